This design comes from an exercise in tuning for a short achievable clock period and few clock cycles on the open sky130 flow, not from production work.
Where RTL was checked, it was by simulation tests only, not by an equivalence proof against the original.
Runs are listed by start time; runs that overlapped did not see each other's results, and the first one shown may already differ from the original design.
Some runs may be left out. An edit can pass the tests and still lose a function that they never use.
For run 2, only the layout was checked, not whether the RTL still works.
Power figures rest on the tool's default switching activity, not on a simulated workload.

`flow/config.mk`:
```
export PLATFORM = sky130hd
export DESIGN_NAME = CONNECTED
export DESIGN_NICKNAME = CONNECTED
export VERILOG_FILES = /design/flow/design.v
export SDC_FILE = /design/flow/constraint.sdc
export NUM_CORES = 4
export LEC_CHECK = 0
export CAP_MARGIN = 20
export CORE_MARGIN = 2
export CORE_UTILIZATION = 40
export PLACE_DENSITY = 0.6
export SLEW_MARGIN = 20
```
`flow/constraint.sdc`:
```
create_clock -name core_clock -period 8.0 [get_ports {clk}]
set_input_delay 1.6000 -clock core_clock [delete_from_list [all_inputs] [get_ports {clk}]]
set_output_delay 1.6000 -clock core_clock [all_outputs]
set_load 0.01 [all_outputs]
```
`flow/design.v`:
```
module MUX2x1(input Sel, input [31:0] A, B, output [31:0] O);
    assign O = (Sel)? B:A;
endmodule
module MUX3x1(input [1:0] Sel, input [31:0] A, B, C, output [31:0] O);
    assign O = (Sel[1])? C:(Sel[0]? B:A);
endmodule
module ALU(out_sig, zero, a, b, alu_ct);
  output reg [31:0]out_sig;
  output zero;
  input [31:0]a;
  input [31:0]b;
  input [3:0]alu_ct;
  assign zero = (out_sig==0);
  always @ ( alu_ct, a, b) begin
	case ( alu_ct)
	0: out_sig <= a & b;  
	1: out_sig <= a | b;   
	2: out_sig <= a + b;  
	6: out_sig <= a - b;  
	default: out_sig <= 0;  
	endcase
   end
endmodule
module alu_control( ALUCtl, ALUOp, FuncCode);
   input [1:0] ALUOp;
   input [3:0] FuncCode;
   output reg [3:0]ALUCtl;
   always @ (ALUOp, FuncCode) begin
   if (ALUOp==2'b00)  
     ALUCtl <= 2;  
   else if(ALUOp==2'b01) 
       ALUCtl <= 6;  
   else if (ALUOp==2'b10)
      begin
      case(FuncCode)              
	   0: ALUCtl <= 2;  
	   8: ALUCtl <= 6;  
	   7: ALUCtl <= 0;  
	   6: ALUCtl <= 1;  
	   default: ALUCtl <=15;  
       endcase
      end
   else ALUCtl <=15;
   end
endmodule
module IMM_GEN(sign_ex_imm, inst);
   input [31:0]inst;
   output reg [31:0]sign_ex_imm;
   wire [6:0]opcode;
   assign opcode = inst[6:0]; 
   always @ (inst)
   begin
   case (opcode)
	7'd03: sign_ex_imm <= { {20{inst[31]}}, inst[31:20]}; 
	7'd35: sign_ex_imm  <= { {20{inst[31]}}, inst[31:25], inst[11:7]};  
	7'd99: sign_ex_imm  <= { {19{inst[31]}}, inst[31], inst[7],
                                    inst[30:25], inst[11:8], 1'b0}; 
	default: sign_ex_imm <= 32'b0;
   endcase
   end
endmodule
module REGISTER_FILE( input [4:0] Read_Reg1,
                      input [4:0] Read_Reg2,
                      input [4:0] Write_Reg,
                      input [31:0] Write_Data,
                      input Reset,
                      input Clk,
                      input RegWrite,
                      output [31:0] Read_Data1,
                      output [31:0] Read_Data2
                     );
reg [31:0] R [15:0];
integer ind;
assign Read_Data1 = (Read_Reg1[3:0] == 4'd0) ? 32'b0 : R[Read_Reg1[3:0]];
assign Read_Data2 = (Read_Reg2[3:0] == 4'd0) ? 32'b0 : R[Read_Reg2[3:0]];
always @(posedge Clk)
begin
    if (Reset == 1)
    begin
        for (ind = 0; ind < 16; ind = ind + 1)
            if (ind != 14)
                R[ind] <= 32'b0;
            else
                R[ind] <= 32'h1000;
    end
    else if (RegWrite == 1 && Write_Reg[3:0] != 4'd0)       
        R[Write_Reg[3:0]] <= Write_Data;
end
endmodule
module CONTROL(input [6:0] Opcode, input clk, rst, 
    output reg [1:0] PCSource, ALUOp, ALUSrcB, ALUSrcA,
    output reg PCWriteCond, PCWrite, IorD, MemRead, MemWrite,
        Mem2Reg, IRWrite, RegWrite);
    integer Step;
    always@(posedge clk)
    if(rst) begin 
        {PCSource, ALUOp, ALUSrcB,PCWriteCond, PCWrite, IorD, 
            MemRead, MemWrite, Mem2Reg, IRWrite, ALUSrcA, RegWrite} <= 0;
        Step <= 1;
    end
    else begin
        if (Step == 1)
	    begin
                PCSource <= 0;
                ALUOp <= 0;
                ALUSrcA <= 0;
                ALUSrcB <= 1;
                PCWriteCond <= 0;
                PCWrite <= 1;
                IorD <= 0;
                MemRead <= 1;
                MemWrite <= 0;
                Mem2Reg <= 0;
                IRWrite <= 1;
                RegWrite <= 0;
            end
        else if (Step == 2)
	    begin
                ALUSrcA <= 2;
                ALUSrcB <= 2;
                PCWrite <= 0;
                MemRead <= 0;
                IRWrite <= 0;
            end
        else if (Step == 3)
	    casex(Opcode[6:4])
                3'b0?0: begin
                    ALUSrcA <= 1;
                    ALUSrcB <= 2;
                    ALUOp <= 0;
                end
                3'b011: begin
                    ALUSrcA <= 1;
                    ALUSrcB <= 0;
                    ALUOp <= 2;
                end
                3'b110: begin
                    PCSource <= 1;
                    PCWriteCond <= 1;
                    ALUSrcA <= 1;
                    ALUSrcB <= 0;
                    ALUOp <= 1;
                end
            endcase
        else if (Step == 4)
	    begin
            PCWriteCond <= 0;
	    casex(Opcode[6:4])
                3'b000: begin
                    MemRead <= 1;
                    IorD <= 1;
                end
                3'b010: begin
                    MemWrite <= 1;
                    IorD <= 1;
                end
                3'b011: begin
                    RegWrite <= 1;
                    Mem2Reg <= 0;
                end
            endcase
            end
        else if (Step == 5)
	    begin
            MemWrite <= 0;
            RegWrite <= 0;
	    if(Opcode[6:4] == 3'b000) begin
                RegWrite <= 1;
                Mem2Reg <= 1;
            end
            end
        if (Step == 5) Step <= 1;
        else Step <= Step + 1;
    end
endmodule
module CONNECTED
    (
    input clk, rst,
    input [31:0] mem_rdata,
    output [31:0] mem_addr, mem_wdata,
    output mem_we, mem_re
    );
    wire pc_sel, pc_write_cond, pc_write, I_or_D, mem_read, mem_write,
        mem_to_reg, IR_write, reg_write, alu_zero_out, and_or;
    wire [3:0] alu_ctl;
    wire [31:0] read_data1, read_data2, write_data, imm_out_val, alu_input_A,
        alu_input_B, alu_out_signal, read_mem_data, pc_in, mem_address;
    wire [1:0] pc_src, alu_op, alu_src_B, alu_src_A;
    reg [31:0] pc_out, pc_old, instruction, mem_data_reg, A, B, ALUOut;
    MUX2x1 mux_I_or_D(I_or_D, pc_out, ALUOut, mem_address);
    assign mem_addr = mem_address;
    assign mem_wdata = B;
    assign mem_we = mem_write;
    assign mem_re = mem_read;
    assign read_mem_data = mem_rdata;
    MUX2x1 mux_mem_to_reg(mem_to_reg, ALUOut, mem_data_reg, write_data);
    REGISTER_FILE register_file(instruction[19:15], instruction[24:20], instruction[11:7], write_data, 
        rst, clk , reg_write, read_data1, read_data2);
    IMM_GEN imm_gen(imm_out_val, instruction);
    MUX3x1 mux_alu_input_A(alu_src_A, pc_out, A, pc_old, alu_input_A);
    MUX3x1 mux_alu_input_B(alu_src_B, B, 32'h4, imm_out_val, alu_input_B);
    ALU alu(alu_out_signal, alu_zero_out,alu_input_A, alu_input_B, alu_ctl);
    MUX2x1 muxPCSource(pc_src[0], alu_out_signal, ALUOut, pc_in);
    and(and_or, alu_zero_out, pc_write_cond);
    or(pc_sel, and_or, pc_write);
    CONTROL control(instruction[6:0], clk, rst, pc_src, alu_op, alu_src_B, alu_src_A,
        pc_write_cond, pc_write, I_or_D, mem_read, mem_write,
        mem_to_reg, IR_write, reg_write);
    alu_control aluControl(alu_ctl, alu_op, {instruction[30], instruction[14:12]});
    always@(posedge clk)
    if (rst) begin
        pc_out <= 0;
        pc_old <= 0;
        instruction <= 0;
        mem_data_reg <= 0;
        A <= 0;
        B <= 0;
        ALUOut <= 0;
    end
    else begin
        if(pc_sel) pc_out <= pc_in;
        if(IR_write) begin
            instruction <= read_mem_data;
            pc_old <= pc_out;
        end
        mem_data_reg <= read_mem_data;
        A <= read_data1;
        B <= read_data2;
        ALUOut <= alu_out_signal;
    end
endmodule
```
`flow/run.sh`:
```
#!/bin/bash
# synth_recipe.tcl (not shown) runs the flow's synth.tcl, then flattens the netlist and writes it again
# the make line also repeats each setting of config.mk as NAME=value (left out here)
make -C /OpenROAD-flow-scripts/flow DESIGN_CONFIG=/design/flow/config.mk WORK_HOME=/design/flow/orfs CLKGATE_MAP_FILE= SYNTH_SCRIPT=/design/flow/synth_recipe.tcl finish
```
==> impl_metrics.py, run 1 <==
metrics = {
    "status": {
        "outcome": "timing/DRC/antenna clean",
    },
    "clocking": {
        "cts_tree": "done",
        "insertion_delay_ns": 0.65,
        "clock_tree.root_cell": "clkbuf_16",
        "cts_sinks": 781,
        "numCtsBuffers": 83,
        "htreeDepth": 3,
        "postCtsSetupRepairBufs": 0,
        "path_clk_slew_ns": 0.06,
        "clockBufferDepth": 3,
        "hold_buffers": 0,
        "cts_resized": 0,
    },
    "detailed_routing": {
        "drt_pass1_iterations": 5,
        "via_per_inst": 5.98,
        "wl_mm": 130,
        "drt_iter0_drc": 3136,
        "drc_errors": 0,
        "dr_total_vias": 28024,
        "routedWlPerCell_um": 27.8,
        "ant_nets": 0,
    },
    "sta": {
        "finalMaxSlewViolations": 0,
        "finalSetupTns_ns": 0,
        "relSlewSlack_pct": 16.9,
        "fmax_ghz": 0.143,
        "rsz0062_at_grt": "false",
        "hold_violations": 0,
        "fin_crit_sh_pct": 87.4,
        "period_needed_ns": 6.99,
        "worst_slew_pin_slew_ns": 1.22,
        "setup_viol": 0,
        "worst_clock_skew_ns": 0.0250,
    },
    "worst_setup_path": {
        "r2r_slack_ns": 1.01,
        "cp_slowest_cell": "or4b_4",
        "arrival_ns": 7.52,
        "critical_path_class": "register to register",
        "cp-start-kind": "register",
        "slowest_delay_ns": 0.57,
        "cp-end-kind": "register",
        "r2r-end": "pc_out[10]",
        "cp.required_ns": 8.53,
        "cp.buffers_inverters": 1,
        "path_max_fanout": 20,
        "critical-path-top-delay-family": "simple AND/OR/NAND/NOR gates",
        "r2r_start": "instruction[4]",
        "reg2reg_depth": 26,
        "worstSetupStartpoint": "instruction[4]",
    },
    "global_routing": {
        "track_usage_pct": 25.2,
        "grt_max_degree": 100,
        "grt_first_pass_wirelength_mm": 188,
        "grt_pass1_vias": 27068,
        "antenna_found_initial": 2,
        "grt-ovfl-total": 0,
    },
    "yosys": {
        "synth_ff_type": "edfxtp_1",
        "synth_edf_count": 512,
        "yosysWarnings": 6,
        "syn_area_um2": 40000,
        "syn_avg_cell_area_um2": 12.2,
        "yosysUniqueCellTypes": 89,
        "yosysSeqAreaShare_pct": 51.8,
        "synth-async-reset-ratio_pct": 0,
        "syn_inst": 3280,
        "ys_ff_latch": 781,
    },
    "floorplanning": {
        "rows": 116,
        "die-area_um2": 103000,
        "core_area_um2": 99700,
        "fp.dieH_um": 320,
        "start_util_pct": 40.2,
        "dieWidth_um": 320,
        "io_pins": 100,
    },
    "finish": {
        "fin_cells": 4686,
        "multi_input_area_um2": 18400,
        "fillCellCount": 8923,
        "drive_gt1_share_pct": 19.8,
        "top_register": "register_file.R",
        "largest_reg_flops": 512,
        "nets": 3393,
        "syn_to_final_growth_pct": 13.1,
        "seqCellArea_um2": 20800,
    },
    "pwr": {
        "cellLeakagePower_nw": 15.3,
        "power_density_nw_per_um2": 312,
        "peakVddDrop_mv": 0.170,
    },
    "worst_hold_path": {
        "hold_path_depth": 2,
        "worstHoldPathType": "register to register",
        "min_to": "control.PCWriteCond",
        "min_from": "control.PCWriteCond",
    },
    "place": {
        "place_inst": 4533,
        "gp_congestion": 0.938,
        "io_buffers": 99,
        "hpwlAfterDp_mm": 81.8,
    },
    "flow_run": {
        "maxCapViolations": 0,
    },
}
## final cells by class
class                      count  share of cell area (%)
inverter                      22                   0.182
sequential                   781                    45.9
timing repair buffer         190                    3.76
antenna                        1                 0.00552
tap                         1298                    3.58
multi-input combinational   2242                    40.7
clock buffer                 109                    5.03
clock inverter                43                   0.842
## stage by stage
stage / hold slack [ns] / instance area [µm²] / total power [W] / worst slack, ns / utilization [%]
floorplan: 0.437 / 40200 / 0.00853 / 1.17 / -
global placement: 0.459 / 42600 / 0.0103 / 1.21 / 42.7
detailed placement: 0.459 / 42600 / 0.0103 / 1.11 / 42.7
CTS: 0.478 / 45300 / 0.0142 / 1.07 / 45.4
global route: 0.492 / 45300 / 0.0148 / 0.578 / 45.4
finish: 0.477 / 45300 / 0.0142 / 1.01 / 45.4
## synth_stat cells (12+ instances only)
master / number / area, µm²
mux4_2: 320 / 7210
o21a_1: 18 / 135
o21ai_0: 99 / 495
dfxtp_1: 269 / 5390
maj3_1: 12 / 120
nand3_1: 31 / 155
buf_1: 51 / 191
inv_1: 22 / 82.6
and3_1: 15 / 93.8
xnor2_1: 22 / 193
nand4_1: 15 / 93.8
mux2_2: 34 / 383
or3_1: 14 / 87.6
xor2_1: 43 / 377
a21oi_1: 119 / 596
edfxtp_1: 512 / 15400
clkbuf_1: 194 / 728
nand2_1: 175 / 657
nor3_1: 18 / 90.1
nor2b_1: 135 / 845
buf_2: 17 / 85.1
a31oi_1: 14 / 87.6
a22oi_1: 26 / 195
ha_1: 38 / 475
mux2i_1: 135 / 1350
nor2_1: 756 / 2840
mux2_4: 25 / 375
## placed cells by master, fill, tap and decap left out, types with 16 or more instances in the layout
cell type | synthesis | layout
clkdlybuf4s50_1 | 0 | 98
nand2_2 | 0 | 26
o21ai_0 | 99 | 98
edfxtp_1 | 512 | 512
nand2_1 | 175 | 149
o21a_1 | 18 | 18
buf_4 | 1 | 88
inv_1 | 22 | 22
dfxtp_1 | 269 | 255
clkbuf_1 | 194 | 20
xor2_1 | 43 | 43
ha_1 | 38 | 38
a21oi_1 | 119 | 119
mux2_2 | 34 | 34
clkbuf_16 | 0 | 87
mux2_4 | 25 | 25
a22oi_1 | 26 | 26
clkinv_2 | 0 | 16
nand3_1 | 31 | 27
mux4_2 | 320 | 320
nor2_1 | 756 | 755
mux2i_1 | 135 | 126
conb_1 | 1 | 32
nor3_1 | 18 | 18
nor2b_1 | 135 | 135
xnor2_1 | 22 | 22
## worst max-delay path by stage
stage                 end  cells after the start
2_1_floorplan  pc_out[10]                     31
3_3_place_gp    pc_out[7]                     27
3_5_place_dp   pc_out[10]                     27
4_1_cts        pc_out[13]                     26
6_report       pc_out[10]                     26
5_1_grt        pc_out[10]                     27
## where the power goes
group | total [W] | internal [W] | switching [W]
Combinational | 0.00531 | 0.00216 | 0.00316
Sequential | 0.00503 | 0.00463 | 0.000396
Clock | 0.00382 | 0.00218 | 0.00164
## layer usage
layer	track usage (%)	vias up	share of wire (%)
li1	-	12159	-
met1	34.4	14136	40
met2	41.0	1472	47
met3	4.27	253	8.9
met4	8.44	4	3.4
met5	0	-	0.021
## worst min-delay path, cell delays in order, from the launching register on
cell	delay, ns
dfxtp_1	0.31
nand2_1	0.05
a21oi_1	0.06
## cells by family (layout without fill, tap and decap cells)
group / Yosys count / after routing / synth area share (%)
mux: 514 / 514 / 23.3
compound gates: 365 / 365 / 5.76
flops: 781 / 781 / 51.8
other cells: 1 / 33 / 0.00936
fa+ha+maj: 51 / 51 / 1.54
simple gates: 1214 / 1214 / 13.2
buf+inv: 288 / 364 / 2.88
xor+xnor: 66 / 66 / 1.48
Testbench counts, summed over its fixed seeds: cycles 305,590.
==> run 2, diff against run 1 <==
--- a/flow/design.v
+++ b/flow/design.v
@@ -60,7 +60,7 @@
    end
 endmodule
-module REGISTER_FILE( input [4:0] Read_Reg1,
-                      input [4:0] Read_Reg2,
-                      input [4:0] Write_Reg,
+module REGISTER_FILE( input [3:0] Read_Reg1,
+                      input [3:0] Read_Reg2,
+                      input [3:0] Write_Reg,
                       input [31:0] Write_Data,
                       input Reset,
@@ -70,13 +70,13 @@
                       output [31:0] Read_Data2
                      );
-reg [31:0] R [15:0];
+reg [31:0] R [15:1];
 integer ind;
-assign Read_Data1 = (Read_Reg1[3:0] == 4'd0) ? 32'b0 : R[Read_Reg1[3:0]];
-assign Read_Data2 = (Read_Reg2[3:0] == 4'd0) ? 32'b0 : R[Read_Reg2[3:0]];
+assign Read_Data1 = (Read_Reg1 == 4'd0) ? 32'b0 : R[Read_Reg1];
+assign Read_Data2 = (Read_Reg2 == 4'd0) ? 32'b0 : R[Read_Reg2];
 always @(posedge Clk)
 begin
     if (Reset == 1)
     begin
-        for (ind = 0; ind < 16; ind = ind + 1)
+        for (ind = 1; ind < 16; ind = ind + 1)
             if (ind != 14)
                 R[ind] <= 32'b0;
@@ -84,6 +84,6 @@
                 R[ind] <= 32'h1000;
     end
-    else if (RegWrite == 1 && Write_Reg[3:0] != 4'd0)       
-        R[Write_Reg[3:0]] <= Write_Data;
+    else if (RegWrite == 1 && Write_Reg != 4'd0)
+        R[Write_Reg] <= Write_Data;
 end
 endmodule
@@ -181,51 +181,127 @@
     output mem_we, mem_re
     );
-    wire pc_sel, pc_write_cond, pc_write, I_or_D, mem_read, mem_write,
-        mem_to_reg, IR_write, reg_write, alu_zero_out, and_or;
-    wire [3:0] alu_ctl;
-    wire [31:0] read_data1, read_data2, write_data, imm_out_val, alu_input_A,
-        alu_input_B, alu_out_signal, read_mem_data, pc_in, mem_address;
-    wire [1:0] pc_src, alu_op, alu_src_B, alu_src_A;
-    reg [31:0] pc_out, pc_old, instruction, mem_data_reg, A, B, ALUOut;
-    MUX2x1 mux_I_or_D(I_or_D, pc_out, ALUOut, mem_address);
-    assign mem_addr = mem_address;
-    assign mem_wdata = B;
-    assign mem_we = mem_write;
-    assign mem_re = mem_read;
-    assign read_mem_data = mem_rdata;
-    MUX2x1 mux_mem_to_reg(mem_to_reg, ALUOut, mem_data_reg, write_data);
-    REGISTER_FILE register_file(instruction[19:15], instruction[24:20], instruction[11:7], write_data, 
-        rst, clk , reg_write, read_data1, read_data2);
-    IMM_GEN imm_gen(imm_out_val, instruction);
-    MUX3x1 mux_alu_input_A(alu_src_A, pc_out, A, pc_old, alu_input_A);
-    MUX3x1 mux_alu_input_B(alu_src_B, B, 32'h4, imm_out_val, alu_input_B);
-    ALU alu(alu_out_signal, alu_zero_out,alu_input_A, alu_input_B, alu_ctl);
-    MUX2x1 muxPCSource(pc_src[0], alu_out_signal, ALUOut, pc_in);
-    and(and_or, alu_zero_out, pc_write_cond);
-    or(pc_sel, and_or, pc_write);
-    CONTROL control(instruction[6:0], clk, rst, pc_src, alu_op, alu_src_B, alu_src_A,
-        pc_write_cond, pc_write, I_or_D, mem_read, mem_write,
-        mem_to_reg, IR_write, reg_write);
-    alu_control aluControl(alu_ctl, alu_op, {instruction[30], instruction[14:12]});
-    always@(posedge clk)
-    if (rst) begin
-        pc_out <= 0;
-        pc_old <= 0;
-        instruction <= 0;
-        mem_data_reg <= 0;
-        A <= 0;
-        B <= 0;
-        ALUOut <= 0;
-    end
-    else begin
-        if(pc_sel) pc_out <= pc_in;
-        if(IR_write) begin
-            instruction <= read_mem_data;
-            pc_old <= pc_out;
+    reg [11:0] aout;           
+    reg        re_q, we_q;
+    reg [31:0] wd_q;
+    reg        mcyc;           
+    reg        mload;          
+    reg [3:0]  mrd;            
+    assign mem_addr  = {18'b0, aout, 2'b00};
+    assign mem_re    = re_q;
+    assign mem_we    = we_q;
+    assign mem_wdata = wd_q;
+    reg [11:0] fa;             
+    reg [31:0] ir;
+    reg [11:0] pcD;
+    reg        vD;
+    wire [6:0] opD  = ir[6:0];
+    wire [3:0] rs1D = ir[18:15];
+    wire [3:0] rs2D = ir[23:20];
+    wire [3:0] rdD  = ir[10:7];
+    wire isR_D  = (opD[6:4] == 3'b011);
+    wire isLW_D = (opD[6:4] == 3'b000);
+    wire isSW_D = (opD[6:4] == 3'b010);
+    wire isBQ_D = (opD[6:4] == 3'b110);
+    wire [11:0] immI = ir[31:20];
+    wire [11:0] immS = {ir[31:25], ir[11:7]};
+    wire [11:0] offB = {ir[31], ir[31], ir[7], ir[30:25], ir[11:9]};
+    wire predT_D = isBQ_D & ((ir[19:15] == ir[24:20]) | ir[31]);
+    wire [11:0] tgtD = pcD + offB;
+    wire [11:0] seqD = pcD + 12'd1;
+    wire [31:0] rf_a, rf_b;
+    reg  [31:0] W;
+    reg  [3:0]  rdW;
+    reg         wW;
+    REGISTER_FILE register_file(.Read_Reg1(rs1D), .Read_Reg2(rs2D), .Write_Reg(rdW),
+        .Write_Data(W), .Reset(rst), .Clk(clk), .RegWrite(wW),
+        .Read_Data1(rf_a), .Read_Data2(rf_b));
+    wire [31:0] opA_D = (wW && rdW == rs1D && rs1D != 4'd0) ? W : rf_a;
+    wire [31:0] opB_D = (wW && rdW == rs2D && rs2D != 4'd0) ? W : rf_b;
+    reg        vE;
+    reg        isR_E, isLW_E, isSW_E, isBQ_E;
+    reg        predE;
+    reg [11:0] altE;           
+    reg [3:0]  rdE;
+    reg        wrE;            
+    reg [1:0]  aluE;           
+    reg [11:0] immE;
+    reg [31:0] A, B;
+    reg        fwdA, fwdB;
+    wire [31:0] Ae = fwdA ? W : A;
+    wire [31:0] Be = fwdB ? W : B;
+    reg [31:0] resE;
+    always @* begin
+        case (aluE)
+            2'd0: resE = Ae + Be;
+            2'd1: resE = Ae - Be;
+            2'd2: resE = Ae & Be;
+            default: resE = Ae | Be;
+        endcase
+    end
+    wire [13:0] daddr = Ae[13:0] + {{2{immE[11]}}, immE};
+    wire eq      = (Ae == Be);
+    wire mispE   = vE & isBQ_E & (eq != predE);
+    wire memE    = vE & (isLW_E | isSW_E);
+    wire predT_eff = vD & predT_D & ~mispE;
+    wire [11:0] fa_next = mispE ? altE : (predT_eff ? tgtD : fa + 12'd1);
+    always @(posedge clk) begin
+        if (rst) begin
+            aout <= 12'd0;
+            re_q <= 1'b1;
+            we_q <= 1'b0;
+            mcyc <= 1'b0;
+            mload <= 1'b0;
+            fa <= 12'd0;
+            vD <= 1'b0;
+            vE <= 1'b0;
+            wW <= 1'b0;
+        end else if (mcyc) begin
+            mcyc <= 1'b0;
+            re_q <= 1'b1;
+            we_q <= 1'b0;
+            aout <= fa;
+            wW <= mload;
+        end else begin
+            fa   <= fa_next;
+            mcyc <= memE;
+            mload <= vE & isLW_E;
+            re_q <= ~(vE & isSW_E);
+            we_q <= vE & isSW_E;
+            aout <= memE ? daddr[13:2] : fa_next;
+            vD <= ~(mispE | predT_eff);
+            vE <= vD & ~mispE;
+            wW <= vE & isR_E & wrE;
         end
-        mem_data_reg <= read_mem_data;
-        A <= read_data1;
-        B <= read_data2;
-        ALUOut <= alu_out_signal;
-    end
-endmodule
+    end
+    always @(posedge clk) begin
+        if (!mcyc) begin
+            ir  <= mem_rdata;
+            pcD <= fa;
+            isR_E  <= isR_D;
+            isLW_E <= isLW_D;
+            isSW_E <= isSW_D;
+            isBQ_E <= isBQ_D;
+            predE  <= predT_D;
+            altE   <= predT_D ? seqD : tgtD;
+            rdE    <= rdD;
+            wrE    <= (isR_D | isLW_D) & (rdD != 4'd0);
+            aluE   <= isBQ_D ? 2'd1 :
+                      ~isR_D ? 2'd0 :
+                      (ir[14:12] == 3'b111) ? 2'd2 :
+                      (ir[14:12] == 3'b110) ? 2'd3 :
+                      ir[30] ? 2'd1 : 2'd0;
+            immE   <= isSW_D ? immS : immI;
+            A      <= opA_D;
+            B      <= opB_D;
+            fwdA   <= vE & wrE & (rdE == rs1D);
+            fwdB   <= vE & wrE & (rdE == rs2D);
+            mrd    <= rdE;
+            wd_q   <= Be;
+            W      <= resE;
+            rdW    <= rdE;
+        end else begin
+            W      <= mem_rdata;
+            rdW    <= mrd;
+        end
+    end
+endmodule
--- a/flow/config.mk
+++ b/flow/config.mk
@@ -6,7 +6,9 @@
 export NUM_CORES = 4
 export LEC_CHECK = 0
+export ABC_CLOCK_PERIOD_IN_PS = 2500
 export CAP_MARGIN = 20
 export CORE_MARGIN = 2
 export CORE_UTILIZATION = 40
 export PLACE_DENSITY = 0.6
+export SETUP_SLACK_MARGIN = 5
 export SLEW_MARGIN = 20
==> run 2 against run 1 <==
Compared with the run above:
- via count rose by 4.8%
- clock-buffer cell count up 4
- clock power grew 8.1%
- setup slack better by 3.3 ns
- die area up 7.3%
- critical path depth decreased by 12
- combinational power fell by about 40%
- global-route usage is 0.66 points lower
- critical endpoint is now aout[2]
- largest cell class unchanged
==> impl_metrics.py, run 2 <==
metrics = {
    "finish": {
        "postLayoutCellArea_um2": 51600,
        "fin_cells": 4973,
        "final_common_cell": "edfxtp_1",
        "syn_to_final_growth_pct": 20.0,
        "largest_reg_flops": 512,
        "nets": 3659,
        "fillCellCount": 9219,
        "drive_gt1_share_pct": 26.4,
        "final_cell_mix": "edfxtp_1 (690), and2_1 (481), mux4_2 (257)",
        "top_register": "register_file.R",
    },
    "yosys": {
        "yosysWarnings": 2,
        "syn_inst": 3380,
        "synth_ff_type": "edfxtp_1",
        "synth_commonest_cells": "edfxtp_1 (690), and2_1 (481), mux4_2 (257)",
        "synth_edf_count": 690,
        "synth_top_area_share_pct": 48.2,
        "yosysSeqAreaShare_pct": 51.5,
        "synth-async-reset-ratio_pct": 0,
        "syn_area_um2": 43000,
        "syn_avg_cell_area_um2": 12.7,
        "ys_ff_latch": 761,
        "yosysUniqueCellTypes": 89,
        "yosysMostFrequentCell": "edfxtp_1",
        "ys_top_cells_by_area": "edfxtp_1 (48%), mux4_2 (13%), and2_1 (7.0%), ha_1 (3.7%), dfxtp_1 (3.3%)",
        "synth_top_area_cell": "edfxtp_1",
    },
    "floorplanning": {
        "core_area_um2": 107000,
        "rows": 120,
        "dieWidth_um": 332,
        "die-area_um2": 110000,
        "io_pins": 100,
        "fp.dieH_um": 332,
        "start_util_pct": 40.2,
    },
    "global_routing": {
        "antenna_found_initial": 4,
        "grt_first_pass_wirelength_mm": 200,
        "grt_pass1_vias": 29146,
        "grt-ovfl-total": 0,
        "grt_max_degree": 133,
        "track_usage_pct": 24.6,
    },
    "clocking": {
        "htreeDepth": 3,
        "hold_buffers": 0,
        "insertion_delay_ns": 0.66,
        "cts_tree": "done",
        "path_clk_slew_ns": 0.06,
        "numCtsBuffers": 88,
        "clock_tree.root_cell": "clkbuf_16",
        "clockBufferDepth": 3,
        "cts_sinks": 761,
    },
    "detailed_routing": {
        "drt_iter0_drc": 2861,
        "drc_errors": 0,
        "wl_mm": 139,
        "dr_total_vias": 29370,
        "ant_nets": 0,
        "routedWlPerCell_um": 28.0,
        "via_per_inst": 5.91,
        "drt_pass1_iterations": 5,
    },
    "worst_setup_path": {
        "r2r_slack_ns": 4.30,
        "r2r_start": "fwdA",
        "crit_chain": "buf_6 -> buf_16 -> mux2i_4 -> ha_4 -> or3_4 -> or4_4 -> nor4_4 -> xor2_1 -> and3_4 -> buf_12 -> nor3_2 -> nor2_1 -> o32ai_2 -> o2bb2ai_1",
        "slowest_delay_ns": 0.58,
        "cp.required_ns": 8.58,
        "arrival_ns": 4.29,
        "reg2reg_depth": 14,
        "cp_slowest_cell": "or4_4",
        "critical_path_class": "register to register",
        "r2r-end": "aout[2]",
        "cp-end-kind": "register",
        "cp-start-kind": "register",
        "path_max_fanout": 13,
    },
    "place": {
        "gp_congestion": 0.959,
        "io_buffers": 79,
        "place_inst": 4640,
        "postPlaceCellArea_um2": 45100,
        "hpwlAfterDp_mm": 79.7,
    },
    "worst_hold_path": {
        "min_to": "mload",
        "worstHoldPathType": "register to register",
        "hold_path_depth": 2,
        "min_from": "mload",
    },
    "sta": {
        "fmax_ghz": 0.270,
        "setup_viol": 0,
        "worst_clock_skew_ns": 0.0262,
        "finalMaxSlewViolations": 0,
        "finalSetupTns_ns": 0,
        "relSlewSlack_pct": 24.0,
        "worst_slew_pin_slew_ns": 1.14,
        "fin_crit_sh_pct": 46.3,
        "rsz0062_at_grt": "true",
        "period_needed_ns": 3.70,
        "hold_violations": 0,
    },
    "pwr": {
        "peakVddDrop_mv": 0.170,
        "cellLeakagePower_nw": 19.2,
        "power_density_nw_per_um2": 250,
    },
    "flow_run": {
        "maxCapViolations": 0,
    },
    "status": {
        "outcome": "timing/DRC/antenna clean",
    },
}
[run 2: cell types whose count changed after synthesis, moves of 54 or more]
cell | before | now
nor2b_1 | 135 | 76
nand2_1 | 175 | 115
a211oi_1 | 7 | 82
a21oi_1 | 119 | 173
a22o_1 | 4 | 66
edfxtp_1 | 512 | 690
mux4_2 | 320 | 257
dfxtp_1 | 269 | 71
inv_1 | 22 | 117
and2_1 | 6 | 481
ha_1 | 38 | 128
nor2_1 | 756 | 133
[run 2: worst max path at each step]
stage | to | startpoint | cells after the start
global placement | aout[3] | fwdB | 12
CTS | aout[3] | fwdA | 13
floorplan | aout[7] | fwdB | 16
global route | aout[2] | fwdA | 14
detailed placement | aout[3] | fwdB | 12
finish | aout[2] | fwdA | 14
[run 2: repair_timing]
action	4_1_cts	5_1_grt
gates cloned	19	6
endpoints found under the setup margin	758	371
setup buffers	84	58
resized for setup	405	136
pin swaps	100	96
[run 2: critical path, delay by kind of cell, from the launching register on]
| family | cells | cell delay [ns] |
|---|---|---|
| compound gates | 2 | 0.46 |
| xor+xnor | 1 | 0.12 |
| fa+ha+maj | 1 | 0.30 |
| buf+inv | 3 | 0.47 |
| flops | 1 | 0.42 |
| mux | 1 | 0.20 |
| simple gates | 6 | 1.64 |
[run 2: logic make-up (layout without fill, tap and decap cells)]
kind of cell    count (synthesis)  count (layout)  synth area share [%]
simple gates                  974             991                  12.6
xor+xnor                       77              77                  1.60
compound gates                592             593                  9.15
mux                           415             415                  17.2
buf+inv                       429             547                  4.13
fa+ha+maj                     131             131                  3.86
other cells                     1              55               0.00872
flops                         761             761                  51.5
[run 2: metrics by stage]
step,power (W),setup slack (ns),utilization (%),hold WS (ns)
global route,0.0134,4.24,48.3,0.513
finish,0.0129,4.30,48.3,0.478
global placement,0.00796,3.23,42.1,0.462
floorplan,0.00699,4.63,-,0.406
CTS,0.0126,4.30,47.2,0.483
detailed placement,0.00797,3.17,42.1,0.474
[run 2: metal layers]
| metal | GRT usage, % | share of wire (%) |
|---|---|---|
| met5 | 0 | 0.019 |
| met4 | 9.97 | 4.6 |
| met3 | 4.52 | 8.0 |
| met2 | 40.3 | 47 |
| met1 | 32.2 | 40 |
[run 2: layout make-up]
class,count,area [µm²],area share [%]
Inverter,119,470,0.911
Multi-Input combinational cell,2259,21600,41.7
Sequential cell,761,22200,43.0
Timing Repair Buffer,265,2710,5.25
Clock inverter,50,536,1.04
Clock buffer,113,2390,4.63
Tap cell,1403,1760,3.40
Antenna cell,3,7.51,0.0145
[run 2: where the power goes]
group          switching, W  internal (W)
sequential         0.000810       0.00477
combinational       0.00174       0.00147
clock               0.00171       0.00241
total               0.00426       0.00865
==> run 3, diff against run 2 <==
--- a/flow/design.v
+++ b/flow/design.v
@@ -5,20 +5,6 @@
     assign O = (Sel[1])? C:(Sel[0]? B:A);
 endmodule
-module ALU(out_sig, zero, a, b, alu_ct);
-  output reg [31:0]out_sig;
-  output zero;
-  input [31:0]a;
-  input [31:0]b;
-  input [3:0]alu_ct;
-  assign zero = (out_sig==0);
-  always @ ( alu_ct, a, b) begin
-	case ( alu_ct)
-	0: out_sig <= a & b;  
-	1: out_sig <= a | b;   
-	2: out_sig <= a + b;  
-	6: out_sig <= a - b;  
-	default: out_sig <= 0;  
-	endcase
-   end
+module ADD32(input [31:0] a, input [31:0] b, input cin, output [31:0] s);
+    assign s = a + b + cin;
 endmodule
 module alu_control( ALUCtl, ALUOp, FuncCode);
@@ -181,4 +167,6 @@
     output mem_we, mem_re
     );
+    reg rst_rf;
+    always @(posedge clk) rst_rf <= rst;
     reg [11:0] aout;           
     reg        re_q, we_q;
@@ -205,14 +193,19 @@
     wire [11:0] immI = ir[31:20];
     wire [11:0] immS = {ir[31:25], ir[11:7]};
+    wire [11:0] immD = isSW_D ? immS : immI;
     wire [11:0] offB = {ir[31], ir[31], ir[7], ir[30:25], ir[11:9]};
     wire predT_D = isBQ_D & ((ir[19:15] == ir[24:20]) | ir[31]);
     wire [11:0] tgtD = pcD + offB;
     wire [11:0] seqD = pcD + 12'd1;
+    wire andD = isR_D & (ir[14:12] == 3'b111);
+    wire orD  = isR_D & (ir[14:12] == 3'b110);
+    wire logD = andD | orD;
+    wire subD = isR_D & ~logD & ir[30];
     wire [31:0] rf_a, rf_b;
-    reg  [31:0] W;
+    reg  [31:0] W, Wn;         
     reg  [3:0]  rdW;
     reg         wW;
     REGISTER_FILE register_file(.Read_Reg1(rs1D), .Read_Reg2(rs2D), .Write_Reg(rdW),
-        .Write_Data(W), .Reset(rst), .Clk(clk), .RegWrite(wW),
+        .Write_Data(W), .Reset(rst_rf), .Clk(clk), .RegWrite(wW),
         .Read_Data1(rf_a), .Read_Data2(rf_b));
     wire [31:0] opA_D = (wW && rdW == rs1D && rs1D != 4'd0) ? W : rf_a;
@@ -224,25 +217,36 @@
     reg [3:0]  rdE;
     reg        wrE;            
-    reg [1:0]  aluE;           
+    reg        subE, orE;
     reg [11:0] immE;
-    reg [31:0] A, B;
-    reg        fwdA, fwdB;
+    reg [31:0] A, B, Bs;       
+    reg        fwdA, fwdB;     
+    reg        selAB, selWB, selAW, selAWn, selWW, selLOG;
     wire [31:0] Ae = fwdA ? W : A;
     wire [31:0] Be = fwdB ? W : B;
-    reg [31:0] resE;
-    always @* begin
-        case (aluE)
-            2'd0: resE = Ae + Be;
-            2'd1: resE = Ae - Be;
-            2'd2: resE = Ae & Be;
-            default: resE = Ae | Be;
-        endcase
-    end
-    wire [13:0] daddr = Ae[13:0] + {{2{immE[11]}}, immE};
-    wire eq      = (Ae == Be);
+    wire [31:0] sAB, sWB, sAW, sAWn;
+    ADD32 addAB (.a(A), .b(Bs), .cin(subE), .s(sAB));
+    ADD32 addWB (.a(W), .b(Bs), .cin(subE), .s(sWB));
+    ADD32 addAW (.a(A), .b(W),  .cin(1'b0), .s(sAW));
+    ADD32 addAWn(.a(A), .b(Wn), .cin(1'b1), .s(sAWn));
+    wire [31:0] sWW  = {W[30:0], 1'b0};
+    wire [31:0] logE = orE ? (Ae | Be) : (Ae & Be);
+    wire [31:0] resE = ({32{selAB}}  & sAB)  | ({32{selWB}} & sWB) |
+                       ({32{selAW}}  & sAW)  | ({32{selAWn}} & sAWn) |
+                       ({32{selWW}}  & sWW)  | ({32{selLOG}} & logE);
+    wire [13:0] dA = A[13:0] + {{2{immE[11]}}, immE};
+    wire [13:0] dW = W[13:0] + {{2{immE[11]}}, immE};
+    wire [11:0] daddr = fwdA ? dW[13:2] : dA[13:2];
+    wire eqAB = (A == B);
+    wire eqWB = (W == B);
+    wire eqAW = (A == W);
+    wire eq   = fwdA ? (fwdB | eqWB) : (fwdB ? eqAW : eqAB);
     wire mispE   = vE & isBQ_E & (eq != predE);
     wire memE    = vE & (isLW_E | isSW_E);
     wire predT_eff = vD & predT_D & ~mispE;
-    wire [11:0] fa_next = mispE ? altE : (predT_eff ? tgtD : fa + 12'd1);
+    wire [11:0] fa_seq  = predT_eff ? tgtD : fa + 12'd1;
+    wire [11:0] fa_next = mispE ? altE : fa_seq;
+    wire [11:0] aout_next = mispE ? altE : (memE ? daddr : fa_seq);
+    wire fA_D = vE & wrE & (rdE == rs1D);
+    wire fB_D = vE & wrE & (rdE == rs2D);
     always @(posedge clk) begin
         if (rst) begin
@@ -268,5 +272,5 @@
             re_q <= ~(vE & isSW_E);
             we_q <= vE & isSW_E;
-            aout <= memE ? daddr[13:2] : fa_next;
+            aout <= aout_next;
             vD <= ~(mispE | predT_eff);
             vE <= vD & ~mispE;
@@ -286,20 +290,26 @@
             rdE    <= rdD;
             wrE    <= (isR_D | isLW_D) & (rdD != 4'd0);
-            aluE   <= isBQ_D ? 2'd1 :
-                      ~isR_D ? 2'd0 :
-                      (ir[14:12] == 3'b111) ? 2'd2 :
-                      (ir[14:12] == 3'b110) ? 2'd3 :
-                      ir[30] ? 2'd1 : 2'd0;
-            immE   <= isSW_D ? immS : immI;
+            subE   <= subD;
+            orE    <= orD;
+            immE   <= immD;
             A      <= opA_D;
             B      <= opB_D;
-            fwdA   <= vE & wrE & (rdE == rs1D);
-            fwdB   <= vE & wrE & (rdE == rs2D);
+            Bs     <= opB_D ^ {32{subD}};
+            fwdA   <= fA_D;
+            fwdB   <= fB_D;
+            selAB  <= ~logD & ~fA_D & ~fB_D;
+            selWB  <= ~logD &  fA_D & ~fB_D;
+            selAW  <= ~logD & ~subD & ~fA_D & fB_D;
+            selAWn <=  subD & ~fA_D & fB_D;
+            selWW  <= ~logD & ~subD &  fA_D & fB_D;
+            selLOG <=  logD;
             mrd    <= rdE;
             wd_q   <= Be;
             W      <= resE;
+            Wn     <= ~resE;
             rdW    <= rdE;
         end else begin
             W      <= mem_rdata;
+            Wn     <= ~mem_rdata;
             rdW    <= mrd;
         end
==> run 3 against run 2 <==
Compared with the run above:
- global-route usage up 2.5 points
- clock power up 5.8%
- synthesized cell count up 18%
- highest routed layer is now met4
- sequential share of layout area down 1.0 points
- first-iteration DRC count up 52%
- largest power group is now combinational cells
- clock skew up 0.013 ns
==> impl_metrics.py, run 3 <==
metrics = {
    "sta": {
        "setup_viol": 0,
        "period_needed_ns": 3.78,
        "fin_crit_sh_pct": 47.2,
        "rsz0062_at_grt": "true",
        "whs_ns": 0.482,
        "worst_slew_pin_slew_ns": 1.21,
        "finalMaxSlewViolations": 0,
        "relSlewSlack_pct": 19.1,
        "fmax_ghz": 0.265,
        "worst_clock_skew_ns": 0.0392,
        "finalSetupTns_ns": 0,
        "hold_violations": 0,
    },
    "clocking": {
        "cts_sinks": 832,
        "hold_buffers": 0,
        "htreeDepth": 3,
        "clockBufferDepth": 3,
        "insertion_delay_ns": 0.71,
        "clock_tree.root_cell": "clkbuf_16",
        "cts_tree": "done",
        "numCtsBuffers": 93,
        "path_clk_slew_ns": 0.06,
    },
    "worst_hold_path": {
        "min_to": "wW",
        "worstHoldPathType": "register to register",
        "min_from": "mload",
        "hold_path_depth": 2,
    },
    "finish": {
        "fin_util_pct": 47.0,
        "final_cell_mix": "edfxtp_1 (728), and2_1 (489), mux4_2 (256)",
        "nets": 4292,
        "largest_reg_flops": 512,
        "final_common_cell": "edfxtp_1",
        "drive_gt1_share_pct": 23.2,
        "top_register": "register_file.R",
        "syn_to_final_growth_pct": 16.8,
        "fillCellCount": 10908,
    },
    "pwr": {
        "power_density_nw_per_um2": 292,
        "internal_power_w": 0.0105,
        "peakVddDrop_mv": 0.165,
        "p_switching_w": 0.00628,
        "share_seq_of_total_power_pct": 36.5,
        "comb_power_share_pct": 37.4,
        "p_clk_share_pct": 26.1,
        "cellLeakagePower_nw": 21.5,
        "switching_share_pct": 37.5,
    },
    "floorplanning": {
        "start_util_pct": 40.3,
        "die-area_um2": 125000,
        "rows": 128,
        "dieWidth_um": 354,
        "io_pins": 100,
        "core_area_um2": 122000,
        "fp.dieH_um": 354,
    },
    "place": {
        "io_buffers": 79,
        "gp_congestion": 0.986,
        "hpwlAfterDp_mm": 109,
    },
    "yosys": {
        "ys_top_cells_by_area": "edfxtp_1 (45%), mux4_2 (12%), and2_1 (6.3%), dfxtp_1 (4.2%), ha_1 (3.8%)",
        "syn_avg_cell_area_um2": 12.3,
        "yosysSeqAreaShare_pct": 48.9,
        "yosysMostFrequentCell": "edfxtp_1",
        "synth_top_area_cell": "edfxtp_1",
        "synth_edf_count": 728,
        "yosysWarnings": 2,
        "syn_area_um2": 49000,
        "syn_inst": 3985,
        "synth_ff_type": "edfxtp_1",
        "synth_top_area_share_pct": 44.6,
        "yosysUniqueCellTypes": 91,
        "ys_ff_latch": 832,
        "synth_commonest_cells": "edfxtp_1 (728), and2_1 (490), clkbuf_1 (256), mux4_2 (256), a21oi_1 (239)",
        "synth-async-reset-ratio_pct": 0,
    },
    "worst_setup_path": {
        "r2r_slack_ns": 4.22,
        "path_max_fanout": 3,
        "reg2reg_depth": 12,
        "r2r_start": "Bs[0]",
        "crit_path_frequent_cell": "a21oi_2",
        "arrival_ns": 4.37,
        "slowest_delay_ns": 0.45,
        "r2r-end": "Wn[30]",
        "cp_slowest_cell": "edfxtp_1",
        "crit_chain": "fa_2 -> fa_2 -> a21oi_2 -> nand4b_1 -> a21oi_2 -> a311o_1 -> a41o_4 -> a221o_1 -> a221oi_2 -> xnor2_2 -> a21oi_2 -> a32o_1",
        "critical_path_class": "register to register",
        "cp.required_ns": 8.60,
        "cp-end-kind": "register",
        "cp-start-kind": "register",
    },
    "global_routing": {
        "grt-ovfl-total": 0,
        "grt_max_degree": 133,
        "grt_first_pass_wirelength_mm": 245,
        "antenna_found_initial": 9,
        "track_usage_pct": 27.0,
        "grt_pass1_vias": 34406,
    },
    "flow_run": {
        "maxCapViolations": 0,
    },
    "detailed_routing": {
        "drt_pass1_iterations": 8,
        "via_per_inst": 6.15,
        "drt_iter0_drc": 4362,
        "dr_total_vias": 35721,
        "routedWlPerCell_um": 30.1,
        "drc_errors": 0,
        "wl_mm": 175,
        "ant_nets": 0,
    },
    "status": {
        "outcome": "timing/DRC/antenna clean",
    },
}
run 3: cell count changes in the layout (fill, tap and decap cells not counted), sizes merged, moves of 21 or more:
cell         before  now
xnor2            51  176
a21oi           174  242
mux2i           142   82
mux2             16   72
buf             186  240
nand2           115  168
xor2             25   73
a21o             15   60
edfxtp          690  728
inv             119   83
dfxtp            71  104
o21ai           102  126
dlygate4sd2      37   14
maj3              0   21
run 3: layout make-up:
type,count,area (µm²),area share [%]
inverter,78,300,0.525
tap,1625,2030,3.55
sequential,832,24000,42.0
clock buffer,122,2570,4.49
clock inverter,53,483,0.844
timing repair buffer,291,2740,4.79
multi-input combinational,2808,25000,43.8
antenna,3,7.51,0.0131
run 3: metrics by stage:
stage / setup slack [ns] / std cells / instance area [µm²] / power [W]
global placement: 3.57 / 5499 / 51500 / 0.0114
CTS: 4.20 / 5769 / 56300 / 0.0163
detailed placement: 3.49 / 5500 / 51500 / 0.0114
floorplan: 4.72 / 4036 / 49300 / 0.00963
finish: 4.22 / 5812 / 57200 / 0.0167
global route: 4.16 / 5809 / 57200 / 0.0174
run 3: critical path, delay by kind of cell (launching register included):
| kind | cells | cell delay (ns) |
|---|---|---|
| and+or+nand+nor | 1 | 0.18 |
| adders and majority gates | 2 | 0.84 |
| DFF | 1 | 0.45 |
| xor gates and xnor gates | 1 | 0.18 |
| AOI/OAI and AO/OA | 8 | 2.04 |
run 3: logic make-up after synthesis:
kind of cell             synth area share [%]
other                                 0.00765
flip-flops                               48.9
AND/OR/NAND/NOR                          12.4
XOR/XNOR                                 4.50
AO/OA/AOI/OAI                            11.3
buffers and inverters                    3.32
multiplexers                             15.2
adder cells (fa/ha/maj)                  4.47
run 3: per-layer routing:
metal	vias up	wire length, µm	global-route usage, %
li1	15277	-	-
met1	18155	70700	36.9
met2	1907	80000	42.8
met3	382	16400	4.61
met4	0	7760	11.0
met5	-	0	0
run 3: how the worst max path moves through the flow:
stage | end | from | slack (ns) | cells after the start
4_1_cts | Wn[30] | A[0] | 4.20 | 12
3_3_place_gp | aout[10] | fwdB | 3.57 | 12
5_1_grt | Wn[30] | Bs[0] | 4.16 | 12
6_report | Wn[30] | Bs[0] | 4.22 | 12
3_5_place_dp | aout[9] | fwdB | 3.49 | 11
2_1_floorplan | W[28] | subE | 4.72 | 12
run 3: what timing repair did:
item	in CTS	in global routing
cloned	7	0
gates resized for setup	367	136
pin swaps	53	99
endpoints found under the setup margin	500	391
setup buffers	87	40
run 3: power by group through the flow:
stage	registers [W]	clock network (W)	logic, W
detailed placement	0.00618	0	0.00520
CTS	0.00609	0.00441	0.00580
floorplan	0.00563	0	0.00400
global placement	0.00618	0	0.00520
global route	0.00617	0.00456	0.00664
finish	0.00610	0.00437	0.00626
Testbench counts for the RTL of run 3, summed over its fixed seeds: cycles 93,178.
==> run 4, diff against run 3 <==
--- a/flow/design.v
+++ b/flow/design.v
@@ -5,6 +5,25 @@
     assign O = (Sel[1])? C:(Sel[0]? B:A);
 endmodule
-module ADD32(input [31:0] a, input [31:0] b, input cin, output [31:0] s);
-    assign s = a + b + cin;
+module PREFIX32(input [31:0] g0, input [31:0] p0, output [31:0] c);
+    reg [31:0] g, p, gn, pn;
+    integer k, i;
+    always @* begin
+        g = g0;
+        p = p0;
+        for (k = 1; k < 32; k = k * 2) begin
+            for (i = 0; i < 32; i = i + 1) begin
+                if (i >= k) begin
+                    gn[i] = g[i] | (p[i] & g[i-k]);
+                    pn[i] = p[i] & p[i-k];
+                end else begin
+                    gn[i] = g[i];
+                    pn[i] = p[i];
+                end
+            end
+            g = gn;
+            p = pn;
+        end
+    end
+    assign c = {g[30:0], 1'b0};
 endmodule
 module alu_control( ALUCtl, ALUOp, FuncCode);
@@ -180,6 +199,11 @@
     assign mem_wdata = wd_q;
     reg [11:0] fa;             
+    wire [31:0] fw = mem_rdata;
+    wire predT_F = (fw[6:4] == 3'b110) & ((fw[19:15] == fw[24:20]) | fw[31]);
+    wire [11:0] offF = {fw[31], fw[31], fw[7], fw[30:25], fw[11:9]};
+    wire [11:0] tgtF = fa + offF;
     reg [31:0] ir;
     reg [11:0] pcD;
+    reg [11:0] pcD1;           
     reg        vD;
     wire [6:0] opD  = ir[6:0];
@@ -193,22 +217,19 @@
     wire [11:0] immI = ir[31:20];
     wire [11:0] immS = {ir[31:25], ir[11:7]};
-    wire [11:0] immD = isSW_D ? immS : immI;
+    wire [31:0] immD = {{20{isSW_D ? immS[11] : immI[11]}}, isSW_D ? immS : immI};
     wire [11:0] offB = {ir[31], ir[31], ir[7], ir[30:25], ir[11:9]};
     wire predT_D = isBQ_D & ((ir[19:15] == ir[24:20]) | ir[31]);
-    wire [11:0] tgtD = pcD + offB;
-    wire [11:0] seqD = pcD + 12'd1;
+    wire [11:0] altD = predT_D ? pcD1 : pcD + offB;
     wire andD = isR_D & (ir[14:12] == 3'b111);
     wire orD  = isR_D & (ir[14:12] == 3'b110);
-    wire logD = andD | orD;
-    wire subD = isR_D & ~logD & ir[30];
+    wire subD = isR_D & ~andD & ~orD & ir[30];
+    wire immSelD = isLW_D | isSW_D;
     wire [31:0] rf_a, rf_b;
-    reg  [31:0] W, Wn;         
-    reg  [3:0]  rdW;
-    reg         wW;
-    REGISTER_FILE register_file(.Read_Reg1(rs1D), .Read_Reg2(rs2D), .Write_Reg(rdW),
-        .Write_Data(W), .Reset(rst_rf), .Clk(clk), .RegWrite(wW),
+    wire [31:0] wdata;
+    wire [3:0]  wreg;
+    wire        wen;
+    REGISTER_FILE register_file(.Read_Reg1(rs1D), .Read_Reg2(rs2D), .Write_Reg(wreg),
+        .Write_Data(wdata), .Reset(rst_rf), .Clk(clk), .RegWrite(wen),
         .Read_Data1(rf_a), .Read_Data2(rf_b));
-    wire [31:0] opA_D = (wW && rdW == rs1D && rs1D != 4'd0) ? W : rf_a;
-    wire [31:0] opB_D = (wW && rdW == rs2D && rs2D != 4'd0) ? W : rf_b;
     reg        vE;
     reg        isR_E, isLW_E, isSW_E, isBQ_E;
@@ -217,36 +238,34 @@
     reg [3:0]  rdE;
     reg        wrE;            
-    reg        subE, orE;
-    reg [11:0] immE;
-    reg [31:0] A, B, Bs;       
-    reg        fwdA, fwdB;     
-    reg        selAB, selWB, selAW, selAWn, selWW, selLOG;
-    wire [31:0] Ae = fwdA ? W : A;
-    wire [31:0] Be = fwdB ? W : B;
-    wire [31:0] sAB, sWB, sAW, sAWn;
-    ADD32 addAB (.a(A), .b(Bs), .cin(subE), .s(sAB));
-    ADD32 addWB (.a(W), .b(Bs), .cin(subE), .s(sWB));
-    ADD32 addAW (.a(A), .b(W),  .cin(1'b0), .s(sAW));
-    ADD32 addAWn(.a(A), .b(Wn), .cin(1'b1), .s(sAWn));
-    wire [31:0] sWW  = {W[30:0], 1'b0};
-    wire [31:0] logE = orE ? (Ae | Be) : (Ae & Be);
-    wire [31:0] resE = ({32{selAB}}  & sAB)  | ({32{selWB}} & sWB) |
-                       ({32{selAW}}  & sAW)  | ({32{selAWn}} & sAWn) |
-                       ({32{selWW}}  & sWW)  | ({32{selLOG}} & logE);
-    wire [13:0] dA = A[13:0] + {{2{immE[11]}}, immE};
-    wire [13:0] dW = W[13:0] + {{2{immE[11]}}, immE};
-    wire [11:0] daddr = fwdA ? dW[13:2] : dA[13:2];
-    wire eqAB = (A == B);
-    wire eqWB = (W == B);
-    wire eqAW = (A == W);
-    wire eq   = fwdA ? (fwdB | eqWB) : (fwdB ? eqAW : eqAB);
+    reg        subE, andE, orE, immSelE;
+    reg [31:0] immE;
+    reg [31:0] Araw, Braw;     
+    reg        ldA, ldB;       
+    reg [31:0] g0, p0;         
+    wire [31:0] cy;
+    PREFIX32 carry(.g0(g0), .p0(p0), .c(cy));
+    wire [31:0] sum  = p0 ^ cy;
+    wire [31:0] resE = andE ? g0 : orE ? (g0 | p0) : subE ? ~sum : sum;
+    wire [11:0] daddr = sum[13:2];
+    wire eq      = ~|p0;
     wire mispE   = vE & isBQ_E & (eq != predE);
     wire memE    = vE & (isLW_E | isSW_E);
-    wire predT_eff = vD & predT_D & ~mispE;
-    wire [11:0] fa_seq  = predT_eff ? tgtD : fa + 12'd1;
+    wire fA = vE & isR_E & wrE & (rdE == rs1D);
+    wire fB = vE & isR_E & wrE & (rdE == rs2D);
+    wire [31:0] opA = fA ? resE : rf_a;
+    wire [31:0] opB = fB ? resE : rf_b;
+    assign wdata = mcyc ? mem_rdata : resE;
+    assign wreg  = mcyc ? mrd : rdE;
+    assign wen   = mcyc ? mload : (vE & isR_E & wrE);
+    wire [31:0] xA   = mcyc ? (ldA ? mem_rdata : Araw) : opA;
+    wire [31:0] xB   = mcyc ? (ldB ? mem_rdata : Braw) : opB;
+    wire        xsub = mcyc ? subE : subD;
+    wire        ximm = mcyc ? immSelE : immSelD;
+    wire [31:0] xI   = mcyc ? immE : immD;
+    wire [31:0] aIn  = xA ^ {32{xsub}};
+    wire [31:0] bIn  = ximm ? xI : xB;
+    wire [11:0] fa_seq  = predT_F ? tgtF : fa + 12'd1;
     wire [11:0] fa_next = mispE ? altE : fa_seq;
     wire [11:0] aout_next = mispE ? altE : (memE ? daddr : fa_seq);
-    wire fA_D = vE & wrE & (rdE == rs1D);
-    wire fB_D = vE & wrE & (rdE == rs2D);
     always @(posedge clk) begin
         if (rst) begin
@@ -259,5 +278,4 @@
             vD <= 1'b0;
             vE <= 1'b0;
-            wW <= 1'b0;
         end else if (mcyc) begin
             mcyc <= 1'b0;
@@ -265,21 +283,24 @@
             we_q <= 1'b0;
             aout <= fa;
-            wW <= mload;
         end else begin
             fa   <= fa_next;
             mcyc <= memE;
-            mload <= vE & isLW_E;
+            mload <= vE & isLW_E & wrE;
             re_q <= ~(vE & isSW_E);
             we_q <= vE & isSW_E;
             aout <= aout_next;
-            vD <= ~(mispE | predT_eff);
+            vD <= ~mispE;
             vE <= vD & ~mispE;
-            wW <= vE & isR_E & wrE;
         end
     end
     always @(posedge clk) begin
+        g0   <= aIn & bIn;
+        p0   <= aIn ^ bIn;
+        Araw <= xA;
+        Braw <= xB;
         if (!mcyc) begin
             ir  <= mem_rdata;
             pcD <= fa;
+            pcD1 <= fa + 12'd1;
             isR_E  <= isR_D;
             isLW_E <= isLW_D;
@@ -287,30 +308,16 @@
             isBQ_E <= isBQ_D;
             predE  <= predT_D;
-            altE   <= predT_D ? seqD : tgtD;
+            altE   <= altD;
             rdE    <= rdD;
             wrE    <= (isR_D | isLW_D) & (rdD != 4'd0);
             subE   <= subD;
+            andE   <= andD;
             orE    <= orD;
+            immSelE <= immSelD;
             immE   <= immD;
-            A      <= opA_D;
-            B      <= opB_D;
-            Bs     <= opB_D ^ {32{subD}};
-            fwdA   <= fA_D;
-            fwdB   <= fB_D;
-            selAB  <= ~logD & ~fA_D & ~fB_D;
-            selWB  <= ~logD &  fA_D & ~fB_D;
-            selAW  <= ~logD & ~subD & ~fA_D & fB_D;
-            selAWn <=  subD & ~fA_D & fB_D;
-            selWW  <= ~logD & ~subD &  fA_D & fB_D;
-            selLOG <=  logD;
+            ldA    <= vE & isLW_E & wrE & (rdE == rs1D);
+            ldB    <= vE & isLW_E & wrE & (rdE == rs2D);
             mrd    <= rdE;
-            wd_q   <= Be;
-            W      <= resE;
-            Wn     <= ~resE;
-            rdW    <= rdE;
-        end else begin
-            W      <= mem_rdata;
-            Wn     <= ~mem_rdata;
-            rdW    <= mrd;
+            wd_q   <= Braw;
         end
     end
==> run 4 against run 3 <==
Compared with the run above:
- still clean
- cell count down 11%
- global-route usage is essentially flat
- sequential power decreased by 9.8%
- synthesized cell count decreased by 13%
- flip-flop and latch count fell by 5
- die area decreased by 13%
- maximum frequency grew 16%
- sequential share of layout area is 0.72 points higher
- setup slack improved by 0.52 ns
- first-iteration DRC count is the same
- clock skew grew 0.0058 ns
- critical endpoint is now p0[28]
==> impl_metrics.py, run 4 <==
metrics = {
    "detailed_routing": {
        "drc_errors": 0,
        "routedWlPerCell_um": 29.8,
        "ant_nets": 0,
        "via_per_inst": 6.16,
        "drt_iter0_drc": 4362,
        "wl_mm": 155,
        "drt_pass1_iterations": 7,
        "dr_total_vias": 31923,
    },
    "sta": {
        "hold_violations": 0,
        "worst_clock_skew_ns": 0.0449,
        "finalMaxSlewViolations": 0,
        "worst_slew_pin_slew_ns": 1.09,
        "layout_setup_ws_ns": 4.74,
        "rsz0062_at_grt": "true",
        "setup_viol": 0,
        "period_needed_ns": 3.26,
        "finalSetupTns_ns": 0,
        "fmax_ghz": 0.306,
        "relSlewSlack_pct": 27.2,
        "fin_crit_sh_pct": 40.8,
    },
    "worst_setup_path": {
        "critical_path_depth": 8,
        "slowest_delay_ns": 0.92,
        "cp-start-kind": "register",
        "path_max_fanout": 14,
        "reg2reg_depth": 8,
        "r2r-end": "p0[28]",
        "cp.buffers_inverters": 3,
        "endpoint": "p0[28]",
        "worstSetupStartpoint": "andE",
        "r2r_start": "andE",
        "crit_chain": "buf_4 -> buf_4 -> clkinvlp_4 -> nor2_1 -> o41ai_2 -> a21boi_2 -> mux2_4 -> ha_4",
        "arrival_ns": 3.81,
        "critical_path_class": "register to register",
        "cp-end-kind": "register",
        "r2r_slack_ns": 4.74,
        "crit_path_frequent_cell": "buf_4",
        "critical-path-top-delay-family": "simple AND/OR/NAND/NOR gates",
        "cp.required_ns": 8.55,
        "cp_slowest_cell": "nor2_1",
    },
    "yosys": {
        "ys_ff_latch": 827,
        "synth_top_area_share_pct": 43.8,
        "yosysSeqAreaShare_pct": 53.4,
        "syn_inst": 3453,
        "yosysMostFrequentCell": "edfxtp_1",
        "synth_top_area_cell": "edfxtp_1",
        "syn_avg_cell_area_um2": 12.4,
        "syn_area_um2": 42700,
        "synth_ff_type": "edfxtp_1",
        "yosysWarnings": 3,
        "ys_top_cells_by_area": "edfxtp_1 (44%), mux4_2 (14%), dfxtp_1 (9.6%), nor2_1 (5.3%), mux2i_1 (3.2%)",
        "yosysUniqueCellTypes": 91,
        "synth_commonest_cells": "edfxtp_1 (622), nor2_1 (602), mux4_2 (268)",
        "synth_edf_count": 622,
        "synth-async-reset-ratio_pct": 0,
    },
    "clocking": {
        "insertion_delay_ns": 0.68,
        "cts_sinks": 827,
        "cts_tree": "done",
        "numCtsBuffers": 89,
        "clock_tree.root_cell": "clkbuf_16",
        "clockBufferDepth": 3,
        "htreeDepth": 3,
        "path_clk_slew_ns": 0.06,
    },
    "finish": {
        "postLayoutCellArea_um2": 53600,
        "final_common_cell": "edfxtp_1",
        "syn_to_final_growth_pct": 25.7,
        "largest_reg_flops": 512,
        "final_cell_mix": "edfxtp_1 (622), nor2_1 (520), mux4_2 (268)",
        "drive_gt1_share_pct": 33.7,
        "top_register": "register_file.R",
        "fin_util_pct": 50.8,
        "nets": 3811,
    },
    "floorplanning": {
        "core_area_um2": 106000,
        "die-area_um2": 109000,
        "rows": 119,
        "io_pins": 100,
        "dieWidth_um": 331,
        "fp.dieH_um": 331,
        "start_util_pct": 40.4,
    },
    "pwr": {
        "p_total_w": 0.0141,
        "peakVddDrop_mv": 0.164,
        "power_density_nw_per_um2": 264,
        "cellLeakagePower_nw": 20.0,
    },
    "status": {
        "outcome": "timing/DRC/antenna clean",
    },
    "worst_hold_path": {
        "worstHoldPathType": "register to register",
    },
    "place": {
        "io_buffers": 79,
        "hpwlAfterDp_mm": 83.6,
        "dp_slack_ns": 3.55,
        "postPlaceCellArea_um2": 45100,
        "gp_congestion": 0.936,
    },
    "global_routing": {
        "grt_first_pass_wirelength_mm": 213,
        "antenna_found_initial": 1,
        "grt_max_degree": 76,
        "grt-ovfl-total": 0,
        "grt_pass1_vias": 30249,
        "track_usage_pct": 27.1,
    },
    "flow_run": {
        "maxCapViolations": 0,
    },
}
==> run 4: per-stage QoR <==
stage	cells	hold slack, ns
after floorplan	3504	0.401
after global placement	4766	0.405
after detailed placement	4766	0.411
after CTS	5077	0.425
after global routing	5184	0.431
final	5186	0.426
==> run 4: worst min path at each step <==
stage,startpoint,endpoint,depth (start not counted),slack [ns]
floorplan,Braw[30],wd_q[30],0,0.40
global placement,Braw[30],wd_q[30],0,0.41
detailed placement,Braw[30],wd_q[30],0,0.41
CTS,Braw[30],wd_q[30],0,0.42
global route,Braw[28],wd_q[28],0,0.43
finish,Braw[30],wd_q[30],0,0.43
==> run 4: layout make-up <==
class	count	area, µm²
fill	8867	51900
sequential	827	22900
multi-input combinational	2294	21200
timing repair buffer	416	4580
clock buffer	122	2510
tap	1391	1740
inverter	89	353
clock inverter	43	347
timing repair inverter	2	15.0
antenna	2	5.00
==> run 4: report_power, final <==
part,internal [W],switching (W),leakage (nW)
sequential,0.00507,0.000431,8.21
clock,0.00235,0.00176,1.39
combinational,0.00189,0.00264,10.3
total,0.00932,0.00483,20.0
==> run 4: what timing repair did <==
item | CTS | global route
buffers inserted | 130 | 91
pin swaps | 92 | 168
endpoints found under the hold margin | 0 | 0
endpoints found under the setup margin | 1226 | 820
gates cloned | 16 | 16
hold buffers | 0 | 0
gates resized for setup | 442 | 440
==> run 4: worst reg2reg max path, stage by stage, from the launching register on <==
cell	delay (ns)
edfxtp_1	0.46
buf_4	0.20
buf_4	0.28
clkinvlp_4	0.37
nor2_1	0.92
o41ai_2	0.18
a21boi_2	0.20
mux2_4	0.29
ha_4	0.23
==> run 4: layer usage <==
layer / global-route usage [%] / up-vias / wire [µm]
met1: 35.4 / 16177 / 58200
met2: 43.3 / 1922 / 72500
met4: 12.6 / 0 / 7550
met3: 5.74 / 377 / 16500
met5: 0 / - / 0
li1: - / 13447 / -
==> run 4: cells by family (layout without fill, tap and decap cells) <==
family / count (synthesis) / in the layout / synth area share, %
AND/OR/NAND/NOR: 1039 / 1043 / 10.6
flip-flops: 827 / 827 / 53.4
AO/OA/AOI/OAI: 563 / 564 / 9.13
multiplexers: 462 / 462 / 18.9
buffers and inverters: 388 / 672 / 3.77
XOR/XNOR: 115 / 115 / 2.48
adder cells (fa/ha/maj): 58 / 58 / 1.74
other: 1 / 54 / 0.00879
Testbench counts for the RTL of run 4, summed over its fixed seeds: cycles 88,240.
==> run 5, diff against run 4 <==
--- a/flow/design.v
+++ b/flow/design.v
@@ -69,7 +69,10 @@
                       input [3:0] Write_Reg,
                       input [31:0] Write_Data,
+                      input RegWrite,
+                      input [3:0] Write_Reg2,
+                      input [31:0] Write_Data2,
+                      input RegWrite2,
                       input Reset,
                       input Clk,
-                      input RegWrite,
                       output [31:0] Read_Data1,
                       output [31:0] Read_Data2
@@ -81,14 +84,11 @@
 always @(posedge Clk)
 begin
-    if (Reset == 1)
-    begin
-        for (ind = 1; ind < 16; ind = ind + 1)
-            if (ind != 14)
-                R[ind] <= 32'b0;
-            else
-                R[ind] <= 32'h1000;
-    end
-    else if (RegWrite == 1 && Write_Reg != 4'd0)
-        R[Write_Reg] <= Write_Data;
+    for (ind = 1; ind < 16; ind = ind + 1)
+        if (Reset == 1)
+            R[ind] <= (ind == 14) ? 32'h1000 : 32'b0;
+        else if (RegWrite == 1 && Write_Reg == ind)
+            R[ind] <= Write_Data;
+        else if (RegWrite2 == 1 && Write_Reg2 == ind)
+            R[ind] <= Write_Data2;
 end
 endmodule
@@ -186,4 +186,6 @@
     output mem_we, mem_re
     );
+    localparam CB = 4;                  
+    localparam CN = 1 << CB;
     reg rst_rf;
     always @(posedge clk) rst_rf <= rst;
@@ -203,4 +205,14 @@
     wire [11:0] offF = {fw[31], fw[31], fw[7], fw[30:25], fw[11:9]};
     wire [11:0] tgtF = fa + offF;
+    reg          c_v   [0:CN-1];
+    reg [11-CB:0] c_tag [0:CN-1];
+    reg [31:0]   c_ins [0:CN-1];
+    reg          c_pt  [0:CN-1];
+    reg [11:0]   c_tgt [0:CN-1];
+    wire [CB-1:0] cidx = fa[CB-1:0];
+    wire chit = c_v[cidx] & (c_tag[cidx] == fa[11:CB]);
+    wire [31:0] fins = mcyc ? c_ins[cidx] : fw;
+    wire        fpt  = mcyc ? c_pt[cidx]  : predT_F;
+    wire [11:0] ftgt = mcyc ? c_tgt[cidx] : tgtF;
     reg [31:0] ir;
     reg [11:0] pcD;
@@ -225,11 +237,4 @@
     wire subD = isR_D & ~andD & ~orD & ir[30];
     wire immSelD = isLW_D | isSW_D;
-    wire [31:0] rf_a, rf_b;
-    wire [31:0] wdata;
-    wire [3:0]  wreg;
-    wire        wen;
-    REGISTER_FILE register_file(.Read_Reg1(rs1D), .Read_Reg2(rs2D), .Write_Reg(wreg),
-        .Write_Data(wdata), .Reset(rst_rf), .Clk(clk), .RegWrite(wen),
-        .Read_Data1(rf_a), .Read_Data2(rf_b));
     reg        vE;
     reg        isR_E, isLW_E, isSW_E, isBQ_E;
@@ -249,23 +254,32 @@
     wire [11:0] daddr = sum[13:2];
     wire eq      = ~|p0;
-    wire mispE   = vE & isBQ_E & (eq != predE);
-    wire memE    = vE & (isLW_E | isSW_E);
+    wire stallE  = mcyc & (ldA | ldB);
+    wire exE     = vE & ~stallE;
+    wire mispE   = exE & isBQ_E & (eq != predE);
+    wire memE    = exE & (isLW_E | isSW_E);
+    wire [31:0] rf_a, rf_b;
+    REGISTER_FILE register_file(.Read_Reg1(rs1D), .Read_Reg2(rs2D),
+        .Write_Reg(rdE), .Write_Data(resE), .RegWrite(exE & isR_E & wrE),
+        .Write_Reg2(mrd), .Write_Data2(mem_rdata), .RegWrite2(mcyc & mload),
+        .Reset(rst_rf), .Clk(clk), .Read_Data1(rf_a), .Read_Data2(rf_b));
     wire fA = vE & isR_E & wrE & (rdE == rs1D);
     wire fB = vE & isR_E & wrE & (rdE == rs2D);
-    wire [31:0] opA = fA ? resE : rf_a;
-    wire [31:0] opB = fB ? resE : rf_b;
-    assign wdata = mcyc ? mem_rdata : resE;
-    assign wreg  = mcyc ? mrd : rdE;
-    assign wen   = mcyc ? mload : (vE & isR_E & wrE);
-    wire [31:0] xA   = mcyc ? (ldA ? mem_rdata : Araw) : opA;
-    wire [31:0] xB   = mcyc ? (ldB ? mem_rdata : Braw) : opB;
-    wire        xsub = mcyc ? subE : subD;
-    wire        ximm = mcyc ? immSelE : immSelD;
-    wire [31:0] xI   = mcyc ? immE : immD;
+    wire mA = mcyc & mload & (mrd == rs1D);
+    wire mB = mcyc & mload & (mrd == rs2D);
+    wire [31:0] opA = fA ? resE : mA ? mem_rdata : rf_a;
+    wire [31:0] opB = fB ? resE : mB ? mem_rdata : rf_b;
+    wire [31:0] xA   = stallE ? (ldA ? mem_rdata : Araw) : opA;
+    wire [31:0] xB   = stallE ? (ldB ? mem_rdata : Braw) : opB;
+    wire        xsub = stallE ? subE : subD;
+    wire        ximm = stallE ? immSelE : immSelD;
+    wire [31:0] xI   = stallE ? immE : immD;
     wire [31:0] aIn  = xA ^ {32{xsub}};
     wire [31:0] bIn  = ximm ? xI : xB;
-    wire [11:0] fa_seq  = predT_F ? tgtF : fa + 12'd1;
+    wire moveD   = ~stallE;
+    wire fetch   = (~mcyc | chit) & (moveD | ~vD);
+    wire [11:0] fa_seq  = fetch ? (fpt ? ftgt : fa + 12'd1) : fa;
     wire [11:0] fa_next = mispE ? altE : fa_seq;
     wire [11:0] aout_next = mispE ? altE : (memE ? daddr : fa_seq);
+    integer ci;
     always @(posedge clk) begin
         if (rst) begin
@@ -278,29 +292,38 @@
             vD <= 1'b0;
             vE <= 1'b0;
-        end else if (mcyc) begin
-            mcyc <= 1'b0;
-            re_q <= 1'b1;
-            we_q <= 1'b0;
-            aout <= fa;
+            for (ci = 0; ci < CN; ci = ci + 1) c_v[ci] <= 1'b0;
         end else begin
-            fa   <= fa_next;
-            mcyc <= memE;
-            mload <= vE & isLW_E & wrE;
-            re_q <= ~(vE & isSW_E);
-            we_q <= vE & isSW_E;
-            aout <= aout_next;
-            vD <= ~mispE;
-            vE <= vD & ~mispE;
+            fa    <= fa_next;
+            aout  <= aout_next;
+            mcyc  <= memE;
+            mload <= memE & isLW_E & wrE;
+            re_q  <= ~(memE & isSW_E);
+            we_q  <= memE & isSW_E;
+            vD    <= ~mispE & (fetch | (vD & ~moveD));
+            vE    <= stallE ? vE : (vD & ~mispE);
+            if (~mcyc) c_v[cidx] <= 1'b1;
         end
     end
     always @(posedge clk) begin
+        if (~mcyc) begin
+            c_tag[cidx] <= fa[11:CB];
+            c_ins[cidx] <= fw;
+            c_pt[cidx]  <= predT_F;
+            c_tgt[cidx] <= tgtF;
+        end
+        if (fetch) begin
+            ir   <= fins;
+            pcD  <= fa;
+            pcD1 <= fa + 12'd1;
+        end
         g0   <= aIn & bIn;
         p0   <= aIn ^ bIn;
         Araw <= xA;
         Braw <= xB;
-        if (!mcyc) begin
-            ir  <= mem_rdata;
-            pcD <= fa;
-            pcD1 <= fa + 12'd1;
+        if (memE) begin
+            mrd  <= rdE;
+            wd_q <= Braw;
+        end
+        if (moveD) begin
             isR_E  <= isR_D;
             isLW_E <= isLW_D;
@@ -316,8 +339,6 @@
             immSelE <= immSelD;
             immE   <= immD;
-            ldA    <= vE & isLW_E & wrE & (rdE == rs1D);
-            ldB    <= vE & isLW_E & wrE & (rdE == rs2D);
-            mrd    <= rdE;
-            wd_q   <= Braw;
+            ldA    <= vD & memE & isLW_E & wrE & (rdE == rs1D);
+            ldB    <= vD & memE & isLW_E & wrE & (rdE == rs2D);
         end
     end
==> run 5 against run 4 <==
Compared with the run above:
- largest power group unchanged
- cell count is 76% higher
- clock power is 87% higher
- still clean
- critical endpoint is now p0[7]
- setup slack worse by 0.13 ns
- maximum frequency is 3.8% lower
==> impl_metrics.py, run 5 <==
metrics = {
    "worst_hold_path": {
        "hold_path_depth": 0,
        "worstHoldPathType": "register to register",
    },
    "global_routing": {
        "grt_first_pass_wirelength_mm": 432,
        "grt-ovfl-total": 0,
        "antenna_found_initial": 25,
        "track_usage_pct": 31.4,
        "grt_pass1_vias": 57461,
        "grt_max_degree": 208,
    },
    "sta": {
        "relSlewSlack_pct": 12.6,
        "finalSetupTns_ns": 0,
        "worst_slew_pin_slew_ns": 1.31,
        "rsz0062_at_grt": "true",
        "worst_clock_skew_ns": 0.0300,
        "setup_viol": 0,
        "layout_setup_ws_ns": 4.61,
        "fmax_ghz": 0.295,
        "finalMaxSlewViolations": 0,
        "period_needed_ns": 3.39,
        "fin_crit_sh_pct": 42.4,
        "hold_violations": 0,
    },
    "yosys": {
        "yosysMostFrequentCell": "edfxtp_1",
        "syn_inst": 6253,
        "synth-async-reset-ratio_pct": 0,
        "synth_top_area_share_pct": 36.0,
        "synth_ff_type": "edfxtp_1",
        "ys_top_cells_by_area": "edfxtp_1 (36%), dfxtp_1 (18%), mux4_2 (6.7%), mux2i_1 (6.3%), a211oi_1 (5.8%)",
        "yosysSeqAreaShare_pct": 54.5,
        "ys_ff_latch": 1587,
        "syn_area_um2": 74800,
        "yosysWarnings": 36,
        "synth_commonest_cells": "edfxtp_1 (898), dfxtp_1 (689), a211oi_1 (579), nor2_1 (579), mux2i_1 (474)",
        "synth_edf_count": 898,
        "synth_top_area_cell": "edfxtp_1",
        "syn_avg_cell_area_um2": 12.0,
        "yosysUniqueCellTypes": 100,
    },
    "worst_setup_path": {
        "arrival_ns": 4.10,
        "path_max_fanout": 8,
        "cp-end-kind": "register",
        "cp-start-kind": "register",
        "reg2reg_depth": 16,
        "crit_path_frequent_cell": "buf_6",
        "critical_path_depth": 16,
        "cp.required_ns": 8.71,
        "critical_path_class": "register to register",
        "slowest_delay_ns": 0.41,
        "critical-path-top-delay-family": "buffers and inverters",
        "crit_chain": "buf_6 -> buf_6 -> buf_6 -> nor4bb_4 -> buf_6 -> buf_12 -> buf_16 -> a22oi_2 -> nand4_1 -> nor2_2 -> nor3_2 -> a211o_1 -> o211ai_1 -> o21ai_2 -> xnor2_1 -> ha_2",
        "cp.buffers_inverters": 6,
        "cp_slowest_cell": "edfxtp_1",
    },
    "detailed_routing": {
        "wl_mm": 321,
        "dr_total_vias": 63109,
        "drt_pass1_iterations": 17,
        "drc_errors": 0,
        "routedWlPerCell_um": 35.1,
        "ant_nets": 0,
        "via_per_inst": 6.90,
        "drt_iter0_drc": 12492,
    },
    "place": {
        "hpwlAfterDp_mm": 162,
        "dp_slack_ns": 2.88,
        "gp_congestion": 0.955,
        "io_buffers": 79,
    },
    "clocking": {
        "htreeDepth": 4,
        "cts_sinks": 1587,
        "insertion_delay_ns": 0.84,
        "path_clk_slew_ns": 0.06,
        "clock_tree.root_cell": "clkbuf_16",
        "clockBufferDepth": 3,
        "numCtsBuffers": 164,
        "cts_tree": "done",
    },
    "finish": {
        "final_common_cell": "edfxtp_1",
        "final_cell_mix": "edfxtp_1 (898), dfxtp_1 (650), a211oi_1 (555)",
        "top_regs": "register_file.R (480), c_ins (448), c_tgt (192)",
        "drive_gt1_share_pct": 27.9,
        "top_register": "register_file.R",
        "seqCellArea_um2": 40900,
        "syn_to_final_growth_pct": 24.7,
        "multi_input_area_um2": 35000,
        "largest_reg_flops": 480,
        "nets": 6612,
        "fillCellCount": 15574,
    },
    "floorplanning": {
        "die-area_um2": 191000,
        "fp.dieH_um": 437,
        "io_pins": 100,
        "rows": 158,
        "start_util_pct": 40.3,
        "core_area_um2": 186000,
        "dieWidth_um": 437,
    },
    "flow_run": {
        "maxCapViolations": 0,
    },
    "pwr": {
        "power_density_nw_per_um2": 220,
        "cellLeakagePower_nw": 32.4,
        "peakVddDrop_mv": 0.170,
    },
    "status": {
        "outcome": "timing/DRC/antenna clean",
    },
}
run 5: cell types whose count changed in the layout (fill, tap and decap cells not counted), sizes merged, moves of 276 or more:
cell,change
dfxtp,+484
a211oi,+481
mux2i,+338
buf,+324
a22oi,+318
edfxtp,+276
run 5: where the power goes:
part	internal (W)	leakage [nW]	total [W]	switching [W]
Sequential	0.00902	14.0	0.00925	0.000228
Combinational	0.00141	15.9	0.00363	0.00222
Clock	0.00427	2.55	0.00768	0.00340
run 5: layout make-up:
cell class              instances  area share, %
diodes                         16         0.0429
multi-input cells            3979           37.5
well taps                    2480           3.33
clock buffers                 216           4.88
inverters                      64          0.296
repair inverters                2         0.0188
repair buffers                719           9.39
flip-flops and latches       1587           43.8
clock inverters                81          0.738
run 5: logic make-up after synthesis:
logic type                 Yosys count  share of synthesized area, %
AOI/OAI and AO/OA                 1628                          15.7
xor gates and xnor gates           128                          1.63
adders and majority gates           61                          1.04
buffers and inverters              714                          3.95
DFF                               1587                          54.5
muxes                              817                          14.9
other                                1                       0.00501
and+or+nand+nor                   1317                          8.23
run 5: metal layers:
metal,up-vias,share of wire [%],track usage [%]
li1,24848,-,-
met1,30963,36,41.0
met2,5601,41,44.6
met3,1685,15,10.8
met4,12,7.8,18.6
met5,-,0.075,0.756
run 5: per-stage QoR:
step	util [%]	hold slack, ns	total power, W	area (µm²)	cells
2_1_floorplan	-	0.401	0.0110	75300	6272
3_3_place_gp	42.2	0.413	0.0120	78300	8376
3_5_place_dp	42.2	0.417	0.0121	78300	8376
4_1_cts	48.1	0.434	0.0201	89300	8940
5_1_grt	50.2	0.445	0.0210	93300	9131
6_report	50.3	0.433	0.0206	93300	9144
run 5: what timing repair did:
action,4_1_cts,5_1_grt
setup buffers,224,159
gates cloned,43,29
endpoints found under the setup margin,1602,667
hold buffers,0,0
resized for setup,835,424
pin swaps,153,298
run 5: worst paths after layout:
kind                  from        to  slack [ns]
setup / recovery    ir[17]     p0[7]        4.61
hold / removal    Braw[27]  wd_q[27]        0.43
setup reg to reg    ir[17]     p0[7]        4.61
hold reg to reg   Braw[27]  wd_q[27]        0.43
run 5: worst reg2reg max path, delay by kind of cell, from the launching register on:
family                   cells  cell delay [ns]
flip-flops                   1             0.41
buffers and inverters        6             1.01
XOR/XNOR                     1             0.16
adder cells (fa/ha/maj)      1             0.28
AO/OA/AOI/OAI                4             0.61
AND/OR/NAND/NOR              4             0.80
Testbench counts for the RTL of run 5, summed over its fixed seeds: cycles 80,955.
==> run 6, diff against run 5 <==
--- a/flow/design.v
+++ b/flow/design.v
@@ -5,25 +5,26 @@
     assign O = (Sel[1])? C:(Sel[0]? B:A);
 endmodule
-module PREFIX32(input [31:0] g0, input [31:0] p0, output [31:0] c);
-    reg [31:0] g, p, gn, pn;
-    integer k, i;
-    always @* begin
-        g = g0;
-        p = p0;
-        for (k = 1; k < 32; k = k * 2) begin
-            for (i = 0; i < 32; i = i + 1) begin
-                if (i >= k) begin
-                    gn[i] = g[i] | (p[i] & g[i-k]);
-                    pn[i] = p[i] & p[i-k];
-                end else begin
-                    gn[i] = g[i];
-                    pn[i] = p[i];
-                end
+module PFXLVL #(parameter K = 1) (input [31:0] gi, input [31:0] pi, output [31:0] go, output [31:0] po);
+    genvar i;
+    generate
+        for (i = 0; i < 32; i = i + 1) begin : col
+            if (i >= K) begin : comb
+                assign go[i] = gi[i] | (pi[i] & gi[i-K]);
+                assign po[i] = pi[i] & pi[i-K];
+            end else begin : pass
+                assign go[i] = gi[i];
+                assign po[i] = pi[i];
             end
-            g = gn;
-            p = pn;
         end
-    end
-    assign c = {g[30:0], 1'b0};
+    endgenerate
+endmodule
+module PREFIX32(input [31:0] g0, input [31:0] p0, output [31:0] c);
+    wire [31:0] g1, p1, g2, p2, g3, p3, g4, p4, g5, p5;
+    PFXLVL #(1)  l1(.gi(g0), .pi(p0), .go(g1), .po(p1));
+    PFXLVL #(2)  l2(.gi(g1), .pi(p1), .go(g2), .po(p2));
+    PFXLVL #(4)  l3(.gi(g2), .pi(p2), .go(g3), .po(p3));
+    PFXLVL #(8)  l4(.gi(g3), .pi(p3), .go(g4), .po(p4));
+    PFXLVL #(16) l5(.gi(g4), .pi(p4), .go(g5), .po(p5));
+    assign c = {g5[30:0], 1'b0};
 endmodule
 module alu_control( ALUCtl, ALUOp, FuncCode);
@@ -65,21 +66,24 @@
    end
 endmodule
-module REGISTER_FILE( input [3:0] Read_Reg1,
-                      input [3:0] Read_Reg2,
+module REGISTER_FILE( input [15:0] Read_Sel1,
+                      input [15:0] Read_Sel2,
                       input [3:0] Write_Reg,
                       input [31:0] Write_Data,
                       input RegWrite,
-                      input [3:0] Write_Reg2,
-                      input [31:0] Write_Data2,
-                      input RegWrite2,
                       input Reset,
                       input Clk,
-                      output [31:0] Read_Data1,
-                      output [31:0] Read_Data2
+                      output reg [31:0] Read_Data1,
+                      output reg [31:0] Read_Data2
                      );
 reg [31:0] R [15:1];
 integer ind;
-assign Read_Data1 = (Read_Reg1 == 4'd0) ? 32'b0 : R[Read_Reg1];
-assign Read_Data2 = (Read_Reg2 == 4'd0) ? 32'b0 : R[Read_Reg2];
+always @* begin
+    Read_Data1 = 32'b0;
+    Read_Data2 = 32'b0;
+    for (ind = 1; ind < 16; ind = ind + 1) begin
+        Read_Data1 = Read_Data1 | ({32{Read_Sel1[ind]}} & R[ind]);
+        Read_Data2 = Read_Data2 | ({32{Read_Sel2[ind]}} & R[ind]);
+    end
+end
 always @(posedge Clk)
 begin
@@ -89,6 +93,4 @@
         else if (RegWrite == 1 && Write_Reg == ind)
             R[ind] <= Write_Data;
-        else if (RegWrite2 == 1 && Write_Reg2 == ind)
-            R[ind] <= Write_Data2;
 end
 endmodule
@@ -211,12 +213,16 @@
     reg [11:0]   c_tgt [0:CN-1];
     wire [CB-1:0] cidx = fa[CB-1:0];
-    wire chit = c_v[cidx] & (c_tag[cidx] == fa[11:CB]);
+    reg [CN-1:0] cmatch;
+    integer mi;
+    always @* for (mi = 0; mi < CN; mi = mi + 1) cmatch[mi] = c_v[mi] & (c_tag[mi] == fa[11:CB]);
+    wire chit = cmatch[cidx];
     wire [31:0] fins = mcyc ? c_ins[cidx] : fw;
-    wire        fpt  = mcyc ? c_pt[cidx]  : predT_F;
-    wire [11:0] ftgt = mcyc ? c_tgt[cidx] : tgtF;
     reg [31:0] ir;
     reg [11:0] pcD;
     reg [11:0] pcD1;           
     reg        vD;
+    reg        irOK;           
+    reg [CN-1:0] pcDoh;        
+    reg [15:0] sel1D, sel2D;   
     wire [6:0] opD  = ir[6:0];
     wire [3:0] rs1D = ir[18:15];
@@ -232,5 +238,6 @@
     wire [11:0] offB = {ir[31], ir[31], ir[7], ir[30:25], ir[11:9]};
     wire predT_D = isBQ_D & ((ir[19:15] == ir[24:20]) | ir[31]);
-    wire [11:0] altD = predT_D ? pcD1 : pcD + offB;
+    wire [11:0] tgtD = pcD + offB;
+    wire [11:0] altD = predT_D ? pcD1 : tgtD;
     wire andD = isR_D & (ir[14:12] == 3'b111);
     wire orD  = isR_D & (ir[14:12] == 3'b110);
@@ -251,5 +258,8 @@
     PREFIX32 carry(.g0(g0), .p0(p0), .c(cy));
     wire [31:0] sum  = p0 ^ cy;
-    wire [31:0] resE = andE ? g0 : orE ? (g0 | p0) : subE ? ~sum : sum;
+    wire [31:0] logE = andE ? g0 : (g0 | p0);
+    wire        arE  = ~(andE | orE);
+    wire [31:0] resE  = arE ? (subE ? ~sum : sum) : logE;
+    wire [31:0] resEn = arE ? (subE ? sum : ~sum) : ~logE;      
     wire [11:0] daddr = sum[13:2];
     wire eq      = ~|p0;
@@ -259,14 +269,22 @@
     wire memE    = exE & (isLW_E | isSW_E);
     wire [31:0] rf_a, rf_b;
-    REGISTER_FILE register_file(.Read_Reg1(rs1D), .Read_Reg2(rs2D),
-        .Write_Reg(rdE), .Write_Data(resE), .RegWrite(exE & isR_E & wrE),
-        .Write_Reg2(mrd), .Write_Data2(mem_rdata), .RegWrite2(mcyc & mload),
+    reg  [31:0] W;
+    reg  [3:0]  rdW;
+    reg         wW;
+    wire        ldw = mcyc & mload;
+    REGISTER_FILE register_file(.Read_Sel1(sel1D), .Read_Sel2(sel2D),
+        .Write_Reg(ldw ? mrd : rdW), .Write_Data(ldw ? mem_rdata : W), .RegWrite(ldw | wW),
         .Reset(rst_rf), .Clk(clk), .Read_Data1(rf_a), .Read_Data2(rf_b));
     wire fA = vE & isR_E & wrE & (rdE == rs1D);
     wire fB = vE & isR_E & wrE & (rdE == rs2D);
-    wire mA = mcyc & mload & (mrd == rs1D);
-    wire mB = mcyc & mload & (mrd == rs2D);
-    wire [31:0] opA = fA ? resE : mA ? mem_rdata : rf_a;
-    wire [31:0] opB = fB ? resE : mB ? mem_rdata : rf_b;
+    wire mA = ldw & (mrd == rs1D);
+    wire mB = ldw & (mrd == rs2D);
+    wire wA = wW & (rdW == rs1D);
+    wire wB = wW & (rdW == rs2D);
+    wire [31:0] rdA = mA ? mem_rdata : wA ? W : rf_a;
+    wire [31:0] rdB = mB ? mem_rdata : wB ? W : rf_b;
+    wire [31:0] opA = fA ? resE : rdA;
+    wire [31:0] opB = fB ? resE : rdB;
+    wire [31:0] opAs = fA ? (subD ? resEn : resE) : (rdA ^ {32{subD}});
     wire [31:0] xA   = stallE ? (ldA ? mem_rdata : Araw) : opA;
     wire [31:0] xB   = stallE ? (ldB ? mem_rdata : Braw) : opB;
@@ -274,12 +292,14 @@
     wire        ximm = stallE ? immSelE : immSelD;
     wire [31:0] xI   = stallE ? immE : immD;
-    wire [31:0] aIn  = xA ^ {32{xsub}};
+    wire [31:0] aIn  = stallE ? (xA ^ {32{xsub}}) : opAs;
     wire [31:0] bIn  = ximm ? xI : xB;
     wire moveD   = ~stallE;
     wire fetch   = (~mcyc | chit) & (moveD | ~vD);
-    wire [11:0] fa_seq  = fetch ? (fpt ? ftgt : fa + 12'd1) : fa;
-    wire [11:0] fa_next = mispE ? altE : fa_seq;
-    wire [11:0] aout_next = mispE ? altE : (memE ? daddr : fa_seq);
-    integer ci;
+    wire [11:0] fa_inc  = fa + 12'd1;
+    wire        useT    = ~mcyc & predT_F & ~mispE;
+    wire [11:0] fa_oth  = mispE ? altE : (~mcyc ? fa_inc : (fetch ? (c_pt[cidx] ? c_tgt[cidx] : fa_inc) : fa));
+    wire [11:0] fa_next = useT ? tgtF : fa_oth;
+    wire [11:0] aout_next = (useT & ~memE) ? tgtF : (memE & ~mispE) ? daddr : fa_oth;
+    integer ci, wi;
     always @(posedge clk) begin
         if (rst) begin
@@ -292,4 +312,6 @@
             vD <= 1'b0;
             vE <= 1'b0;
+            wW <= 1'b0;
+            irOK <= 1'b0;
             for (ci = 0; ci < CN; ci = ci + 1) c_v[ci] <= 1'b0;
         end else begin
@@ -302,18 +324,24 @@
             vD    <= ~mispE & (fetch | (vD & ~moveD));
             vE    <= stallE ? vE : (vD & ~mispE);
-            if (~mcyc) c_v[cidx] <= 1'b1;
+            wW    <= exE & isR_E & wrE;
+            if (fetch) irOK <= 1'b1;
+            for (ci = 0; ci < CN; ci = ci + 1) if (irOK & pcDoh[ci]) c_v[ci] <= 1'b1;
         end
     end
     always @(posedge clk) begin
-        if (~mcyc) begin
-            c_tag[cidx] <= fa[11:CB];
-            c_ins[cidx] <= fw;
-            c_pt[cidx]  <= predT_F;
-            c_tgt[cidx] <= tgtF;
-        end
+        for (wi = 0; wi < CN; wi = wi + 1)
+            if (irOK & pcDoh[wi]) begin
+                c_tag[wi] <= pcD[11:CB];
+                c_ins[wi] <= ir;
+                c_pt[wi]  <= predT_D;
+                c_tgt[wi] <= tgtD;
+            end
         if (fetch) begin
             ir   <= fins;
             pcD  <= fa;
             pcD1 <= fa + 12'd1;
+            pcDoh <= {{(CN-1){1'b0}}, 1'b1} << fa[CB-1:0];
+            sel1D <= 16'd1 << fins[18:15];
+            sel2D <= 16'd1 << fins[23:20];
         end
         g0   <= aIn & bIn;
@@ -321,8 +349,8 @@
         Araw <= xA;
         Braw <= xB;
-        if (memE) begin
-            mrd  <= rdE;
-            wd_q <= Braw;
-        end
+        wd_q <= Braw;
+        W    <= resE;
+        rdW  <= rdE;
+        if (memE) mrd <= rdE;
         if (moveD) begin
             isR_E  <= isR_D;
--- a/flow/config.mk
+++ b/flow/config.mk
@@ -13,2 +13,4 @@
 export SETUP_SLACK_MARGIN = 5
 export SLEW_MARGIN = 20
+export SYNTH_HIERARCHICAL = 1
+export SYNTH_MINIMUM_KEEP_SIZE = 0
==> run 6 against run 5 <==
Compared with the run above:
- synthesized cell count decreased by 1.8%
- cell count decreased by 1.3%
- critical path depth decreased by 3
- total power decreased by 1.3%
- non-clock buffer count decreased by 173
- worst hold slack got worse by 0.088 ns
- first-iteration DRC count decreased by 43%
- global-route usage decreased by 3.3 points
- flip-flop and latch count increased by 84
- setup slack improved by 0.13 ns
- sequential share of layout area increased by 3.9 points
- synthesized area decreased by 0.44%
- critical path type unchanged
- highest routed layer unchanged
==> impl_metrics.py, run 6 <==
metrics = {
    "clocking": {
        "insertion_delay_ns": 0.84,
        "path_clk_slew_ns": 0.06,
        "htreeDepth": 4,
        "clockBufferDepth": 3,
        "hold_buffers": 0,
        "cts_sinks": 1671,
        "numCtsBuffers": 177,
        "cts_tree": "done",
        "clock_tree.root_cell": "clkbuf_16",
    },
    "worst_setup_path": {
        "cp-end-kind": "register",
        "cp-start-kind": "register",
        "cp.required_ns": 8.74,
        "critical_path_class": "register to register",
        "arrival_ns": 4.00,
        "path_max_fanout": 10,
    },
    "yosys": {
        "syn_avg_cell_area_um2": 12.1,
        "syn_inst": 6142,
        "yosysWarnings": 14,
        "syn_area_um2": 74500,
    },
    "detailed_routing": {
        "drc_errors": 0,
        "via_per_inst": 6.19,
        "drt_pass1_iterations": 9,
        "drt_iter0_drc": 7070,
        "routedWlPerCell_um": 31.4,
        "wl_mm": 283,
        "dr_total_vias": 55812,
        "ant_nets": 0,
    },
    "floorplanning": {
        "dieWidth_um": 436,
        "rows": 158,
        "io_pins": 100,
        "die-area_um2": 190000,
        "fp.dieH_um": 436,
        "core_area_um2": 185000,
        "start_util_pct": 40.2,
    },
    "finish": {
        "final_common_cell": "edfxtp_1",
        "nets": 6477,
        "largest_reg_flops": 480,
        "fin_cells": 9022,
        "multi_input_area_um2": 31800,
        "drive_gt1_share_pct": 21.1,
        "top_regs": "register_file.R (480), c_ins (448), c_tgt (192)",
        "fillCellCount": 16199,
        "seqCellArea_um2": 42700,
        "top_register": "register_file.R",
        "final_cell_mix": "edfxtp_1 (912), dfxtp_1 (702), mux2i_1 (653)",
        "syn_to_final_growth_pct": 20.3,
    },
    "global_routing": {
        "track_usage_pct": 28.0,
        "grt_max_degree": 220,
        "grt-ovfl-total": 0,
        "grt_pass1_vias": 52282,
        "grt_first_pass_wirelength_mm": 388,
        "antenna_found_initial": 19,
    },
    "sta": {
        "setup_viol": 0,
        "hold_violations": 0,
        "finalSetupTns_ns": 0,
        "period_needed_ns": 3.26,
        "worst_clock_skew_ns": 0.0512,
        "worst_slew_pin_slew_ns": 1.15,
        "fin_crit_sh_pct": 40.8,
        "fmax_ghz": 0.306,
        "relSlewSlack_pct": 23.4,
        "finalMaxSlewViolations": 0,
        "rsz0062_at_grt": "true",
    },
    "place": {
        "place_inst": 8332,
        "io_buffers": 79,
        "hpwlAfterDp_mm": 149,
        "gp_congestion": 0.917,
    },
    "pwr": {
        "cellLeakagePower_nw": 34.8,
        "peakVddDrop_mv": 0.218,
        "power_density_nw_per_um2": 226,
    },
    "worst_hold_path": {
        "worstHoldPathType": "register to register",
    },
    "status": {
        "outcome": "timing/DRC/antenna clean",
    },
    "flow_run": {
        "maxCapViolations": 0,
    },
}
[run 6: changes by cell type in the layout (fill, tap and decap cells not counted), moves of 100 or more]
cell	previous run	this run
nand2b_1	10	512
xnor2_1	76	229
a211oi_1	555	67
mux2i_1	466	653
nand2_1	189	89
a22oi_1	299	433
a21o_1	42	153
nor2_1	516	197
mux4_2	222	2
[run 6: metrics by stage]
step	util, %	hold WS (ns)	area, µm²	total power [W]	worst slack (ns)
2_1_floorplan	-	0.330	74800	0.0108	4.00
3_3_place_gp	41.6	0.338	77100	0.0116	3.00
3_5_place_dp	41.6	0.339	77100	0.0116	3.14
4_1_cts	46.7	0.349	86400	0.0200	4.84
5_1_grt	48.4	0.360	89600	0.0207	4.70
6_report	48.4	0.345	89600	0.0203	4.74
[run 6: repair_timing]
action / in CTS / in global routing
gates resized for setup: 659 / 385
setup endpoints to repair: 936 / 416
buffers inserted: 177 / 134
pin swaps: 112 / 284
gates cloned: 23 / 16
hold endpoints to repair: 0 / 0
[run 6: critical path: stages (launching register included)]
cell,delay (ns)
dfxtp_2,0.34
inv_2,0.12
buf_6,0.14
ha_4,0.19
buf_6,0.12
nor3b_4,0.40
bufbuf_16,0.40
a22oi_1,0.10
nand3_1,0.13
o22ai_1,0.11
a2111o_1,0.43
a21o_1,0.18
and3_4,0.18
a2111oi_4,0.32
[run 6: path summary, 6_finish.rpt]
path                               start  depth (start not counted)  slack [ns]  endpoint
worst max-delay path               fa[0]                         13        4.74     fa[4]
worst min-delay path            Braw[30]                          0        0.35  wd_q[30]
worst max register to register     fa[0]                         13        4.74     fa[4]
worst min register to register  Braw[30]                          0        0.35  wd_q[30]
[run 6: layout make-up]
type / count / share of cell area, %
Inverter: 89 / 0.406
Antenna cell: 14 / 0.0391
Tap cell: 2480 / 3.46
Timing Repair inverter: 1 / 0.00559
Multi-Input combinational cell: 3895 / 35.5
Clock buffer: 243 / 5.54
Clock inverter: 83 / 0.825
Timing Repair Buffer: 546 / 6.49
Sequential cell: 1671 / 47.7
[run 6: power by group]
group	switching (W)	internal, W	leakage [nW]
clock network	0.00355	0.00463	2.79
logic	0.00157	0.000866	17.2
registers	0.000235	0.00943	14.8
total	0.00535	0.0149	34.8
[run 6: per-layer routing]
metal,share of wire [%],track usage (%)
met1,38,36.5
met4,5.9,13.6
met5,0.012,0
met3,9.9,5.63
met2,46,44.5
Testbench counts for the RTL of run 6, summed over its fixed seeds: cycles 80,955.
==> run 7, diff against run 6 <==
--- a/flow/design.v
+++ b/flow/design.v
@@ -68,7 +68,6 @@
 module REGISTER_FILE( input [15:0] Read_Sel1,
                       input [15:0] Read_Sel2,
-                      input [3:0] Write_Reg,
+                      input [15:0] Write_Sel,
                       input [31:0] Write_Data,
-                      input RegWrite,
                       input Reset,
                       input Clk,
@@ -91,5 +90,5 @@
         if (Reset == 1)
             R[ind] <= (ind == 14) ? 32'h1000 : 32'b0;
-        else if (RegWrite == 1 && Write_Reg == ind)
+        else if (Write_Sel[ind])
             R[ind] <= Write_Data;
 end
@@ -210,6 +209,5 @@
     reg [11-CB:0] c_tag [0:CN-1];
     reg [31:0]   c_ins [0:CN-1];
-    reg          c_pt  [0:CN-1];
-    reg [11:0]   c_tgt [0:CN-1];
+    reg [11:0]   c_nxt [0:CN-1];    
     wire [CB-1:0] cidx = fa[CB-1:0];
     reg [CN-1:0] cmatch;
@@ -273,6 +271,8 @@
     reg         wW;
     wire        ldw = mcyc & mload;
+    reg  [15:0] wsel;
+    reg         wld;
     REGISTER_FILE register_file(.Read_Sel1(sel1D), .Read_Sel2(sel2D),
-        .Write_Reg(ldw ? mrd : rdW), .Write_Data(ldw ? mem_rdata : W), .RegWrite(ldw | wW),
+        .Write_Sel(wsel), .Write_Data(wld ? mem_rdata : W),
         .Reset(rst_rf), .Clk(clk), .Read_Data1(rf_a), .Read_Data2(rf_b));
     wire fA = vE & isR_E & wrE & (rdE == rs1D);
@@ -298,5 +298,5 @@
     wire [11:0] fa_inc  = fa + 12'd1;
     wire        useT    = ~mcyc & predT_F & ~mispE;
-    wire [11:0] fa_oth  = mispE ? altE : (~mcyc ? fa_inc : (fetch ? (c_pt[cidx] ? c_tgt[cidx] : fa_inc) : fa));
+    wire [11:0] fa_oth  = mispE ? altE : (~mcyc ? fa_inc : (fetch ? c_nxt[cidx] : fa));
     wire [11:0] fa_next = useT ? tgtF : fa_oth;
     wire [11:0] aout_next = (useT & ~memE) ? tgtF : (memE & ~mispE) ? daddr : fa_oth;
@@ -313,4 +313,5 @@
             vE <= 1'b0;
             wW <= 1'b0;
+            wsel <= 16'd0;
             irOK <= 1'b0;
             for (ci = 0; ci < CN; ci = ci + 1) c_v[ci] <= 1'b0;
@@ -325,4 +326,6 @@
             vE    <= stallE ? vE : (vD & ~mispE);
             wW    <= exE & isR_E & wrE;
+            wsel  <= (exE & (isR_E | isLW_E) & wrE) ? (16'd1 << rdE) : 16'd0;
+            wld   <= isLW_E;
             if (fetch) irOK <= 1'b1;
             for (ci = 0; ci < CN; ci = ci + 1) if (irOK & pcDoh[ci]) c_v[ci] <= 1'b1;
@@ -334,6 +337,5 @@
                 c_tag[wi] <= pcD[11:CB];
                 c_ins[wi] <= ir;
-                c_pt[wi]  <= predT_D;
-                c_tgt[wi] <= tgtD;
+                c_nxt[wi] <= predT_D ? tgtD : pcD1;
             end
         if (fetch) begin
==> run 7 against run 6 <==
Compared with the run above:
- worst hold slack better by 0.0027 ns
- total power up 2.3%
- clock-buffer cell count up 14
- critical path type unchanged
- wire length down 5.3%
- largest cell class unchanged
- utilization down 1.0 points
- combinational power up 11%
- cell area down 4.6%
- flip-flop and latch count unchanged
==> impl_metrics.py, run 7 <==
metrics = {
    "detailed_routing": {
        "ant_nets": 0,
        "wl_mm": 268,
        "dr_total_vias": 54034,
        "drt_pass1_iterations": 8,
        "via_per_inst": 6.17,
        "drt_iter0_drc": 7138,
        "routedWlPerCell_um": 30.7,
        "drc_errors": 0,
    },
    "place": {
        "hpwlAfterDp_mm": 144,
        "io_buffers": 79,
        "gp_congestion": 0.952,
    },
    "worst_setup_path": {
        "cp.required_ns": 8.71,
        "crit_chain": "buf_12 -> a222oi_1 -> and3_1 -> nand4_1 -> mux2i_1 -> a211oi_1 -> a211oi_1 -> a21oi_1 -> mux2_2 -> ha_1",
        "crit_path_frequent_cell": "a211oi_1",
        "critical-path-top-delay-family": "compound AO/OA/AOI/OAI gates",
        "path_max_fanout": 32,
        "cp-start-kind": "register",
        "cp.buffers_inverters": 1,
        "arrival_ns": 3.79,
        "slowest_delay_ns": 0.41,
        "cp_slowest_cell": "edfxtp_1",
        "critical_path_class": "register to register",
        "cp-end-kind": "register",
    },
    "clocking": {
        "path_clk_slew_ns": 0.06,
        "htreeDepth": 4,
        "numCtsBuffers": 178,
        "cts_tree": "done",
        "cts_sinks": 1671,
        "insertion_delay_ns": 0.86,
        "clock_tree.root_cell": "clkbuf_16",
        "clockBufferDepth": 3,
    },
    "pwr": {
        "comb_power_share_pct": 13.0,
        "p_switching_w": 0.00567,
        "internal_power_w": 0.0151,
        "p_clk_share_pct": 39.9,
        "peakVddDrop_mv": 0.192,
        "power_density_nw_per_um2": 243,
        "p_total_w": 0.0208,
        "cellLeakagePower_nw": 30.6,
        "share_seq_of_total_power_pct": 47.1,
        "switching_share_pct": 27.3,
    },
    "finish": {
        "final_common_cell": "edfxtp_1",
        "fin_util_pct": 47.3,
        "nets": 6324,
        "final_cell_mix": "edfxtp_1 (897), nor2_1 (709), dfxtp_1 (696)",
        "syn_to_final_growth_pct": 17.8,
        "largest_reg_flops": 480,
        "top_regs": "register_file.R (480), c_ins (448), c_nxt (192)",
        "drive_gt1_share_pct": 17.0,
        "top_register": "register_file.R",
    },
    "yosys": {
        "syn_avg_cell_area_um2": 11.9,
        "yosysWarnings": 13,
        "syn_area_um2": 72600,
        "syn_inst": 6102,
    },
    "global_routing": {
        "grt_max_degree": 244,
        "grt-ovfl-total": 0,
        "grt_first_pass_wirelength_mm": 371,
        "antenna_found_initial": 13,
        "track_usage_pct": 27.6,
        "grt_pass1_vias": 50761,
    },
    "status": {
        "outcome": "timing/DRC/antenna clean",
    },
    "sta": {
        "setup_viol": 0,
        "relSlewSlack_pct": 12.1,
        "worst_slew_pin_slew_ns": 1.32,
        "fin_crit_sh_pct": 38.5,
        "worst_clock_skew_ns": 0.0547,
        "finalSetupTns_ns": 0,
        "rsz0062_at_grt": "true",
        "hold_violations": 0,
        "finalMaxSlewViolations": 0,
        "period_needed_ns": 3.08,
        "fmax_ghz": 0.324,
        "whs_ns": 0.348,
    },
    "floorplanning": {
        "fp.dieH_um": 430,
        "start_util_pct": 40.2,
        "die-area_um2": 185000,
        "core_area_um2": 181000,
        "io_pins": 100,
        "rows": 156,
        "dieWidth_um": 430,
    },
    "worst_hold_path": {
        "worstHoldPathType": "register to register",
    },
    "flow_run": {
        "maxCapViolations": 0,
    },
}
==> run 7: cell type report <==
class                      instances  area, µm²
antenna                            6       15.0
clock buffer                     257       5130
clock inverter                    72        712
fill                           15949      95100
inverter                          89        372
multi-input combinational       3859      29100
sequential                      1671      42600
tap                             2370       2970
timing repair buffer             428       4590
timing repair inverter             1       8.76
==> run 7: power groups by stage <==
stage	Combinational, W	Sequential (W)	Clock (W)
after floorplan	0.00121	0.00984	0
after global placement	0.00203	0.00997	0
after detailed placement	0.00205	0.00998	0
after CTS	0.00244	0.00977	0.00835
after global routing	0.00275	0.00980	0.00869
final	0.00269	0.00977	0.00829
==> run 7: repair_timing <==
item | CTS | global route
gates cloned | 22 | 12
hold buffers | 0 | 0
gates resized for setup | 552 | 238
buffers inserted | 122 | 76
pin swaps | 57 | 135
endpoints found under the setup margin | 610 | 209
==> run 7: layer usage <==
layer	share of wire, %	track usage [%]
met5	0.013	0
met4	5.4	13.3
met3	10	5.78
met2	45	43.6
met1	40	36.1
==> run 7: worst reg2reg max path: cells and delay by family, from the launching register on <==
| family | cells | cell delay (ns) |
|---|---|---|
| DFF | 1 | 0.41 |
| and+or+nand+nor | 2 | 0.58 |
| adders and majority gates | 1 | 0.29 |
| muxes | 2 | 0.62 |
| AOI/OAI and AO/OA | 4 | 0.85 |
| buffers and inverters | 1 | 0.21 |
==> run 7: worst paths after layout <==
| path | from | end | slack, ns | depth (start not counted) |
|---|---|---|---|---|
| min reg2reg | Braw[25] | wd_q[25] | 0.35 | 0 |
| max | sel2D[4] | p0[1] | 4.92 | 10 |
| min | Braw[25] | wd_q[25] | 0.35 | 0 |
| max reg2reg | sel2D[4] | p0[1] | 4.92 | 10 |
==> run 7: through the flow <==
stage,worst slack (ns),area [µm²],instances
2_1_floorplan,3.70,72800,6121
3_3_place_gp,3.32,75300,8186
3_5_place_dp,3.28,75300,8186
4_1_cts,4.91,83800,8659
5_1_grt,4.84,85500,8748
6_report,4.92,85500,8753
Testbench counts for the RTL of run 7, summed over its fixed seeds: cycles 80,955.
==> run 8, diff against run 7 <==
--- a/flow/design.v
+++ b/flow/design.v
@@ -28,4 +28,7 @@
     assign c = {g5[30:0], 1'b0};
 endmodule
+module SEL16 #(parameter W = 1) (input [3:0] idx, input [16*W-1:0] d, output [W-1:0] q);
+    assign q = d[idx*W +: W];
+endmodule
 module alu_control( ALUCtl, ALUOp, FuncCode);
    input [1:0] ALUOp;
@@ -214,6 +217,20 @@
     integer mi;
     always @* for (mi = 0; mi < CN; mi = mi + 1) cmatch[mi] = c_v[mi] & (c_tag[mi] == fa[11:CB]);
-    wire chit = cmatch[cidx];
-    wire [31:0] fins = mcyc ? c_ins[cidx] : fw;
+    wire chit;
+    wire [31:0] c_ins_r;
+    wire [11:0] c_nxt_r;
+    wire [32*CN-1:0] c_ins_v;
+    wire [12*CN-1:0] c_nxt_v;
+    genvar gi;
+    generate
+        for (gi = 0; gi < CN; gi = gi + 1) begin : cflat
+            assign c_ins_v[32*gi +: 32] = c_ins[gi];
+            assign c_nxt_v[12*gi +: 12] = c_nxt[gi];
+        end
+    endgenerate
+    assign chit = cmatch[cidx];
+    SEL16 #(32) sel_ins(.idx(cidx), .d(c_ins_v), .q(c_ins_r));
+    SEL16 #(12) sel_nxt(.idx(cidx), .d(c_nxt_v), .q(c_nxt_r));
+    wire [31:0] fins = mcyc ? c_ins_r : fw;
     reg [31:0] ir;
     reg [11:0] pcD;
@@ -292,13 +309,21 @@
     wire        ximm = stallE ? immSelE : immSelD;
     wire [31:0] xI   = stallE ? immE : immD;
-    wire [31:0] aIn  = stallE ? (xA ^ {32{xsub}}) : opAs;
-    wire [31:0] bIn  = ximm ? xI : xB;
+    wire        fAn  = ~stallE & fA;
+    wire        fBn  = ~ximm & ~stallE & fB;
+    wire        rfA  = ~stallE & ~mA & ~wA;
+    wire        rfB  = ~ximm & ~stallE & ~mB & ~wB;
+    wire [31:0] aAlt = stallE ? ((ldA ? mem_rdata : Araw) ^ {32{subE}}) : ((mA ? mem_rdata : W) ^ {32{subD}});
+    wire [31:0] bAlt = ximm ? xI : stallE ? (ldB ? mem_rdata : Braw) : mB ? mem_rdata : W;
+    wire [31:0] aIn  = fAn ? (subD ? resEn : resE) : rfA ? (rf_a ^ {32{subD}}) : aAlt;
+    wire [31:0] bIn  = fBn ? resE : rfB ? rf_b : bAlt;
     wire moveD   = ~stallE;
     wire fetch   = (~mcyc | chit) & (moveD | ~vD);
+    wire loadD   = moveD | ~vD;
     wire [11:0] fa_inc  = fa + 12'd1;
     wire        useT    = ~mcyc & predT_F & ~mispE;
-    wire [11:0] fa_oth  = mispE ? altE : (~mcyc ? fa_inc : (fetch ? c_nxt[cidx] : fa));
-    wire [11:0] fa_next = useT ? tgtF : fa_oth;
-    wire [11:0] aout_next = (useT & ~memE) ? tgtF : (memE & ~mispE) ? daddr : fa_oth;
+    wire        useC    = mcyc & fetch & ~mispE;
+    wire [11:0] fa_oth  = mispE ? altE : (~mcyc ? fa_inc : fa);
+    wire [11:0] fa_next = useC ? c_nxt_r : useT ? tgtF : fa_oth;
+    wire [11:0] aout_next = (useC & ~memE) ? c_nxt_r : (useT & ~memE) ? tgtF : (memE & ~mispE) ? daddr : fa_oth;
     integer ci, wi;
     always @(posedge clk) begin
@@ -328,5 +353,5 @@
             wsel  <= (exE & (isR_E | isLW_E) & wrE) ? (16'd1 << rdE) : 16'd0;
             wld   <= isLW_E;
-            if (fetch) irOK <= 1'b1;
+            if (loadD) irOK <= ~mcyc | chit;
             for (ci = 0; ci < CN; ci = ci + 1) if (irOK & pcDoh[ci]) c_v[ci] <= 1'b1;
         end
@@ -339,5 +364,5 @@
                 c_nxt[wi] <= predT_D ? tgtD : pcD1;
             end
-        if (fetch) begin
+        if (loadD) begin
             ir   <= fins;
             pcD  <= fa;
==> run 8 against run 7 <==
Compared with the run above:
- non-clock buffer count fell by 80
- clock-buffer cell count down 16
- total power fell by 3.3%
- global-route usage is 0.44 points lower
- critical path depth grew 1
- maximum frequency up 1.5%
- sequential power is 2% lower
- clock skew grew 0.0097 ns
- synthesized area up 5.2%
==> impl_metrics.py, run 8 <==
metrics = {
    "status": {
        "outcome": "timing/DRC/antenna clean",
    },
    "global_routing": {
        "grt-ovfl-total": 0,
        "track_usage_pct": 27.2,
        "grt_max_degree": 218,
        "grt_first_pass_wirelength_mm": 383,
        "grt_pass1_vias": 53235,
        "antenna_found_initial": 18,
    },
    "worst_hold_path": {
        "worstHoldPathType": "register to register",
        "hold_path_depth": 0,
        "min_from": "Braw[17]",
    },
    "floorplanning": {
        "rows": 160,
        "fp.dieH_um": 441,
        "start_util_pct": 40.2,
        "die-area_um2": 194000,
        "dieWidth_um": 441,
        "core_area_um2": 190000,
        "io_pins": 100,
    },
    "place": {
        "gp_congestion": 0.935,
        "hpwlAfterDp_mm": 148,
        "postPlaceCellArea_um2": 79000,
        "io_buffers": 79,
        "place_inst": 8522,
    },
    "finish": {
        "top_regs": "register_file.R (480), c_ins (448), c_nxt (192)",
        "final_common_cell": "edfxtp_1",
        "fin_cells": 9010,
        "top_register": "register_file.R",
        "postLayoutCellArea_um2": 87200,
        "nets": 6436,
        "largest_reg_flops": 480,
        "final_cell_mix": "edfxtp_1 (898), dfxtp_1 (711), nor2_1 (660)",
        "drive_gt1_share_pct": 16.2,
        "syn_to_final_growth_pct": 14.2,
    },
    "pwr": {
        "peakVddDrop_mv": 0.198,
        "cellLeakagePower_nw": 30.5,
        "power_density_nw_per_um2": 230,
    },
    "worst_setup_path": {
        "cp.required_ns": 8.79,
        "reg2reg_depth": 9,
        "r2r_start": "p0[1]",
        "path_max_fanout": 5,
        "cp-start-kind": "input pin",
        "worstSetupStartpoint": "mem_rdata[26]",
        "critical_path_class": "input pin to register",
        "arrival_ns": 3.83,
        "cp-end-kind": "register",
    },
    "yosys": {
        "syn_inst": 6356,
        "syn_area_um2": 76400,
        "syn_avg_cell_area_um2": 12.0,
        "yosysWarnings": 13,
    },
    "sta": {
        "worst_slew_pin_slew_ns": 1.15,
        "fmax_ghz": 0.329,
        "worst_clock_skew_ns": 0.0644,
        "hold_violations": 0,
        "relSlewSlack_pct": 23.4,
        "finalMaxSlewViolations": 0,
        "setup_viol": 0,
        "fin_crit_sh_pct": 38.0,
        "rsz0062_at_grt": "true",
        "whs_ns": 0.342,
        "finalSetupTns_ns": 0,
        "period_needed_ns": 3.04,
    },
    "clocking": {
        "hold_buffers": 0,
        "clock_tree.root_cell": "clkbuf_16",
        "htreeDepth": 4,
        "insertion_delay_ns": 0.86,
        "clockBufferDepth": 3,
        "numCtsBuffers": 177,
        "cts_sinks": 1671,
        "cts_tree": "done",
        "path_clk_slew_ns": 0.06,
    },
    "detailed_routing": {
        "ant_nets": 0,
        "dr_total_vias": 56201,
        "drt_pass1_iterations": 8,
        "wl_mm": 272,
        "routedWlPerCell_um": 30.2,
        "via_per_inst": 6.24,
        "drc_errors": 0,
        "drt_iter0_drc": 7798,
    },
    "flow_run": {
        "maxCapViolations": 0,
    },
}
-- run 8: metrics by stage --
step	setup slack, ns	total power [W]	utilization [%]
CTS	4.98	0.0200	45.5
global placement	2.85	0.0118	41.5
global route	4.91	0.0206	45.9
finish	4.96	0.0201	45.9
floorplan	4.49	0.0110	-
detailed placement	2.79	0.0118	41.6
-- run 8: report_power, final --
group | internal [W] | leakage (nW) | total [W] | switching [W]
logic | 0.000840 | 12.9 | 0.00229 | 0.00145
registers | 0.00935 | 14.8 | 0.00958 | 0.000233
clock network | 0.00459 | 2.80 | 0.00820 | 0.00361
-- run 8: worst paths after layout --
path	slack, ns	endpoint
hold reg to reg	0.34	wd_q[17]
setup reg to reg	4.99	fa[7]
hold / removal	0.34	wd_q[17]
setup / recovery	4.96	aout[10]
-- run 8: cell type report --
class / count / area, µm²
timing repair inverter: 2 / 17.5
antenna: 15 / 37.5
clock inverter: 82 / 830
multi-input combinational: 4072 / 32100
fill: 17066 / 103000
sequential: 1671 / 42600
tap: 2511 / 3140
timing repair buffer: 348 / 3360
clock buffer: 241 / 4880
inverter: 68 / 279
-- run 8: per-layer routing --
| metal | vias up | GRT usage [%] | wire (µm) |
|---|---|---|---|
| li1 | 23869 | - | - |
| met1 | 28349 | 36.2 | 109000 |
| met2 | 3272 | 41.6 | 121000 |
| met3 | 697 | 6.74 | 28000 |
| met4 | 14 | 12.8 | 13800 |
| met5 | - | 0 | 80 |
-- run 8: worst max-delay path, stage by stage --
cell and delay [ns]:
dlygate4sd2_1 0.27, buf_12 0.15, ha_4 0.29, nand3_1 0.11, a21oi_4 0.15, nor3_2 0.07, o31ai_2 0.24, a21oi_2 0.11
xor2_2 0.19, a2111oi_1 0.43, mux2_1 0.20
-- run 8: repair_timing --
action | in CTS | in global routing
pin swaps | 21 | 42
gates resized for setup | 433 | 137
buffers inserted | 93 | 43
hold endpoints to repair | 0 | 0
gates cloned | 13 | 1
setup endpoints to repair | 517 | 215
Testbench counts for the RTL of run 8, summed over its fixed seeds: cycles 80,955.
==> run 9, diff against run 8 <==
--- a/flow/design.v
+++ b/flow/design.v
@@ -31,4 +31,28 @@
     assign q = d[idx*W +: W];
 endmodule
+module PFXLVL12 #(parameter K = 1) (input [11:0] gi, input [11:0] pi, output [11:0] go, output [11:0] po);
+    genvar i;
+    generate
+        for (i = 0; i < 12; i = i + 1) begin : col
+            if (i >= K) begin : comb
+                assign go[i] = gi[i] | (pi[i] & gi[i-K]);
+                assign po[i] = pi[i] & pi[i-K];
+            end else begin : pass
+                assign go[i] = gi[i];
+                assign po[i] = pi[i];
+            end
+        end
+    endgenerate
+endmodule
+module ADD12(input [11:0] a, input [11:0] b, output [11:0] s);
+    wire [11:0] g0 = a & b;
+    wire [11:0] p0 = a ^ b;
+    wire [11:0] g1, p1, g2, p2, g3, p3, g4, p4;
+    PFXLVL12 #(1) l1(.gi(g0), .pi(p0), .go(g1), .po(p1));
+    PFXLVL12 #(2) l2(.gi(g1), .pi(p1), .go(g2), .po(p2));
+    PFXLVL12 #(4) l3(.gi(g2), .pi(p2), .go(g3), .po(p3));
+    PFXLVL12 #(8) l4(.gi(g3), .pi(p3), .go(g4), .po(p4));
+    assign s = p0 ^ {g4[10:0], 1'b0};
+endmodule
 module alu_control( ALUCtl, ALUOp, FuncCode);
    input [1:0] ALUOp;
@@ -208,5 +232,6 @@
     wire predT_F = (fw[6:4] == 3'b110) & ((fw[19:15] == fw[24:20]) | fw[31]);
     wire [11:0] offF = {fw[31], fw[31], fw[7], fw[30:25], fw[11:9]};
-    wire [11:0] tgtF = fa + offF;
+    wire [11:0] tgtF;
+    ADD12 addF(.a(fa), .b(offF), .s(tgtF));
     reg          c_v   [0:CN-1];
     reg [11-CB:0] c_tag [0:CN-1];
==> run 9 against run 8 <==
Compared with the run above:
- clock power rose by 1%
- die area rose by 0.16%
- cell area fell by 0.24%
- sequential share of layout area rose by 0.083 points
- maximum frequency rose by 1.3%
- synthesized cell count fell by 0.13%
- first-iteration DRC count fell by 11%
- synthesized area rose by 0.16%
- register-to-register slack barely moved
- wire length fell by 3.7%
- cell count fell by 0.41%
- via count fell by 2.5%
- highest routed layer unchanged
==> impl_metrics.py, run 9 <==
metrics = {
    "status": {
        "outcome": "timing/DRC/antenna clean",
    },
    "worst_setup_path": {
        "cp-end-kind": "register",
        "path_max_fanout": 5,
        "critical_path_class": "register to register",
        "cp.required_ns": 8.71,
        "arrival_ns": 3.71,
        "cp-start-kind": "register",
    },
    "sta": {
        "whs_ns": 0.343,
        "hold_violations": 0,
        "fmax_ghz": 0.334,
        "worst_clock_skew_ns": 0.0397,
        "period_needed_ns": 3.00,
        "finalMaxSlewViolations": 0,
        "rsz0062_at_grt": "true",
        "setup_viol": 0,
        "finalSetupTns_ns": 0,
        "fin_crit_sh_pct": 37.5,
        "relSlewSlack_pct": 27.2,
        "worst_slew_pin_slew_ns": 1.09,
    },
    "finish": {
        "drive_gt1_share_pct": 15.8,
        "nets": 6403,
        "final_cell_mix": "edfxtp_1 (898), dfxtp_1 (724), nor2_1 (704)",
        "top_regs": "register_file.R (480), c_ins (448), c_nxt (192)",
        "largest_reg_flops": 480,
        "top_register": "register_file.R",
        "syn_to_final_growth_pct": 13.7,
        "fin_util_pct": 45.8,
        "final_common_cell": "edfxtp_1",
    },
    "detailed_routing": {
        "drt_pass1_iterations": 10,
        "routedWlPerCell_um": 29.2,
        "wl_mm": 262,
        "ant_nets": 0,
        "drt_iter0_drc": 6944,
        "drc_errors": 0,
        "dr_total_vias": 54793,
        "via_per_inst": 6.11,
    },
    "yosys": {
        "yosysWarnings": 13,
        "syn_avg_cell_area_um2": 12.0,
        "syn_area_um2": 76500,
        "syn_inst": 6348,
    },
    "global_routing": {
        "grt_first_pass_wirelength_mm": 371,
        "grt_pass1_vias": 52211,
        "grt-ovfl-total": 0,
        "grt_max_degree": 131,
        "track_usage_pct": 26.0,
        "antenna_found_initial": 19,
    },
    "place": {
        "io_buffers": 79,
        "hpwlAfterDp_mm": 147,
        "gp_congestion": 0.928,
    },
    "clocking": {
        "cts_sinks": 1671,
        "path_clk_slew_ns": 0.07,
        "insertion_delay_ns": 0.85,
        "clock_tree.root_cell": "clkbuf_16",
        "cts_tree": "done",
        "clockBufferDepth": 3,
        "numCtsBuffers": 173,
        "hold_buffers": 0,
        "htreeDepth": 4,
    },
    "floorplanning": {
        "die-area_um2": 195000,
        "fp.dieH_um": 441,
        "core_area_um2": 190000,
        "dieWidth_um": 441,
        "start_util_pct": 40.3,
        "io_pins": 100,
        "rows": 160,
    },
    "pwr": {
        "cellLeakagePower_nw": 30.7,
        "power_density_nw_per_um2": 230,
        "peakVddDrop_mv": 0.199,
    },
    "worst_hold_path": {
        "worstHoldPathType": "register to register",
    },
    "flow_run": {
        "maxCapViolations": 0,
    },
}
[run 9: stage by stage]
stage	area (µm²)	total power (W)	setup slack (ns)	cells
after floorplan	76700	0.0109	4.74	6367
after global placement	79200	0.0116	3.16	8522
after detailed placement	79200	0.0116	3.17	8522
after CTS	86200	0.0200	4.95	8916
after global routing	87000	0.0205	4.91	8968
final	87000	0.0200	5.00	8973
[run 9: worst max-delay path, cell delays in order, from the launching register on]
cell and delay [ns]:
dfxtp_1 0.47, and2_1 0.23, a21o_1 0.24, a21o_1 0.22, a21o_1 0.21, xor2_1 0.19, xnor2_1 0.08, a21oi_1 0.47
xnor2_1 0.12, a221oi_1 0.32, ha_1 0.29
[run 9: metal layers]
layer / wire length [µm] / share of wire, % / global-route usage [%]
met5: 69 / 0.026 / 0
met4: 11500 / 4.4 / 10.8
met3: 23700 / 9.0 / 5.03
met2: 120000 / 46 / 41.2
met1: 107000 / 41 / 34.9
[run 9: final timing paths]
check | start | endpoint | slack [ns] | depth (start not counted)
setup reg to reg | p0[1] | p0[15] | 5.00 | 10
hold reg to reg | Braw[14] | wd_q[14] | 0.34 | 0
hold / removal | Braw[14] | wd_q[14] | 0.34 | 0
setup / recovery | p0[1] | p0[15] | 5.00 | 10
[run 9: cell type report]
type	count	area, µm²
antenna	9	22.5
inverter	63	267
timing repair buffer	328	3110
clock buffer	227	4760
clock inverter	94	1070
multi-input combinational	4070	32100
sequential	1671	42500
fill	17039	103000
tap	2511	3140
[run 9: where the power goes]
group          switching (W)  leakage, nW  total [W]  internal [W]
logic                0.00138         13.0    0.00216      0.000780
clock network        0.00360         2.84    0.00831       0.00472
registers           0.000191         14.8    0.00949       0.00930
total                0.00517         30.7     0.0200        0.0148
[run 9: timing repair]
item | 4_1_cts | 5_1_grt
setup buffers | 65 | 39
cloned | 8 | 8
pin swaps | 28 | 35
endpoints found under the setup margin | 336 | 150
gates resized for setup | 425 | 81
Testbench counts for the RTL of run 9, summed over its fixed seeds: cycles 80,955.

[afterwards: timing with drivers on the ports]
The results above use ideal ports. As a check the final layouts listed here were re-extracted and re-timed, cells and wires unchanged. Step 1: set_driving_cell puts a clkbuf_16 on clk and a buf_2 on each other input, an assumption about the parent block. Step 2 times the ports against the registers' clock, not the clock port: input delays grow and output delays shrink by t, the midpoint of the rising clock arrivals with the driver on. Three values: ideal, step 1, step 2; two values: the first two.
| run | shift t [ns] | slack for setup (ns) | hold WS [ns] | worst slew at a driven data input, ns | cell pins on the clock port's net |
|---|---|---|---|---|---|
| run 1 | 0.710 | 1.008 / 1.008 / 1.008 | 0.477 / 0.477 / 0.477 | 0.05 | 1 |
| run 2 | 0.723 | 4.297 / 4.297 / 3.634 | 0.478 / 0.478 / 0.478 | 0.06 | 1 |
| run 3 | 0.768 | 4.222 / 4.222 / 4.075 | 0.482 / 0.482 / 0.482 | 0.12 | 1 |
| run 4 | 0.741 | 4.737 / 4.737 / 4.228 | 0.426 / 0.426 / 0.426 | 0.08 | 1 |
| run 5 | 0.905 | 4.609 / 4.609 / 3.861 | 0.433 / 0.433 / 0.433 | 0.30 | 1 |
| run 6 | 0.905 | 4.736 / 4.736 / 3.929 | 0.345 / 0.345 / 0.345 | 0.24 | 1 |
| run 7 | 0.927 | 4.917 / 4.871 / 4.043 | 0.348 / 0.348 / 0.348 | 0.18 | 1 |
| run 8 | 0.910 | 4.964 / 4.827 / 3.917 | 0.342 / 0.342 / 0.342 | 0.23 | 1 |
| run 9 | 0.919 | 5.003 / 4.907 / 3.988 | 0.343 / 0.343 / 0.343 | 0.18 | 1 |
After both steps setup and hold are still met in every run listed. For run 8, which loses most, drivers alone change the setup slack by -0.137 ns; drivers and shift together by -1.047 ns.
